From an optimization exercise on the open Yosys and OpenROAD flow, aimed at small area, a short achievable clock period and few clock cycles; shortcuts taken in it are not production practice.
Function was checked by simulation only, so behaviour that the tests miss may differ from the original.
Order is by start time. A run may have started before the one above it ended, and the first run may already hold edits.
Some runs may be left out. An edit can pass the tests and still lose a function that they never use.
Power figures rest on the tool's default switching activity, not on a simulated workload.

$ cat flow/constraint.sdc
create_clock -name core_clock -period 10.0 [get_ports {clk}]
set_input_delay 2.0000 -clock core_clock [delete_from_list [all_inputs] [get_ports {clk}]]
set_output_delay 2.0000 -clock core_clock [all_outputs]
set_load 0.01 [all_outputs]
$ cat flow/run.sh
#!/bin/bash
# synth_recipe.tcl (not shown) runs the flow's synth.tcl, then flattens the netlist and writes it again
# the make line also repeats each setting of config.mk as NAME=value (left out here)
make -C /OpenROAD-flow-scripts/flow DESIGN_CONFIG=/design/flow/config.mk WORK_HOME=/design/flow/orfs CLKGATE_MAP_FILE= SYNTH_SCRIPT=/design/flow/synth_recipe.tcl finish
$ cat flow/design.v
module fpu(
  input logic [31:0] data_a,
  input logic [31:0] data_b,
  input logic [5:0] data_op, 
  output logic [31:0] result
  );
  localparam FPU_FUNCT_MOV  = 6'b000110;
  localparam FPU_FUNCT_NEG  = 6'b000111;
  localparam FPU_FUNCT_ABS  = 6'b000101;
  localparam FPU_FUNCT_C_EQ = 6'b110001;
  localparam FPU_FUNCT_C_LT = 6'b110010;
  localparam FPU_FUNCT_C_LE = 6'b110011;
  logic a_nan, b_nan, unordered, both_zero;
  assign a_nan = (data_a[30:23] == 8'hff) && (data_a[22:0] != 23'b0);
  assign b_nan = (data_b[30:23] == 8'hff) && (data_b[22:0] != 23'b0);
  assign unordered = a_nan || b_nan;
  assign both_zero = (data_a[30:0] == 31'b0) && (data_b[30:0] == 31'b0);
  logic mag_lt, mag_eq, lt, eq;
  assign mag_lt = data_a[30:0] < data_b[30:0];
  assign mag_eq = data_a[30:0] == data_b[30:0];
  assign eq = !unordered && (both_zero || (data_a == data_b));
  assign lt = !unordered && !both_zero &&
              ((data_a[31] && !data_b[31]) ||
               (!data_a[31] && !data_b[31] && mag_lt) ||
               (data_a[31] && data_b[31] && !mag_lt && !mag_eq));
  always_comb begin
    case(data_op)
      FPU_FUNCT_NEG: result = {~data_a[31],data_a[30:0]};
      FPU_FUNCT_MOV: result = data_a[31:0];
      FPU_FUNCT_ABS: result = {1'b0,data_a[30:0]};
      FPU_FUNCT_C_EQ: result = {31'b0,eq};
      FPU_FUNCT_C_LT: result = {31'b0,lt};
      FPU_FUNCT_C_LE: result = {31'b0,lt|eq};
      default result = 32'b0;
    endcase
  end
endmodule
`timescale 1 ns / 100 ps
module top_core #(
	parameter MEM_WIDTH = 16,
	parameter INST_WIDTH = 16
)(
		input logic clk,
		input logic rst,
	output logic [INST_WIDTH-1:0] imem_addr,
	input logic [31:0] imem_rdata,
	output logic [MEM_WIDTH-1:0] dmem_addr,
	output logic [31:0] dmem_wdata,
	output logic dmem_we,
	input logic [31:0] dmem_rdata,
	input logic in_valid,
	input logic [31:0] in_data,
	output logic in_ready,
	output logic out_valid,
	output logic [31:0] out_data,
	output logic out_byte
);
	localparam OP_SPECIAL = 6'b000000;
	localparam OP_FPU     = 6'b010001;
	localparam OP_ADDI    = 6'b001000;
	localparam OP_ANDI    = 6'b001100;
	localparam OP_ORI     = 6'b001101;
	localparam OP_IN      = 6'b011010;
	localparam OP_OUT     = 6'b011011;
	localparam OP_LUI    = 6'b001111;
	localparam OP_BEQ     = 6'b000100;
	localparam OP_BNE     = 6'b000101;
	localparam OP_BGEZ     = 6'b000001;
	localparam OP_BGTZ     = 6'b000111;
	localparam OP_BLEZ  = 6'b000110;
	localparam OP_J       = 6'b000010;
	localparam OP_JAL     = 6'b000011;
	localparam OP_LW      = 6'b100011;
	localparam OP_SW      = 6'b101011;
	localparam OP_FSW      = 6'b110001;
	localparam OP_FLW      = 6'b111001;
	localparam OP_MTFC	  = 6'b010011;
	localparam OP_FBCT     = 6'b010101;
	localparam FPU_FUNCT_FTOI = 6'b011000;
	localparam FUNCT_ADD  = 6'b100000;
	localparam FUNCT_SUB  = 6'b100010;
	localparam FUNCT_AND  = 6'b100100;
	localparam FUNCT_OR   = 6'b100101;
	localparam FUNCT_SLL  = 6'b000000;
	localparam FUNCT_SRL  = 6'b000010;
	localparam FUNCT_JR   = 6'b001000;
	localparam FUNCT_JALR = 6'b001001;
	localparam FPU_FUNCT_C_EQ = 6'b110001;
	localparam FPU_FUNCT_C_LT = 6'b110010;
	localparam FPU_FUNCT_C_LE = 6'b110011;
	localparam FETCH = 2'b00;
	localparam DECODE = 2'b01;
	localparam EXECUTE = 2'b10;
	localparam WRITE = 2'b11;
	logic [31:0] instr;
	logic [1:0] stage;
	logic [31:0] [31:0] gpr;
	logic [31:0] [31:0] fpr;
	logic [0:0] cond_reg;
	logic [31:0] reg_ew;
	logic [INST_WIDTH-1:0] reg_pc;
 logic [MEM_WIDTH-1:0] addra;
 logic [31:0] din;
 logic [31:0] dout;
 logic wea;
 assign dmem_addr = addra;
 assign dmem_wdata = din;
 assign dmem_we = wea;
 assign dout = dmem_rdata;
 logic [0:0] latency;
	logic [INST_WIDTH-1:0] pc;
	logic [INST_WIDTH-1:0] pc_add_1;
	assign pc_add_1 = pc +1;
   logic [31:0] doutb;
   assign imem_addr = pc;
   assign doutb = imem_rdata;
 logic [31:0] res_fp;
 fpu fpu(.data_a(fpr[instr[15:11]]),.data_b(fpr[instr[20:16]]),.data_op(instr[5:0]),.result(res_fp));
	logic valid_rec;
	logic ready_rec;
	assign ready_rec = (instr[31:26] == OP_IN && stage == EXECUTE) ? 1:0;
	assign in_ready = ready_rec;
	assign valid_rec = in_valid;
	logic [31:0] data_rec;
	assign data_rec = in_data;
	logic valid_send;
	logic [31:0] data_send;
	logic [0:0] id;
	assign out_valid = valid_send;
	assign out_data = data_send;
	assign out_byte = id;
	logic gpr_we, fpr_we;
	logic [4:0] gpr_waddr, fpr_waddr;
	logic [31:0] gpr_wdata, fpr_wdata;
	always_comb begin
		gpr_we = 1'b0;
		gpr_waddr = instr[20:16];
		gpr_wdata = reg_ew;
		fpr_we = 1'b0;
		fpr_waddr = instr[20:16];
		fpr_wdata = reg_ew;
		case(instr[31:26])
			OP_SPECIAL:
				case(instr[5:0])
					FUNCT_ADD,FUNCT_SUB,FUNCT_AND,FUNCT_OR,FUNCT_JALR,FUNCT_SLL,FUNCT_SRL:begin
						gpr_we = 1'b1;
						gpr_waddr = instr[15:11];
					end
				endcase
			OP_FPU:
				case(instr[5:0])
					FPU_FUNCT_C_EQ,FPU_FUNCT_C_LE,FPU_FUNCT_C_LT:;
					FPU_FUNCT_FTOI:begin
						gpr_we = 1'b1;
						gpr_waddr = instr[10:6];
					end
					default begin
						fpr_we = 1'b1;
						fpr_waddr = instr[10:6];
					end
				endcase
			OP_LUI,OP_ADDI,OP_ANDI,OP_ORI,OP_IN:gpr_we = 1'b1;
			OP_JAL:begin
				gpr_we = 1'b1;
				gpr_waddr = 5'd31;
				gpr_wdata = {16'b0,reg_pc};
			end
			OP_MTFC:begin
				if(instr[25:21]==5'b0) begin
					gpr_we = 1'b1;
				end else begin
					fpr_we = 1'b1;
					fpr_waddr = instr[15:11];
				end
			end
			OP_LW:begin
				gpr_we = !latency;
				gpr_wdata = dout;
			end
			OP_FLW:begin
				fpr_we = !latency;
				fpr_wdata = dout;
			end
			default:;
		endcase
		if (stage != WRITE) begin
			gpr_we = 1'b0;
			fpr_we = 1'b0;
		end
	end
	always@(posedge clk) begin
	if (rst) begin
		stage <= FETCH;
		pc <= 0;
		cond_reg <= 0;
		wea <= 1'b0;
		latency <= 1'b0;
		valid_send <= 1'b0;
		gpr[0] <= 32'b0;
		addra <= 0;
	end else begin
		if(stage == FETCH) begin
			stage <= stage +1;
		end else if (stage == DECODE) begin 
			instr <= doutb;
			stage <= stage +1;
		end else if (stage == EXECUTE) begin 
			case(instr[31:26])
				OP_SPECIAL:
					case(instr[5:0])
						FUNCT_ADD:reg_ew <= gpr[instr[25:21]] + gpr[instr[20:16]];
						FUNCT_SUB:reg_ew <= gpr[instr[25:21]] - gpr[instr[20:16]];
						FUNCT_AND:reg_ew <= gpr[instr[25:21]] & gpr[instr[20:16]];
						FUNCT_OR:reg_ew <= gpr[instr[25:21]] | gpr[instr[20:16]];
						FUNCT_SLL:reg_ew <= gpr[instr[20:16]] << instr[10:6];
						FUNCT_SRL:reg_ew <= gpr[instr[20:16]] >> instr[10:6];
						FUNCT_JALR:begin
							reg_pc<=gpr[instr[25:21]][INST_WIDTH-1:0];
							reg_ew <= {16'b0,pc_add_1};
						end
						FUNCT_JR:reg_pc <= gpr[instr[25:21]][INST_WIDTH-1:0];
					endcase
				OP_ADDI:reg_ew <= gpr[instr[25:21]] + $signed({{16{instr[15]}},instr[15:0]});
				OP_ANDI:reg_ew <= gpr[instr[25:21]] & {16'b0,instr[15:0]};
				OP_ORI:reg_ew<= gpr[instr[25:21]] | {16'b0,instr[15:0]};
				OP_LUI:reg_ew<= {instr[15:0],16'b0};
				OP_J:reg_pc <= instr[INST_WIDTH-1:0];
				OP_JAL:reg_pc <= pc_add_1;
				OP_MTFC:begin
					if(instr[25:21]==5'b0) begin
						reg_ew<=fpr[instr[15:11]];
					end else begin
						reg_ew<=gpr[instr[20:16]];
					end
				end
				OP_LW:begin
					addra [MEM_WIDTH-1:0] <= gpr[instr[25:21]][MEM_WIDTH-1:0]+$signed({instr[15],instr[MEM_WIDTH-2:0]});
					latency <= 1'b1;
				end
				OP_SW:begin
					addra [MEM_WIDTH-1:0] <= gpr[instr[25:21]][MEM_WIDTH-1:0]+$signed({instr[15],instr[MEM_WIDTH-2:0]});
					din <= gpr[instr[20:16]];
					wea <= 1'b1;
				end
				OP_FLW:begin
					addra [MEM_WIDTH-1:0] <= gpr[instr[25:21]][MEM_WIDTH-1:0]+$signed({instr[15],instr[MEM_WIDTH-2:0]});
					latency <= 1'b1;
				end
				OP_FSW:begin
					addra [MEM_WIDTH-1:0] <= gpr[instr[25:21]][MEM_WIDTH-1:0]+$signed({instr[15],instr[MEM_WIDTH-2:0]});
					din <= fpr[instr[20:16]];
					wea <= 1'b1;
				end
				OP_BEQ:reg_pc <= pc+$signed({instr[15],instr[MEM_WIDTH-2:0]});
				OP_BNE:reg_pc <= pc+$signed({instr[15],instr[MEM_WIDTH-2:0]});
				OP_BGEZ:reg_pc <= pc+$signed({instr[15],instr[MEM_WIDTH-2:0]});
				OP_BGTZ:reg_pc <= pc+$signed({instr[15],instr[MEM_WIDTH-2:0]});
				OP_BLEZ:reg_pc <= pc+$signed({instr[15],instr[MEM_WIDTH-2:0]});
				OP_FBCT:reg_pc <= pc+$signed({instr[15],instr[MEM_WIDTH-2:0]});
			OP_FPU:reg_ew <= res_fp;
			OP_IN:begin
				if (valid_rec) begin
								reg_ew <= data_rec;
							end
			end
			OP_OUT:	begin
									id <= instr[21];
									data_send <= gpr[instr[20:16]];
									valid_send <= 1'b1;
							end
					default reg_ew <= reg_ew;
			endcase
	case(instr[31:26])
		OP_IN:begin
			if (valid_rec) begin
				stage <= stage +1;
			end else begin
					stage <= stage;
			end
		end
		OP_OUT:begin
						if (valid_send) begin
							stage <= stage + 1;
							valid_send <= 1'b0;
						end else begin
							stage <= stage;
						end
					end
		default stage <= stage + 1;
	endcase
		end else if (stage == WRITE) begin
			if (gpr_we) gpr[gpr_waddr] <= gpr_wdata;
			if (fpr_we) fpr[fpr_waddr] <= fpr_wdata;
			case(instr[31:26])
				OP_FPU:
					case(instr[5:0])
						FPU_FUNCT_C_EQ,FPU_FUNCT_C_LE,FPU_FUNCT_C_LT:cond_reg <= reg_ew[0];
					endcase
				OP_LW,OP_FLW:begin
					if(latency) begin
						latency <= 1'b0;
					end
				end
				OP_SW,OP_FSW:wea <= 1'b0;
			endcase
			case(instr[31:26])
				OP_SPECIAL:
					case(instr[5:0])
						FUNCT_JALR:pc <= reg_pc;
						FUNCT_JR:pc <= reg_pc;
						default  pc <= pc_add_1;
					endcase
				OP_BEQ:begin
					if (gpr[instr[25:21]] == gpr[instr[20:16]])	begin
						pc <= reg_pc;
					end else begin
						pc <= pc_add_1;
					end
				end
				OP_BNE:begin
					if (gpr[instr[25:21]] != gpr[instr[20:16]])	begin
						pc <= reg_pc;
					end else begin
						pc <= pc_add_1;
					end
				end
				OP_BGEZ:begin
					if (gpr[instr[25:21]] >= gpr[0])	begin
						pc <= reg_pc;
					end else begin
						pc <= pc_add_1;
					end
				end
				OP_BGTZ:begin
					if (gpr[instr[25:21]] > gpr[0])	begin
						pc <= reg_pc;
					end else begin
						pc <= pc_add_1;
					end
				end
				OP_BLEZ:begin
					if (gpr[instr[25:21]] <= gpr[0])	begin
						pc <= reg_pc;
					end else begin
						pc <= pc_add_1;
					end
				end
				OP_FBCT:begin
					if (cond_reg)	begin
						pc <= reg_pc;
					end else begin
						pc <= pc_add_1;
					end
				end
				OP_J:pc <= reg_pc;
				OP_JAL:pc <= pc+$signed({instr[15],instr[INST_WIDTH-2:0]});
				OP_LW,OP_FLW:begin
					if(latency) begin
						pc <= pc;
					end else begin
						pc <= pc_add_1;
					end
				end
				default : pc <= pc_add_1;
			endcase
			if(latency)begin
				stage <= stage;
			end else begin
		 		stage <= stage+1;
			end
		end
	end
	end
endmodule
$ cat flow/config.mk
export PLATFORM = sky130hd
export DESIGN_NAME = top_core
export DESIGN_NICKNAME = top_core
export VERILOG_FILES = /design/flow/design.v
export SDC_FILE = /design/flow/constraint.sdc
export NUM_CORES = 4
export LEC_CHECK = 0
export CAP_MARGIN = 20
export CELL_PAD_IN_SITES_DETAIL_PLACEMENT = 1
export CELL_PAD_IN_SITES_GLOBAL_PLACEMENT = 2
export CORE_MARGIN = 2
export CORE_UTILIZATION = 30
export PLACE_DENSITY = 0.5
export SLEW_MARGIN = 20
==> notes.md, run 1 <==
Final Net Count=around 12k; largest family of logic cells by synthesized area=multiplexers; final worst slack=1.77 ns; status=finished clean; die height=roughly 690 um; xor/xnor cell area share of the yosys netlist=0.566%; Max Cap Viol=0; syn avg cell area=12.5 sq um; Lkg Pwr=0.0536 uW; CTS resizes=0; Post-Syn Nets=11.6k; Syn. warnings=2; Finished Cell Area=0.161 sq mm; row count=between 200 and 300; ys async rst share=0%; flip-flop and latch count after synthesis=2231; largest registers=fpr (1024), gpr (1024); CTS Buffer Depth=4; Final Non-Filler Cells=17.7k; final wirelength=730 mm; CP arrival=9.02 ns; first-pass GRT wire length=about 990 mm; die area=0.474 sq mm; prevailing post-synth register cell=edfxtp_1; fin crit period=just over 8 ns; register area share after synthesis=47.1%; Hold Path Class=register to register; slowest stage delay, CP=between 0.9 and 1 ns; Top cell by count, worst path=buf_4; CTS tree=yes; Layout Skew=about 0.075 ns; GRT Util Overall=a little under a third; Slowest-stage cell, CP=nor4_2; setup_tns=0 ns; dpl ws=approximately 2.1 ns; Worst Setup Start Kind=register; DP Wirelength=between 400 and 500 mm; placed inst area=0.151 sq mm; Placed Cells=~17k; Compound-Gate Fraction of Synth Area=10.7%; Post-CTS Setup Inserts=0; Data required, critical path=10.79 ns; PwrDens=180 mW/mm^2; Vias=108k; # DRC=0; PnR Total Power=28900 uW; number of enable flip-flop cells after synthesis=~2.2k; Mapped Area=0.141 sq mm; Placer Congestion=between 0.9 and 1; Mapped Cells=roughly 11k; Adder-Cell Fraction of Synth Area=~2.1%; worst slew pin tran=between 1 and 1.5 ns; routed vias/inst=6.11; initial antenna violation count=62; post-synth cell types=110; Core Area=0.467 sq mm; fin crit share=82.3%; clock-pin slew on the worst setup and hold paths=0.06 ns; DR WL/cell=41.4 um; Layout area overhead=14.4%; Peak VDD IR=0.123 mV; CP cell instances=buf_4, nand4b_1, buf_4, buf_4, o22ai_1, nor4_2, nand3_2, inv_1, ha_1, nor3_1, buf_4, nand3_1, nor4_2, xnor2_1, a221oi_1, o211a_1, nand2_1, a221oi_1, a221oi_1; share of cells above drive strength 1=between 20% and 30%; Root Driver=clkbuf_16; clk sinks=approximately 2.2k; DRT Pass-1 Iters=12; top-area cell type share of the netlist area=46.1%; Post-DRT Antenna Nets=0; number of global-route vias before repair=around 110k; H-tree depth=5; Iter 0 DRT Violations=12.1k; top post-synthesis cells by area=edfxtp_1 (46%), mux4_2 (14%), mux2_2 (7.2%); grt ovf=0; max-slew violations=0; area leader, netlist=edfxtp_1; Max FO, Critical Path=50; largest net degree at the start of global routing=170; slew margin rel.=16.2%; Fin. Hold Viols=0; post-synthesis mux area share=about 28%; IO buf count=198; # IOs=about 200; Crit Path Class=register to register; clock latency on the worst-skew pair=0.98 ns; Crit. End Element=register; f_max=0.122 GHz; final setup fails=0; Simple-Gate Fraction of Synth Area=7.89%; Fillers=49.0k; initial core utilization=between 30% and 40%; CTS buffer count=302; cts hold-fix bufs=0; die width=689 um; RSZ-0062 raised after global routing=false
-- per-layer routing --
metal | part of all wire [%] | global-route usage [%] | wire [um]
met1 | 45 | 43.6 | 332000
met2 | 44 | 45.4 | 319000
met3 | 6.7 | 4.47 | 48800
met4 | 4.1 | 10.5 | 29900
met5 | 0.0099 | 0 | 72
-- synth_stat cells (all sizes together) (32+ instances only) --
library cell	count
and3	69
clkbuf	589
ha	232
o211ai	46
nor2b	37
nand3	152
a211oi	63
inv	188
mux2	1110
nor4	80
nor2	1052
mux2i	625
a21oi	1069
nor3	118
buf	463
o221ai	44
or3	32
edfxtp	2161
o21ai	451
dfxtp	70
mux4	894
a221o	39
nand4	43
a22oi	179
nand2	624
or2	44
a31oi	46
xnor2	58
o22ai	150
a221oi	102
a21o	37
-- per-stage QoR --
stage	utilization (%)	hold WS, ns
after CTS	34.4	0.500
after global placement	32.3	0.476
after detailed placement	32.4	0.488
final	34.4	0.501
after floorplan	-	0.424
after global routing	34.4	0.538
-- cells in the final DEF (no fill, tap or decap), types with 149 or more instances in the layout --
cell             Yosys  final
mux2i_1            625    617
o21ai_0            435    434
buf_4               39    418
a22oi_1            179    179
clkbuf_16            0    311
nand2_1            624    623
mux2_2             900    900
mux2_1             210    210
o22ai_1            149    149
edfxtp_1          2161   2161
inv_1              186    183
a21oi_1           1066   1044
clkdlybuf4s50_1      0    197
mux4_2             894    894
ha_1               232    232
nor2_1            1051   1036
-- area by class of cell --
| type | instances | area, sq um | area share (%) |
|---|---|---|---|
| Timing Repair Buffer | 683 | 6390 | 3.97 |
| Sequential cell | 2231 | 66300 | 41.2 |
| Antenna cell | 21 | 52.6 | 0.0327 |
| Clock buffer | 381 | 8100 | 5.03 |
| Multi-Input combinational cell | 7785 | 70000 | 43.5 |
| Clock inverter | 160 | 1550 | 0.961 |
| Tap cell | 6198 | 7750 | 4.82 |
| Inverter | 197 | 744 | 0.463 |
-- power by group --
group | switching [uW] | leakage [uW] | internal [uW]
clock network | 4660 | 0.00472 | 6380
logic | 5220 | 0.0289 | 2260
registers | 65.6 | 0.0200 | 10300
total | 9950 | 0.0536 | 18900
-- path summary, 6_finish.rpt --
path / cells past startpoint / startpoint / to / slack (ns)
min reg2reg: 2 / gpr[14] / gpr[14] / 0.50
max reg2reg: 19 / instr[17] / pc[14] / 1.77
max: 19 / instr[17] / pc[14] / 1.77
min: 2 / gpr[14] / gpr[14] / 0.50
-- critical path: cells and delay by family (launching register included) --
| family | cells | cell delay [ns] |
|---|---|---|
| buf+inv | 5 | 2.12 |
| xor+xnor | 1 | 0.27 |
| flops | 1 | 0.35 |
| simple gates | 7 | 3.47 |
| fa+ha+maj | 1 | 0.36 |
| compound gates | 5 | 1.38 |
-- cells by family after synthesis --
group | Yosys count
muxes | 2629
AOI/OAI and AO/OA | 2459
and+or+nand+nor | 2374
DFF | 2231
buffers and inverters | 1249
adders and majority gates | 236
xor gates and xnor gates | 87
Testbench counts, summed over its fixed seeds: cycles 138,437.
==> run 2, diff against run 1 <==
==> flow/design.v (replaced) <==
module fpu(
  input logic [31:0] data_a,
  input logic [31:0] data_b,
  input logic mag_eq,    
  input logic mag_ge,    
  output logic eq,
  output logic lt
  );
  logic a_nan, b_nan, unordered, both_zero, mag_lt;
  assign a_nan = (data_a[30:23] == 8'hff) && (data_a[22:0] != 23'b0);
  assign b_nan = (data_b[30:23] == 8'hff) && (data_b[22:0] != 23'b0);
  assign unordered = a_nan || b_nan;
  assign both_zero = (data_a[30:0] == 31'b0) && (data_b[30:0] == 31'b0);
  assign mag_lt = !mag_ge;
  assign eq = !unordered && (both_zero || (mag_eq && data_a[31] == data_b[31]));
  assign lt = !unordered && !both_zero &&
              ((data_a[31] && !data_b[31]) ||
               (!data_a[31] && !data_b[31] && mag_lt) ||
               (data_a[31] && data_b[31] && !mag_lt && !mag_eq));
endmodule
`timescale 1 ns / 100 ps
module top_core #(
	parameter MEM_WIDTH = 16,
	parameter INST_WIDTH = 16
)(
		input logic clk,
		input logic rst,
	output logic [INST_WIDTH-1:0] imem_addr,
	input logic [31:0] imem_rdata,
	output logic [MEM_WIDTH-1:0] dmem_addr,
	output logic [31:0] dmem_wdata,
	output logic dmem_we,
	input logic [31:0] dmem_rdata,
	input logic in_valid,
	input logic [31:0] in_data,
	output logic in_ready,
	output logic out_valid,
	output logic [31:0] out_data,
	output logic out_byte
);
	localparam OP_SPECIAL = 6'b000000;
	localparam OP_FPU     = 6'b010001;
	localparam OP_ADDI    = 6'b001000;
	localparam OP_ANDI    = 6'b001100;
	localparam OP_ORI     = 6'b001101;
	localparam OP_IN      = 6'b011010;
	localparam OP_OUT     = 6'b011011;
	localparam OP_LUI     = 6'b001111;
	localparam OP_BEQ     = 6'b000100;
	localparam OP_BNE     = 6'b000101;
	localparam OP_BGEZ    = 6'b000001;
	localparam OP_BGTZ    = 6'b000111;
	localparam OP_BLEZ    = 6'b000110;
	localparam OP_J       = 6'b000010;
	localparam OP_JAL     = 6'b000011;
	localparam OP_LW      = 6'b100011;
	localparam OP_SW      = 6'b101011;
	localparam OP_FSW     = 6'b110001;
	localparam OP_FLW     = 6'b111001;
	localparam OP_MTFC    = 6'b010011;
	localparam OP_FBCT    = 6'b010101;
	localparam FUNCT_ADD  = 6'b100000;
	localparam FUNCT_SUB  = 6'b100010;
	localparam FUNCT_AND  = 6'b100100;
	localparam FUNCT_OR   = 6'b100101;
	localparam FUNCT_SLL  = 6'b000000;
	localparam FUNCT_SRL  = 6'b000010;
	localparam FUNCT_JR   = 6'b001000;
	localparam FUNCT_JALR = 6'b001001;
	localparam FPU_FUNCT_MOV  = 6'b000110;
	localparam FPU_FUNCT_NEG  = 6'b000111;
	localparam FPU_FUNCT_ABS  = 6'b000101;
	localparam FPU_FUNCT_C_EQ = 6'b110001;
	localparam FPU_FUNCT_C_LT = 6'b110010;
	localparam FPU_FUNCT_C_LE = 6'b110011;
	localparam FPU_FUNCT_FTOI = 6'b011000;
	logic [63:0][31:0] rf;
	logic flag;
	logic [15:0] pcF, pcF_prev;
	logic vfetch;
	assign imem_addr = pcF;
	logic vD2;
	logic [31:0] ir;
	logic [15:0] pcD2;
	logic [5:0] idA, idB;
	logic useA, useB;
	logic vE;
	logic [31:0] opA, opB;
	logic [15:0] immE, tgtE;
	logic [4:0] shE;
	logic cinE, selSumE, selAndE, selOrE, selBE, selAE, selShlE, selShrE, negE, absE;
	logic brEqE, brNeE, brGeE, brGtE, brLeE, brFcE, jrE, ldE, stE, inE, outE, outByteE;
	logic cmpEqE, cmpLtE, cmpLeE;
	logic wenE;
	logic [5:0] widE;
	logic vM, vW;
	logic [31:0] resM, resW;
	logic wenM, ldM, wenW, ldW;
	logic [5:0] widM, widW;
	logic [31:0] insD1;
	logic [15:0] pcD1;
	logic vD1;
	assign insD1 = imem_rdata;
	assign pcD1 = pcF_prev;
	assign vD1 = vfetch;
	logic [5:0] op1, fn1;
	logic fpA1, fpB1, zB1, useA1, useB1;
	logic [5:0] idA1, idB1;
	always_comb begin
		op1 = insD1[31:26];
		fn1 = insD1[5:0];
		fpA1 = (op1 == OP_FPU) || (op1 == OP_MTFC && insD1[25:21] == 5'd0);
		fpB1 = (op1 == OP_FPU) || (op1 == OP_FSW);
		zB1 = (op1 == OP_BGEZ) || (op1 == OP_BGTZ) || (op1 == OP_BLEZ);
		idA1 = fpA1 ? {1'b1, insD1[15:11]} : {1'b0, insD1[25:21]};
		idB1 = fpB1 ? {1'b1, insD1[20:16]} : (zB1 ? 6'd0 : {1'b0, insD1[20:16]});
		useA1 = 1'b0;
		useB1 = 1'b0;
		case (op1)
			OP_SPECIAL: begin
				useA1 = (fn1 == FUNCT_ADD) || (fn1 == FUNCT_SUB) || (fn1 == FUNCT_AND) ||
				        (fn1 == FUNCT_OR) || (fn1 == FUNCT_JR) || (fn1 == FUNCT_JALR);
				useB1 = (fn1 == FUNCT_ADD) || (fn1 == FUNCT_SUB) || (fn1 == FUNCT_AND) ||
				        (fn1 == FUNCT_OR) || (fn1 == FUNCT_SLL) || (fn1 == FUNCT_SRL);
			end
			OP_ADDI, OP_ANDI, OP_ORI, OP_LW, OP_FLW: useA1 = 1'b1;
			OP_BEQ, OP_BNE, OP_BGEZ, OP_BGTZ, OP_BLEZ, OP_SW, OP_FSW: begin
				useA1 = 1'b1;
				useB1 = 1'b1;
			end
			OP_MTFC: begin
				useA1 = (insD1[25:21] == 5'd0);
				useB1 = (insD1[25:21] != 5'd0);
			end
			OP_FPU: begin
				useA1 = 1'b1;
				useB1 = (fn1 == FPU_FUNCT_C_EQ) || (fn1 == FPU_FUNCT_C_LT) || (fn1 == FPU_FUNCT_C_LE);
			end
			OP_OUT: useB1 = 1'b1;
			default: ;
		endcase
	end
	logic [5:0] op2, fn2;
	logic [15:0] imm2;
	assign op2 = ir[31:26];
	assign fn2 = ir[5:0];
	assign imm2 = ir[15:0];
	logic wen2;
	logic [5:0] wid2;
	logic selSum2, selAnd2, selOr2, selB2, selA2, selShl2, selShr2, neg2, abs2;
	logic bImm2, invB2, rev2;
	logic [31:0] immVal2;
	logic brEq2, brNe2, brGe2, brGt2, brLe2, brFc2, jr2, ld2, st2, in2, out2, jmp2;
	logic cmpEq2, cmpLt2, cmpLe2;
	logic [15:0] pcInc2, pcOff2, tgtD2;
	assign pcInc2 = pcD2 + 16'd1;
	assign pcOff2 = pcD2 + imm2;
	assign tgtD2 = (op2 == OP_J) ? imm2 : pcOff2;
	always_comb begin
		wen2 = 1'b0;
		wid2 = {1'b0, ir[20:16]};
		selSum2 = 1'b0; selAnd2 = 1'b0; selOr2 = 1'b0; selB2 = 1'b0; selA2 = 1'b0;
		selShl2 = 1'b0; selShr2 = 1'b0; neg2 = 1'b0; abs2 = 1'b0;
		bImm2 = 1'b0; invB2 = 1'b0; rev2 = 1'b0; immVal2 = 32'd0;
		brEq2 = 1'b0; brNe2 = 1'b0; brGe2 = 1'b0; brGt2 = 1'b0; brLe2 = 1'b0; brFc2 = 1'b0;
		jr2 = 1'b0; ld2 = 1'b0; st2 = 1'b0; in2 = 1'b0; out2 = 1'b0; jmp2 = 1'b0;
		cmpEq2 = 1'b0; cmpLt2 = 1'b0; cmpLe2 = 1'b0;
		case (op2)
			OP_SPECIAL: begin
				case (fn2)
					FUNCT_ADD: begin wen2 = 1'b1; selSum2 = 1'b1; end
					FUNCT_SUB: begin wen2 = 1'b1; selSum2 = 1'b1; invB2 = 1'b1; end
					FUNCT_AND: begin wen2 = 1'b1; selAnd2 = 1'b1; end
					FUNCT_OR:  begin wen2 = 1'b1; selOr2 = 1'b1; end
					FUNCT_SLL: begin wen2 = 1'b1; selShl2 = 1'b1; end
					FUNCT_SRL: begin wen2 = 1'b1; selShr2 = 1'b1; rev2 = 1'b1; end
					FUNCT_JR:  jr2 = 1'b1;
					FUNCT_JALR: begin
						jr2 = 1'b1; wen2 = 1'b1; selB2 = 1'b1;
						bImm2 = 1'b1; immVal2 = {16'd0, pcInc2};
					end
					default: ;
				endcase
				wid2 = {1'b0, ir[15:11]};
			end
			OP_ADDI: begin wen2 = 1'b1; selSum2 = 1'b1; bImm2 = 1'b1; immVal2 = {{16{imm2[15]}}, imm2}; end
			OP_ANDI: begin wen2 = 1'b1; selAnd2 = 1'b1; bImm2 = 1'b1; immVal2 = {16'd0, imm2}; end
			OP_ORI:  begin wen2 = 1'b1; selOr2 = 1'b1; bImm2 = 1'b1; immVal2 = {16'd0, imm2}; end
			OP_LUI:  begin wen2 = 1'b1; selB2 = 1'b1; bImm2 = 1'b1; immVal2 = {imm2, 16'd0}; end
			OP_IN:   begin wen2 = 1'b1; in2 = 1'b1; end
			OP_OUT:  out2 = 1'b1;
			OP_LW:   begin wen2 = 1'b1; ld2 = 1'b1; end
			OP_FLW:  begin wen2 = 1'b1; ld2 = 1'b1; wid2 = {1'b1, ir[20:16]}; end
			OP_SW, OP_FSW: st2 = 1'b1;
			OP_BEQ:  brEq2 = 1'b1;
			OP_BNE:  brNe2 = 1'b1;
			OP_BGEZ: brGe2 = 1'b1;
			OP_BGTZ: brGt2 = 1'b1;
			OP_BLEZ: brLe2 = 1'b1;
			OP_FBCT: brFc2 = 1'b1;
			OP_J:    jmp2 = 1'b1;
			OP_JAL:  begin
				jmp2 = 1'b1; wen2 = 1'b1; wid2 = {1'b0, 5'd31};
				selB2 = 1'b1; bImm2 = 1'b1; immVal2 = {16'd0, pcInc2};
			end
			OP_MTFC: begin
				wen2 = 1'b1;
				if (ir[25:21] == 5'd0) begin
					selA2 = 1'b1;
				end else begin
					selB2 = 1'b1;
					wid2 = {1'b1, ir[15:11]};
				end
			end
			OP_FPU: begin
				case (fn2)
					FPU_FUNCT_C_EQ: cmpEq2 = 1'b1;
					FPU_FUNCT_C_LT: cmpLt2 = 1'b1;
					FPU_FUNCT_C_LE: cmpLe2 = 1'b1;
					FPU_FUNCT_FTOI: begin wen2 = 1'b1; wid2 = {1'b0, ir[10:6]}; end
					FPU_FUNCT_MOV: begin wen2 = 1'b1; wid2 = {1'b1, ir[10:6]}; selA2 = 1'b1; end
					FPU_FUNCT_NEG: begin wen2 = 1'b1; wid2 = {1'b1, ir[10:6]}; selA2 = 1'b1; neg2 = 1'b1; end
					FPU_FUNCT_ABS: begin wen2 = 1'b1; wid2 = {1'b1, ir[10:6]}; selA2 = 1'b1; abs2 = 1'b1; end
					default: begin wen2 = 1'b1; wid2 = {1'b1, ir[10:6]}; end
				endcase
			end
			default: ;
		endcase
	end
	logic [31:0] rfA, rfB;
	assign rfA = rf[idA];
	assign rfB = rf[idB];
	logic [31:0] resE;
	logic [31:0] wdW;
	assign wdW = ldW ? dmem_rdata : resW;
	logic hEA, hMA, hWA, hEB, hMB, hWB;
	assign hWA = vW & wenW & (widW == idA);
	assign hWB = vW & wenW & (widW == idB);
	assign hEA = vE & wenE & (widE == idA);
	assign hMA = vM & wenM & (widM == idA);
	assign hEB = vE & wenE & (widE == idB);
	assign hMB = vM & wenM & (widM == idB);
	logic [31:0] fwdA, fwdB;
	always_comb begin
		if (hEA) fwdA = resE;
		else if (hMA) fwdA = resM;
		else if (hWA) fwdA = resW;
		else fwdA = rfA;
		if (hEB) fwdB = resE;
		else if (hMB) fwdB = resM;
		else if (hWB) fwdB = resW;
		else fwdB = rfB;
	end
	logic stall;
	assign stall = vD2 & (((ldE | inE) & ((useA & hEA) | (useB & hEB))) |
	                      (ldM & ((useA & ~hEA & hMA) | (useB & ~hEB & hMB))) |
	                      (ldW & ((useA & ~hEA & ~hMA & hWA) | (useB & ~hEB & ~hMB & hWB))));
	logic [32:0] sumE;
	assign sumE = {1'b0, opA} + {1'b0, opB} + {32'd0, cinE};
	logic eq31, ge31, sgnEq, eqvE, geuE, takenE;
	assign eq31 = opA[30:0] == opB[30:0];
	assign ge31 = opA[30:0] >= opB[30:0];
	assign sgnEq = opA[31] == opB[31];
	assign eqvE = eq31 & sgnEq;
	assign geuE = (opA[31] & ~opB[31]) | (sgnEq & ge31);
	logic fcEq, fcLt;
	fpu fpu(.data_a(opA), .data_b(opB), .mag_eq(eq31), .mag_ge(ge31), .eq(fcEq), .lt(fcLt));
	assign takenE = (brEqE & eqvE) | (brNeE & ~eqvE) | (brGeE & geuE) | (brGtE & geuE & ~eqvE) |
	                (brLeE & (~geuE | eqvE)) | (brFcE & flag);
	logic [31:0] shlE, shrE;
	assign shlE = opB << shE;
	always_comb for (int i = 0; i < 32; i++) shrE[i] = shlE[31-i];
	assign resE = ({32{selSumE}} & sumE[31:0]) |
	              ({32{selAndE}} & (opA & opB)) |
	              ({32{selOrE}} & (opA | opB)) |
	              ({32{selBE}} & opB) |
	              ({32{selAE}} & {(opA[31] & ~absE) ^ negE, opA[30:0]}) |
	              ({32{selShlE}} & shlE) |
	              ({32{selShrE}} & shrE);
	logic inFail, jumpE, mD2, mD1, mF, eRedir, eKillD2, eKillD1;
	assign in_ready = vE & inE;
	assign inFail = vE & inE & ~in_valid;
	assign jumpE = vE & (jrE | ((brEqE | brNeE | brGeE | brGtE | brLeE | brFcE) & takenE));
	logic [15:0] tgtSelE;
	assign tgtSelE = jrE ? opA[15:0] : tgtE;
	assign mD2 = vD2 & (pcD2 == tgtSelE);
	assign mD1 = vD1 & (pcD1 == tgtSelE);
	assign mF = (pcF == tgtSelE);
	assign eRedir = inFail | (jumpE & ~mD2 & (stall | (~mD1 & ~mF)));
	assign eKillD2 = jumpE & ~mD2 & ~stall & (mD1 | mF);
	assign eKillD1 = jumpE & ~mD2 & ~stall & ~mD1 & mF;
	logic dJump, dmD1, dmF, dRedir, dKillD1;
	assign dJump = vD2 & jmp2 & ~eKillD2 & ~eRedir;
	assign dmD1 = vD1 & (pcD1 == tgtD2);
	assign dmF = (pcF == tgtD2);
	assign dRedir = dJump & ~dmD1 & ~dmF;
	assign dKillD1 = dJump & ~dmD1 & dmF;
	always_ff @(posedge clk) begin
		if (rst) pcF <= 16'd0;
		else if (eRedir) pcF <= tgtSelE;
		else if (dRedir) pcF <= tgtD2;
		else if (stall) pcF <= pcInc2;
		else pcF <= pcF + 16'd1;
		pcF_prev <= pcF;
		vfetch <= !rst && !eRedir && !dRedir && !stall;
		if (rst || eRedir || dRedir) vD2 <= 1'b0;
		else if (!stall) vD2 <= vD1 & ~eKillD1 & ~dKillD1;
		if (!stall) begin
			ir <= insD1;
			pcD2 <= pcD1;
			idA <= idA1;
			idB <= idB1;
			useA <= useA1;
			useB <= useB1;
		end
		vE <= !rst && !eRedir && !eKillD2 && vD2 && !stall;
		opA <= fwdA;
		if (bImm2) opB <= immVal2;
		else if (rev2) for (int i = 0; i < 32; i++) opB[i] <= fwdB[31-i];
		else opB <= fwdB ^ {32{invB2}};
		immE <= imm2;
		tgtE <= in2 ? pcD2 : pcOff2;
		shE <= ir[10:6];
		cinE <= invB2;
		selSumE <= selSum2; selAndE <= selAnd2; selOrE <= selOr2; selBE <= selB2; selAE <= selA2;
		selShlE <= selShl2; selShrE <= selShr2; negE <= neg2; absE <= abs2;
		brEqE <= brEq2; brNeE <= brNe2; brGeE <= brGe2; brGtE <= brGt2; brLeE <= brLe2; brFcE <= brFc2;
		jrE <= jr2; ldE <= ld2; stE <= st2; inE <= in2; outE <= out2; outByteE <= ir[21];
		cmpEqE <= cmpEq2; cmpLtE <= cmpLt2; cmpLeE <= cmpLe2;
		wenE <= wen2;
		widE <= wid2;
		if (rst) flag <= 1'b0;
		else if (vE & (cmpEqE | cmpLtE | cmpLeE))
			flag <= (cmpEqE & fcEq) | (cmpLtE & fcLt) | (cmpLeE & (fcLt | fcEq));
		dmem_we <= !rst && vE && stE;
		dmem_addr <= opA[15:0] + immE;
		dmem_wdata <= opB;
		out_valid <= !rst && vE && outE;
		out_data <= opB;
		out_byte <= outByteE;
		vM <= !rst && vE && !inFail;
		resM <= inE ? in_data : resE;
		wenM <= wenE; widM <= widE; ldM <= ldE;
		vW <= !rst && vM;
		resW <= resM;
		wenW <= wenM; widW <= widM; ldW <= ldM;
		for (int i = 0; i < 64; i++) begin
			if (rst && i == 0) rf[i] <= 32'd0;
			else if (vW && wenW && widW == 6'(i)) rf[i] <= wdW;
		end
	end
endmodule
--- a/flow/config.mk
+++ b/flow/config.mk
@@ -9,6 +9,9 @@
 export CELL_PAD_IN_SITES_DETAIL_PLACEMENT = 1
 export CELL_PAD_IN_SITES_GLOBAL_PLACEMENT = 2
 export CORE_MARGIN = 2
-export CORE_UTILIZATION = 30
-export PLACE_DENSITY = 0.5
+export CORE_UTILIZATION = 50
+export CTS_CLUSTER_DIAMETER = 50
+export CTS_CLUSTER_SIZE = 20
+export PLACE_DENSITY = 0.7
+export SETUP_SLACK_MARGIN = 5
 export SLEW_MARGIN = 20
==> run 2 against run 1 <==
Still clean. Non-clock buffer count fell by 231. Sequential cell count increased by 176. Count of clock-buffer cells in the layout fell by 57. Global-route usage grew 7.9 points. Sequential share of layout area increased by 10 points. First-iteration DRC count decreased by 8.3%. Wire length shrank 37%. Largest power group is now registers. Highest routed layer unchanged.
==> notes.md, run 2 <==
die width=490 um (-29%); CTS Buffer Depth=4 (unchanged); cts hold-fix bufs=0 (unchanged); Data required, critical path=10.80 ns (about the same); number of enable flip-flop cells after synthesis=2078 (-3.8%); routed vias/inst=7.29 (+19%); final core utilization=57.3% (+23 points); f_max=0.200 GHz (+65%); Layout area overhead=13.9%; Lkg Pwr=0.0439 uW (-18%); fin crit share=49.9% (-32 points); clock-pin slew on the worst setup and hold paths=0.07 ns (about the same); PnR Total Power=25600 uW (-12%); Layout Skew=0.0588 ns (-0.0165 ns); flip-flop and latch count after synthesis=2407 (+7.9%); setup_tns=0 ns (unchanged); initial antenna violation count=34 (-45%); DRT Pass-1 Iters=6 (-6); CTS tree=yes; ys async rst share=0% (unchanged); die height=490 um (-29%); largest net degree at the start of global routing=141 (-17%); CP arrival=5.79 ns (-3.23 ns); Placer Congestion=0.973 (+3.0%); first-pass GRT wire length=630 mm (-36%); final setup fails=0 (unchanged); Largest register FFs=2048; # DRC=0 (unchanged); PwrDens=190 mW/mm^2 (+5.7%); number of global-route vias before repair=75.6k (-30%); count leader, synth=edfxtp_1; commonest non-fill, non-tap cell in the layout=edfxtp_1; top post-synthesis cells by area=edfxtp_1 (53%), mux4_2 (26%), dfxtp_1 (5.6%); DR WL/cell=44.2 um (+6.9%); row count=178 (-29%); clk sinks=2407 (+7.9%); final wirelength=458 mm (-37%); CTS buffer count=285 (-5.6%); most frequent cells after synthesis=edfxtp_1 (2078), mux4_2 (1364), dfxtp_1 (329), clkbuf_1 (315), nand2_1 (310); IO buf count=198 (unchanged); max-slew violations=0 (unchanged); placed inst area=0.124 sq mm (-18%); prevailing post-synth register cell=edfxtp_1; register area share after synthesis=58.4% (+11 points); syn avg cell area=17.4 sq um (+39%); RSZ-0062 raised after global routing=true; Compound-Gate Fraction of Synth Area=4.46% (-6.3 points); Syn. warnings=1 (-1); Crit. End Element=register; Vias=75.6k (-30%); fin crit period=4.99 ns (-3.24 ns); share of cells above drive strength 1=31.7% (+5.7 points); Post-Syn Nets=7034 (-39%); xor/xnor cell area share of the yosys netlist=1.39% (+0.83 points); post-synthesis mux area share=27.7% (+0.036 points); Finished Cell Area=0.135 sq mm (-16%); Worst Setup Start Kind=register; WHS=0.336 ns (-0.165 ns); Mapped Area=0.118 sq mm (-16%); grt ovf=0 (unchanged); Max FO, Critical Path=14 (-72%); Root Driver=clkbuf_16; Simple-Gate Fraction of Synth Area=4.27% (-3.6 points); area leader, netlist=edfxtp_1; # IOs=199 (unchanged); Peak VDD IR=0.161 mV (+31%); GRT Util Overall=37.9% (+7.9 points); Adder-Cell Fraction of Synth Area=1.42% (-0.70 points); Core Area=0.235 sq mm (-50%); Hold Path Class=register to register; top-area cell type share of the netlist area=52.8% (+6.6 points); Post-DRT Antenna Nets=0 (unchanged); die area=0.240 sq mm (-49%); post-synth cell types=102 (-7.3%); Final Net Count=7232 (-37%); H-tree depth=5 (unchanged); largest family of logic cells by synthesized area=multiplexers; Crit Path Class=register to register; Fin. Hold Viols=0 (unchanged); Iter 0 DRT Violations=11.1k (-8.3%); most frequent cells in the layout=edfxtp_1 (2078), mux4_2 (1364), dfxtp_1 (318); worst slew pin tran=1.34 ns (+0.0815 ns); DP Wirelength=268 mm (-46%); slew margin rel.=9.96% (-6.3 points); Mapped Cells=6803 (-40%); clock latency on the worst-skew pair=0.98 ns (about the same); status=finished clean; initial core utilization=50.3% (+20 points); Max Cap Viol=0 (unchanged); largest register by flop count=rf
-- run 2: final timing paths --
path	start	end	slack [ns]	depth (start not counted)
worst min-delay path	outByteE	out_byte	0.34	0
worst max-delay path	opB[3]	pcF[15]	5.01	12
worst max register to register	opB[3]	pcF[15]	5.01	12
worst min register to register	outByteE	out_byte	0.34	0
-- run 2: critical path: stages, from the launching register on --
cell and delay [ns]:
dfxtp_1 0.57, inv_1 0.17, ha_1 0.41, nor4_4 0.48, nand3_1 0.19, or4_1 0.78, mux2_4 0.39, a211oi_2 0.22
nor3b_2 0.42, o211a_1 0.31, o21a_2 0.42, a211oi_1 0.16, a311o_1 0.29
-- run 2: layer usage --
layer	GRT usage, %	routed length (um)	up-vias
met3	9.07	51400	1053
met2	58.6	213000	5133
met1	51.2	168000	40600
li1	-	-	28800
met4	17.8	25700	20
met5	0	114	-
-- run 2: area by class of cell --
class / instances / area [sq um]
fill: 20600 / 100000
clock buffer: 324 / 7510
multi-input combinational: 3715 / 47100
clock inverter: 175 / 2170
timing repair buffer: 452 / 4410
inverter: 140 / 526
sequential: 2407 / 69000
tap: 3150 / 3940
antenna: 9 / 22.5
-- run 2: logic make-up after synthesis --
kind of cell	count (synthesis)
xor+xnor	185
fa+ha+maj	132
compound gates	778
flops	2407
mux	1557
simple gates	1063
buf+inv	681
-- run 2: where the power goes --
| part | leakage, uW | internal [uW] | switching (uW) |
|---|---|---|---|
| registers | 0.0220 | 11100 | 211 |
| logic | 0.0172 | 1410 | 2020 |
| clock network | 0.00471 | 6270 | 4570 |
| total | 0.0439 | 18800 | 6800 |
-- run 2: per-stage QoR --
step	worst slack (ns)	cells
finish	5.01	10400
global route	4.95	10400
CTS	4.94	10400
detailed placement	4.30	9847
global placement	4.28	9844
floorplan	5.98	6803
-- run 2: repair_timing --
action                                  CTS  global route
endpoints found under the setup margin  118            33
buffers inserted                          4             5
endpoints found under the hold margin     0             0
cloned                                    5             3
gates resized for setup                  35            31
pin swaps                                 1             1
Testbench counts for the RTL of run 2, summed over its fixed seeds: cycles 38,788.
==> run 3, diff against run 2 <==
--- a/flow/design.v
+++ b/flow/design.v
@@ -83,11 +83,14 @@
 	logic [31:0] ir;
 	logic [15:0] pcD2;
 	logic [5:0] idA, idB;
+	logic [7:0] loA, loB;    
+	logic [7:0] hiA, hiB;    
 	logic useA, useB;
 	logic vE;
 	logic [31:0] opA, opB;
 	logic [15:0] immE, tgtE;
 	logic [4:0] shE;
+	logic bImmE, immSxE, immHiE, revE;
 	logic cinE, selSumE, selAndE, selOrE, selBE, selAE, selShlE, selShrE, negE, absE;
 	logic brEqE, brNeE, brGeE, brGtE, brLeE, brFcE, jrE, ldE, stE, inE, outE, outByteE;
 	logic cmpEqE, cmpLtE, cmpLeE;
@@ -148,8 +151,7 @@
 	logic wen2;
 	logic [5:0] wid2;
 	logic selSum2, selAnd2, selOr2, selB2, selA2, selShl2, selShr2, neg2, abs2;
-	logic bImm2, invB2, rev2;
-	logic [31:0] immVal2;
+	logic bImm2, invB2, rev2, immSx2, immHi2, link2;
 	logic brEq2, brNe2, brGe2, brGt2, brLe2, brFc2, jr2, ld2, st2, in2, out2, jmp2;
 	logic cmpEq2, cmpLt2, cmpLe2;
 	logic [15:0] pcInc2, pcOff2, tgtD2;
@@ -161,7 +163,7 @@
 		wid2 = {1'b0, ir[20:16]};
 		selSum2 = 1'b0; selAnd2 = 1'b0; selOr2 = 1'b0; selB2 = 1'b0; selA2 = 1'b0;
 		selShl2 = 1'b0; selShr2 = 1'b0; neg2 = 1'b0; abs2 = 1'b0;
-		bImm2 = 1'b0; invB2 = 1'b0; rev2 = 1'b0; immVal2 = 32'd0;
+		bImm2 = 1'b0; invB2 = 1'b0; rev2 = 1'b0; immSx2 = 1'b0; immHi2 = 1'b0; link2 = 1'b0;
 		brEq2 = 1'b0; brNe2 = 1'b0; brGe2 = 1'b0; brGt2 = 1'b0; brLe2 = 1'b0; brFc2 = 1'b0;
 		jr2 = 1'b0; ld2 = 1'b0; st2 = 1'b0; in2 = 1'b0; out2 = 1'b0; jmp2 = 1'b0;
 		cmpEq2 = 1'b0; cmpLt2 = 1'b0; cmpLe2 = 1'b0;
@@ -177,16 +179,16 @@
 					FUNCT_JR:  jr2 = 1'b1;
 					FUNCT_JALR: begin
 						jr2 = 1'b1; wen2 = 1'b1; selB2 = 1'b1;
-						bImm2 = 1'b1; immVal2 = {16'd0, pcInc2};
+						bImm2 = 1'b1; link2 = 1'b1;
 					end
 					default: ;
 				endcase
 				wid2 = {1'b0, ir[15:11]};
 			end
-			OP_ADDI: begin wen2 = 1'b1; selSum2 = 1'b1; bImm2 = 1'b1; immVal2 = {{16{imm2[15]}}, imm2}; end
-			OP_ANDI: begin wen2 = 1'b1; selAnd2 = 1'b1; bImm2 = 1'b1; immVal2 = {16'd0, imm2}; end
-			OP_ORI:  begin wen2 = 1'b1; selOr2 = 1'b1; bImm2 = 1'b1; immVal2 = {16'd0, imm2}; end
-			OP_LUI:  begin wen2 = 1'b1; selB2 = 1'b1; bImm2 = 1'b1; immVal2 = {imm2, 16'd0}; end
+			OP_ADDI: begin wen2 = 1'b1; selSum2 = 1'b1; bImm2 = 1'b1; immSx2 = 1'b1; end
+			OP_ANDI: begin wen2 = 1'b1; selAnd2 = 1'b1; bImm2 = 1'b1; end
+			OP_ORI:  begin wen2 = 1'b1; selOr2 = 1'b1; bImm2 = 1'b1; end
+			OP_LUI:  begin wen2 = 1'b1; selB2 = 1'b1; bImm2 = 1'b1; immHi2 = 1'b1; end
 			OP_IN:   begin wen2 = 1'b1; in2 = 1'b1; end
 			OP_OUT:  out2 = 1'b1;
 			OP_LW:   begin wen2 = 1'b1; ld2 = 1'b1; end
@@ -201,7 +203,7 @@
 			OP_J:    jmp2 = 1'b1;
 			OP_JAL:  begin
 				jmp2 = 1'b1; wen2 = 1'b1; wid2 = {1'b0, 5'd31};
-				selB2 = 1'b1; bImm2 = 1'b1; immVal2 = {16'd0, pcInc2};
+				selB2 = 1'b1; bImm2 = 1'b1; link2 = 1'b1;
 			end
 			OP_MTFC: begin
 				wen2 = 1'b1;
@@ -228,8 +230,25 @@
 		endcase
 	end
 	logic [31:0] rfA, rfB;
-	assign rfA = rf[idA];
-	assign rfB = rf[idB];
+	logic [7:0][31:0] grpA, grpB;
+	always_comb begin
+		for (int k = 0; k < 8; k++) begin
+			grpA[k] = 32'd0;
+			grpB[k] = 32'd0;
+			for (int j = 0; j < 8; j++) begin
+				grpA[k] = grpA[k] | (rf[8*k+j] & {32{loA[j]}});
+				grpB[k] = grpB[k] | (rf[8*k+j] & {32{loB[j]}});
+			end
+		end
+	end
+	always_comb begin
+		rfA = 32'd0;
+		rfB = 32'd0;
+		for (int k = 0; k < 8; k++) begin
+			rfA = rfA | (grpA[k] & {32{hiA[k]}});
+			rfB = rfB | (grpB[k] & {32{hiB[k]}});
+		end
+	end
 	logic [31:0] resE;
 	logic [31:0] wdW;
 	assign wdW = ldW ? dmem_rdata : resW;
@@ -255,8 +274,11 @@
 	assign stall = vD2 & (((ldE | inE) & ((useA & hEA) | (useB & hEB))) |
 	                      (ldM & ((useA & ~hEA & hMA) | (useB & ~hEB & hMB))) |
 	                      (ldW & ((useA & ~hEA & ~hMA & hWA) | (useB & ~hEB & ~hMB & hWB))));
+	logic [31:0] bE, bAddE;
+	assign bE = bImmE ? (immHiE ? {immE, 16'd0} : {{16{immSxE & immE[15]}}, immE}) : opB;
+	assign bAddE = bE ^ {32{cinE}};
 	logic [32:0] sumE;
-	assign sumE = {1'b0, opA} + {1'b0, opB} + {32'd0, cinE};
+	assign sumE = {1'b0, opA} + {1'b0, bAddE} + {32'd0, cinE};
 	logic eq31, ge31, sgnEq, eqvE, geuE, takenE;
 	assign eq31 = opA[30:0] == opB[30:0];
 	assign ge31 = opA[30:0] >= opB[30:0];
@@ -267,13 +289,14 @@
 	fpu fpu(.data_a(opA), .data_b(opB), .mag_eq(eq31), .mag_ge(ge31), .eq(fcEq), .lt(fcLt));
 	assign takenE = (brEqE & eqvE) | (brNeE & ~eqvE) | (brGeE & geuE) | (brGtE & geuE & ~eqvE) |
 	                (brLeE & (~geuE | eqvE)) | (brFcE & flag);
-	logic [31:0] shlE, shrE;
-	assign shlE = opB << shE;
+	logic [31:0] shlE, shrE, shInE;
+	always_comb for (int i = 0; i < 32; i++) shInE[i] = revE ? opB[31-i] : opB[i];
+	assign shlE = shInE << shE;
 	always_comb for (int i = 0; i < 32; i++) shrE[i] = shlE[31-i];
 	assign resE = ({32{selSumE}} & sumE[31:0]) |
-	              ({32{selAndE}} & (opA & opB)) |
-	              ({32{selOrE}} & (opA | opB)) |
-	              ({32{selBE}} & opB) |
+	              ({32{selAndE}} & (opA & bE)) |
+	              ({32{selOrE}} & (opA | bE)) |
+	              ({32{selBE}} & bE) |
 	              ({32{selAE}} & {(opA[31] & ~absE) ^ negE, opA[30:0]}) |
 	              ({32{selShlE}} & shlE) |
 	              ({32{selShrE}} & shrE);
@@ -291,8 +314,13 @@
 	assign eKillD1 = jumpE & ~mD2 & ~stall & ~mD1 & mF;
 	logic dJump, dmD1, dmF, dRedir, dKillD1;
 	assign dJump = vD2 & jmp2 & ~eKillD2 & ~eRedir;
-	assign dmD1 = vD1 & (pcD1 == tgtD2);
-	assign dmF = (pcF == tgtD2);
+	logic [15:0] pcInc2b;
+	logic tgt1, tgt2;
+	assign pcInc2b = pcD2 + 16'd2;
+	assign tgt1 = (op2 == OP_J) ? (imm2 == pcInc2) : (imm2 == 16'd1);
+	assign tgt2 = (op2 == OP_J) ? (imm2 == pcInc2b) : (imm2 == 16'd2);
+	assign dmD1 = vD1 & (pcD1 == pcInc2) & tgt1;
+	assign dmF = (pcF == pcInc2b) & tgt2;
 	assign dRedir = dJump & ~dmD1 & ~dmF;
 	assign dKillD1 = dJump & ~dmD1 & dmF;
 	always_ff @(posedge clk) begin
@@ -310,15 +338,20 @@
 			pcD2 <= pcD1;
 			idA <= idA1;
 			idB <= idB1;
+			for (int j = 0; j < 8; j++) begin
+				loA[j] <= idA1[2:0] == 3'(j);
+				loB[j] <= idB1[2:0] == 3'(j);
+				hiA[j] <= idA1[5:3] == 3'(j);
+				hiB[j] <= idB1[5:3] == 3'(j);
+			end
 			useA <= useA1;
 			useB <= useB1;
 		end
 		vE <= !rst && !eRedir && !eKillD2 && vD2 && !stall;
 		opA <= fwdA;
-		if (bImm2) opB <= immVal2;
-		else if (rev2) for (int i = 0; i < 32; i++) opB[i] <= fwdB[31-i];
-		else opB <= fwdB ^ {32{invB2}};
-		immE <= imm2;
+		opB <= fwdB;
+		immE <= link2 ? pcInc2 : imm2;
+		bImmE <= bImm2; immSxE <= immSx2; immHiE <= immHi2; revE <= rev2;
 		tgtE <= in2 ? pcD2 : pcOff2;
 		shE <= ir[10:6];
 		cinE <= invB2;
==> flow/flow/run.sh (new file) <==
#!/bin/bash
export SETUP_SLACK_MARGIN=6.5
bash standard.sh > standard.log 2>&1
status=$?
exit $status
==> flow/standard.sh (new file) <==
#!/bin/bash
# synth_recipe.tcl (not shown) runs the flow's synth.tcl, then flattens the netlist and writes it again
# the make line also repeats each setting of config.mk as NAME=value (left out here)
make -C /OpenROAD-flow-scripts/flow DESIGN_CONFIG=/design/flow/config.mk WORK_HOME=/design/flow/orfs CLKGATE_MAP_FILE= SYNTH_SCRIPT=/design/flow/synth_recipe.tcl "${@:-finish}"
--- a/flow/config.mk
+++ b/flow/config.mk
@@ -10,8 +10,7 @@
 export CELL_PAD_IN_SITES_GLOBAL_PLACEMENT = 2
 export CORE_MARGIN = 2
 export CORE_UTILIZATION = 50
-export CTS_CLUSTER_DIAMETER = 50
-export CTS_CLUSTER_SIZE = 20
+export CTS_CLUSTER_DIAMETER = 80
+export CTS_CLUSTER_SIZE = 25
 export PLACE_DENSITY = 0.7
-export SETUP_SLACK_MARGIN = 5
 export SLEW_MARGIN = 20
removed: flow/run.sh
==> run 3 against run 2 <==
Still clean on timing, DRC and antenna. Combinational power is 11% lower. Power is 18% lower. Non-clock buffer count is 216 higher. Synthesized area is 6.8% lower. Sequential cell count is 40 higher. Clock power is 38% lower. Sequential power hardly changed. Global-route usage is 8.5 points higher. Critical endpoint is now opB[27]. Largest cell class unchanged. Largest power group unchanged.
==> notes.md, run 3 <==
status=finished clean; Peak VDD IR=0.182 mV (+13%); clock latency on the worst-skew pair=0.88 ns (-0.10 ns); most frequent cells in the layout=edfxtp_1 (2110), a22oi_1 (2065), nand4_1 (569); GRT Util Overall=46.4% (+8.5 points); register area share after synthesis=63.6% (+5.3 points); Mapped Cells=8535 (+25%); top post-synthesis cells by area=edfxtp_1 (57%), a22oi_1 (14%), dfxtp_1 (6.1%); grt ovf=0 (unchanged); slowest stage delay, CP=0.61 ns (-0.17 ns); Vias=93.0k (+23%); DP Wirelength=312 mm (+16%); H-tree depth=4 (-1); area leader, netlist=edfxtp_1; Post-Syn Nets=8734 (+24%); Iter 0 DRT Violations=17.3k (+56%); row count=172 (-3.4%); slew margin rel.=12.8% (+2.9 points); first-pass GRT wire length=727 mm (+15%); Layout Skew=0.0440 ns (-0.0148 ns); fin crit period=3.86 ns (-1.13 ns); routed vias/inst=8.00 (+9.8%); Root Driver=clkbuf_16; max-slew violations=0 (unchanged); number of global-route vias before repair=89.2k (+18%); f_max=0.259 GHz (+29%); post-synth cell types=80 (-22%); final wirelength=542 mm (+18%); number of enable flip-flop cells after synthesis=2110 (+1.5%); Layout area overhead=13.3%; Crit Path Class=register to register; largest net degree at the start of global routing=111 (-21%); top-area cell type share of the netlist area=57.5% (+4.7 points); ys async rst share=0% (unchanged); CTS Buffer Depth=3 (-1); Hold Path Class=register to register; initial core utilization=50.3% (about the same); Worst Setup Start Kind=register; Lkg Pwr=0.0398 uW (-9.3%); Post-DRT Antenna Nets=0 (unchanged); CP cell instances=buf_4, buf_12, buf_6, a22oi_1, nand4_1, a22o_1, a221oi_1, nand3_1, o21ai_0, o211ai_1, o21a_1; cts hold-fix bufs=0 (unchanged); DR WL/cell=46.7 um (+5.5%); Max FO, Critical Path=84 (+70); die height=473 um (-3.4%); Finished Cell Area=0.125 sq mm (-7.3%); Crit. End Element=register; Fin. Hold Viols=0 (unchanged); share of cells above drive strength 1=13.8% (-18 points); clock-pin slew on the worst setup and hold paths=0.10 ns (+0.03 ns); hold depth=0 (unchanged); clk sinks=2447 (+1.7%); syn avg cell area=12.9 sq um (-26%); final setup fails=0 (unchanged); Final Net Count=8815 (+22%); largest register by flop count=rf; CTS buffer count=138 (-52%); die width=473 um (-3.4%); # IOs=199 (unchanged); CP Depth=11 (-1); Mapped Area=0.110 sq mm (-6.8%); CP arrival=4.62 ns (-1.17 ns); count leader, synth=edfxtp_1; CTS tree=yes; fin crit share=38.6% (-11 points); Buffers & Inverters on Critical Path=3 (+2); initial antenna violation count=49 (+44%); prevailing post-synth register cell=edfxtp_1; DRT Pass-1 Iters=8 (+2); Core Area=0.219 sq mm (-6.8%); Syn. warnings=1 (unchanged); die area=0.224 sq mm (-6.7%); setup_tns=0 ns (unchanged); R2R cell count=11 (-1); placed inst area=0.116 sq mm (-6.8%); Slowest-stage cell, CP=nand3_1; Largest delay share family, worst path=compound AO/OA/AOI/OAI gates; RSZ-0062 raised after global routing=true; Max Cap Viol=0 (unchanged); PwrDens=169 mW/mm^2 (-11%); WHS=0.340 ns (+0.00347 ns); commonest non-fill, non-tap cell in the layout=edfxtp_1; Placer Congestion=0.989 (+1.7%); Data required, critical path=10.76 ns (-0.04 ns); IO buf count=198 (unchanged); Largest register FFs=2048 (unchanged); most frequent cells after synthesis=edfxtp_1 (2110), a22oi_1 (2079), nand4_1 (569), clkbuf_1 (566), nor2_1 (361); flip-flop and latch count after synthesis=2447 (+1.7%); # DRC=0 (unchanged); worst slew pin tran=1.30 ns (-0.0339 ns)
==> run 3: final timing paths <==
kind | endpoint | slack (ns) | startpoint
setup / recovery | opB[27] | 6.14 | loB[2]
hold / removal | out_byte | 0.34 | outByteE
setup reg to reg | opB[27] | 6.14 | loB[2]
hold reg to reg | out_byte | 0.34 | outByteE
==> run 3: stage by stage <==
stage | power [uW] | std cells | util [%] | worst slack, ns
final | 21100 | 11600 | 57.0 | 6.14
after floorplan | 13000 | 8535 | - | 6.22
after CTS | 20800 | 11500 | 56.2 | 6.23
after detailed placement | 14300 | 11100 | 52.9 | 4.53
after global routing | 21400 | 11600 | 56.9 | 6.01
after global placement | 14200 | 11100 | 52.8 | 4.48
==> run 3: cell type report <==
class / instances / area (sq um)
clock inverters: 57 / 726
repair inverters: 1 / 16.3
repair buffers: 668 / 6790
clock buffers: 193 / 3840
multi-input cells: 5231 / 39100
flip-flops and latches: 2447 / 70300
diodes: 29 / 72.6
well taps: 2871 / 3590
fillers: 20900 / 94400
inverters: 129 / 514
==> run 3: worst register-to-register path, cell delays in order (launching register included) <==
cell and delay, ns:
edfxtp_1 0.38, buf_4 0.28, buf_12 0.27, buf_6 0.64, a22oi_1 0.25, nand4_1 0.20
a22o_1 0.29, a221oi_1 0.34, nand3_1 0.61, o21ai_0 0.27, o211ai_1 0.11, o21a_1 0.13
==> run 3: power by group <==
part	switching, uW	internal (uW)
registers	204	11200
logic	2020	1030
clock network	3680	2960
==> run 3: repair_timing <==
| action | CTS | global route |
|---|---|---|
| setup buffers | 128 | 55 |
| pin swaps | 123 | 81 |
| gates resized for setup | 501 | 207 |
| gates cloned | 11 | 9 |
| endpoints found under the setup margin | 423 | 219 |
==> run 3: routing by layer <==
layer	GRT usage, %	share of wire [%]	vias to the layer above
met3	15.0	14	2229
met5	0.498	0.082	-
met4	31.4	8.2	44
met1	57.9	34	46700
li1	-	-	35200
met2	68.9	43	8836
==> run 3: logic make-up (layout without fill, tap and decap cells) <==
kind of cell	count (synthesis)	in the layout	share of synthesized area [%]
xor+xnor	224	224	1.82
flops	2447	2447	63.6
mux	201	201	2.27
other cells	0	29	0
buf+inv	858	1048	3.07
fa+ha+maj	100	100	1.16
compound gates	3081	3081	20.4
simple gates	1624	1625	7.68
Testbench counts for the RTL of run 3, summed over its fixed seeds: cycles 38,788.
==> run 4, diff against run 3 <==
==> flow/run.sh (new file) <==
#!/bin/bash
# synth_recipe.tcl (not shown) runs the flow's synth.tcl, then flattens the netlist and writes it again
# the make line also repeats each setting of config.mk as NAME=value (left out here)
make -C /OpenROAD-flow-scripts/flow DESIGN_CONFIG=/design/flow/config.mk WORK_HOME=/design/flow/orfs CLKGATE_MAP_FILE= SYNTH_SCRIPT=/design/flow/synth_recipe.tcl finish
--- a/flow/config.mk
+++ b/flow/config.mk
@@ -13,4 +13,5 @@
 export CTS_CLUSTER_DIAMETER = 80
 export CTS_CLUSTER_SIZE = 25
 export PLACE_DENSITY = 0.7
+export SETUP_SLACK_MARGIN = 5
 export SLEW_MARGIN = 20
removed: flow/flow/run.sh
removed: flow/standard.sh
==> run 4 against run 3 <==
Count of clock-buffer cells in the layout fell by 19. Cell count shrank 1.9%. Cell area down 3.5%. Still clean. Maximum frequency is 19% lower. Hold slack gained 0.018 ns. Sequential power hardly changed. Synthesized area unchanged. Register-to-register slack lost 0.91 ns. Critical endpoint is now pcF[15]. Highest routed layer unchanged. Power decreased by 2.2%.
==> notes.md, run 4 <==
dpl ws=4.26 ns (-0.271 ns); RSZ-0062 raised after global routing=false; Iter 0 DRT Violations=16.9k (-2.1%); Syn. warnings=1 (unchanged); initial antenna violation count=54 (+10%); hold depth=0 (unchanged); Placed Cells=11.1k (-0.090%); Final Net Count=8603 (-2.4%); Peak VDD IR=0.210 mV (+15%); clk sinks=2447 (unchanged); Core Area=0.219 sq mm (unchanged); top post-synthesis cells by area=edfxtp_1 (57%), a22oi_1 (14%), dfxtp_1 (6.1%); DP Wirelength=307 mm (-1.6%); worst reg2reg path endpoint=pcF[15]; DRT Pass-1 Iters=9 (+1); PwrDens=171 mW/mm^2 (+1.3%); Max FO, Critical Path=10 (-88%); share of cells above drive strength 1=7.96% (-5.9 points); die area=0.224 sq mm (unchanged); r2r setup slk=5.24 ns (-0.91 ns); CP arrival=5.45 ns (+0.83 ns); Clock power frac=31.7% (+0.2 points); Mapped Area=0.110 sq mm (unchanged); post-synth cell types=80 (unchanged); internal power=15000 uW (-1.4%); GRT Util Overall=45.2% (-1.3 points); Placer Congestion=0.988 (-0.14%); Hold Path Sink=out_byte; clock latency on the worst-skew pair=0.89 ns (about the same); Worst Setup Start Kind=register; Mapped Cells=8535 (unchanged); CTS buffer count=136 (-1.4%); Min-Delay Startpoint=outByteE; count leader, synth=edfxtp_1; routed vias/inst=7.98 (-0.32%); flip-flop and latch count after synthesis=2447 (unchanged); Post-Syn Nets=8734 (unchanged); Logic pwr share=12.9% (-1.6 points); Crit. End Element=register; row count=172 (unchanged); DR WL/cell=45.7 um (-2.0%); Post-CTS Setup Inserts=0 (-100%); Psw=5650 uW (-4.3%); prevailing post-synth register cell=edfxtp_1; largest net degree at the start of global routing=100 (-9.9%); top-area cell type share of the netlist area=57.5% (unchanged); setup_tns=0 ns (unchanged); final worst slack=5.24 ns (-0.907 ns); largest register by flop count=rf; worst slew pin tran=1.30 ns (-0.000623 ns); ys async rst share=0% (unchanged); final core utilization=55.0% (-2.0 points); CTS tree=yes; IO buf count=198 (unchanged); first-pass GRT wire length=709 mm (-2.5%); Max Cap Viol=0 (unchanged); fin crit share=47.6% (+9.1 points); met3 wire len=73.8 mm (-5.9%); register area share after synthesis=63.6% (unchanged); placed inst area=0.116 sq mm (-0.14%); final wirelength=521 mm (-3.9%); commonest non-fill, non-tap cell in the layout=edfxtp_1; Fin. Hold Viols=0 (unchanged); WL met1=186 mm (+1.1%); Layout Skew=0.0675 ns (+0.0236 ns); routed wire length on met2=224 mm (-4.7%); status=finished clean; max-slew violations=0 (unchanged); clock-pin slew on the worst setup and hold paths=0.10 ns (about the same); CTS Buffer Depth=3 (unchanged); fin crit period=4.76 ns (+0.907 ns); Net Sw Frac=27.4% (-0.61 points); initial core utilization=50.3% (unchanged); part of the power in registers=55.4% (+1.4 points); number of enable flip-flop cells after synthesis=2110 (unchanged); R2R cell count=13 (+2); most frequent cells in the layout=edfxtp_1 (2110), a22oi_1 (2079), nand4_1 (569); syn avg cell area=12.9 sq um (unchanged); Largest register FFs=2048 (unchanged); Vias=90.9k (-2.2%); Hold Path Class=register to register; # DRC=0 (unchanged); area leader, netlist=edfxtp_1; grt ovf=0 (unchanged); slew margin rel.=13.1% (+0.25 points); reg-to-reg startpoint=opB[27]; Final Non-Filler Cells=11.4k (-1.9%); Finished Cell Area=0.121 sq mm (-3.5%); die width=473 um (unchanged); # IOs=199 (unchanged); Crit Path Class=register to register; Root Driver=clkbuf_16; DR top layer=met5; most frequent cells after synthesis=edfxtp_1 (2110), a22oi_1 (2079), nand4_1 (569), clkbuf_1 (566), nor2_1 (361); die height=473 um (unchanged); f_max=0.210 GHz (-19%); Data required, critical path=10.68 ns (-0.08 ns); number of global-route vias before repair=88.9k (-0.31%); final setup fails=0 (unchanged); Post-DRT Antenna Nets=0 (unchanged); Layout area overhead=9.39%; H-tree depth=4 (unchanged); Lkg Pwr=0.0377 uW (-5.4%)
==> run 4: cell counts after synthesis <==
Identical to the previous run, type by type.
==> run 4: how the worst max path moves through the flow <==
stage,cells past startpoint,start,end
6_report,13,opB[27],pcF[15]
4_1_cts,15,bImmE,resM[30]
3_5_place_dp,15,bImmE,resM[30]
5_1_grt,13,opB[27],pcF[15]
3_3_place_gp,15,bImmE,resM[30]
2_1_floorplan,10,idA[1],vD2
==> run 4: stage by stage <==
| stage | total power, uW | hold slack [ns] |
|---|---|---|
| after floorplan | 13000 | 0.310 |
| after global placement | 14200 | 0.313 |
| after detailed placement | 14200 | 0.334 |
| after CTS | 20500 | 0.354 |
| after global routing | 21000 | 0.367 |
| final | 20600 | 0.358 |
==> run 4: cell type report <==
cell class / count / area, sq um
flip-flops and latches: 2447 / 70100
well taps: 2871 / 3590
clock inverters: 62 / 776
clock buffers: 174 / 3730
multi-input cells: 5230 / 37400
inverters: 129 / 487
diodes: 28 / 70.1
repair buffers: 460 / 4400
fillers: 21200 / 98800
==> run 4: per-layer routing <==
layer  up-vias  global-route usage (%)
met4        42                    27.3
met5         -                   0.108
li1      34800                       -
met1     46000                    57.9
met3      1963                    14.6
met2      8112                    66.8
==> run 4: power groups by stage <==
stage                     registers, uW  clock network [uW]  logic (uW)
after floorplan                   11500                   0        1450
after global placement            11700                   0        2510
after detailed placement          11700                   0        2530
after CTS                         11400                6510        2550
after global routing              11400                6830        2760
final                             11400                6530        2660
==> run 4: timing repair <==
item,in CTS,in global routing
setup endpoints to repair,44,24
hold buffers,0,0
gates resized for setup,4,5
==> run 4: cells by family after synthesis <==
| logic type | share of synthesized area [%] |
|---|---|
| mux | 2.27 |
| flops | 63.6 |
| compound gates | 20.4 |
| fa+ha+maj | 1.16 |
| buf+inv | 3.07 |
| simple gates | 7.68 |
| xor+xnor | 1.82 |
==> run 4: worst max-delay path, cell delays in order, from the launching register on <==
cell and delay (ns):
dfxtp_1 0.73, inv_1 0.13, ha_1 0.35, nand3_1 0.11, nor3_1 0.43, nand4_1 0.38
or2_2 0.43, mux2i_1 0.13, a311oi_1 0.27, a41oi_1 0.36, a211oi_4 0.69, buf_8 0.25
mux2i_1 0.22, o22ai_1 0.10
==> run 5, diff against run 4 <==
==> flow/flow/run.sh (new file) <==
#!/bin/bash
export SETUP_SLACK_MARGIN=6.5
bash standard.sh > standard.log 2>&1
status=$?
exit $status
==> flow/standard.sh (new file) <==
#!/bin/bash
# synth_recipe.tcl (not shown) runs the flow's synth.tcl, then flattens the netlist and writes it again
# the make line also repeats each setting of config.mk as NAME=value (left out here)
make -C /OpenROAD-flow-scripts/flow DESIGN_CONFIG=/design/flow/config.mk WORK_HOME=/design/flow/orfs CLKGATE_MAP_FILE= SYNTH_SCRIPT=/design/flow/synth_recipe.tcl "${@:-finish}"
--- a/flow/config.mk
+++ b/flow/config.mk
@@ -9,9 +9,8 @@
 export CELL_PAD_IN_SITES_DETAIL_PLACEMENT = 1
 export CELL_PAD_IN_SITES_GLOBAL_PLACEMENT = 2
 export CORE_MARGIN = 2
-export CORE_UTILIZATION = 50
+export CORE_UTILIZATION = 58
 export CTS_CLUSTER_DIAMETER = 80
 export CTS_CLUSTER_SIZE = 25
-export PLACE_DENSITY = 0.7
-export SETUP_SLACK_MARGIN = 5
+export PLACE_DENSITY = 0.78
 export SLEW_MARGIN = 20
removed: flow/run.sh
==> run 5 against run 4 <==
Clock skew is 0.0055 ns higher. Cell count is 1.8% lower. Worst setup slack improved by 0.79 ns. Critical endpoint is now opB[22]. Power grew 1.1%. Highest routed layer unchanged. Still clean on timing, DRC and antenna. Synthesized cell count did not move.
==> notes.md, run 5 <==
Logic pwr share=14.2% (+1.3 points); Syn. warnings=1 (unchanged); PnR Total Power=20800 uW (+1.1%); CTS Buffer Depth=3 (unchanged); first-pass GRT wire length=730 mm (+3.0%); Post-Syn Nets=8734 (unchanged); Layout area overhead=11.9%; row count=159 (-7.6%); post-synth cell types=80 (unchanged); Layout Skew=0.0730 ns (+0.00549 ns); Largest register FFs=2048 (unchanged); die area=0.193 sq mm (-14%); commonest non-fill, non-tap cell in the layout=edfxtp_1; most frequent cells after synthesis=edfxtp_1 (2110), a22oi_1 (2079), nand4_1 (569), clkbuf_1 (566), nor2_1 (361); GRT Util Overall=54.0% (+8.9 points); CTS buffer count=136 (unchanged); die height=440 um (-7.1%); Fin. Hold Viols=0 (unchanged); Net Sw Frac=27.6% (+0.15 points); clock latency on the worst-skew pair=0.89 ns (about the same); top-area cell type share of the netlist area=57.5% (unchanged); Worst Setup Start Kind=register; final worst slack=6.03 ns (+0.794 ns); # DRC=0 (unchanged); area leader, netlist=edfxtp_1; Psw=5740 uW (+1.6%); share of cells above drive strength 1=12.9% (+5.0 points); Data required, critical path=10.70 ns (+0.02 ns); DR top layer=met5; WL met1=162 mm (-13%); part of the power in registers=54.7% (-0.7 points); initial antenna violation count=44 (-19%); H-tree depth=4 (unchanged); die width=440 um (-7.1%); Iter 0 DRT Violations=22.1k (+31%); register area share after synthesis=63.6% (unchanged); Final Net Count=8762 (+1.8%); DP Wirelength=306 mm (-0.57%); Crit Path Class=register to register; Crit. End Element=register; Placed Cells=10.8k (-3.4%); Mapped Cells=8535 (unchanged); initial core utilization=58.6% (+8.3 points); Root Driver=clkbuf_16; Lkg Pwr=0.0393 uW (+4.3%); max-slew violations=0 (unchanged); DRT Pass-1 Iters=10 (+1); largest net degree at the start of global routing=114 (+14%); Post-DRT Antenna Nets=0 (unchanged); Slowest-stage cell, CP=buf_16; setup_tns=0 ns (unchanged); Final Non-Filler Cells=11.2k (-1.8%); IO buf count=198 (unchanged); ys async rst share=0% (unchanged); CP arrival=4.67 ns (-0.78 ns); clock-pin slew on the worst setup and hold paths=0.10 ns (about the same); final setup fails=0 (unchanged); routed wire length on met2=224 mm (about the same); internal power=15100 uW (+0.86%); most frequent cells in the layout=edfxtp_1 (2110), a22oi_1 (2064), nand4_1 (569); syn avg cell area=12.9 sq um (unchanged); WHS=0.316 ns (-0.0418 ns); CTS tree=yes; dpl ws=4.76 ns (+0.504 ns); RSZ-0062 raised after global routing=true; Fillers=17.4k (-18%); DR WL/cell=48.5 um (+6.0%); worst slew pin tran=1.40 ns (+0.0948 ns); fin crit share=39.7% (-7.9 points); Max Cap Viol=0 (unchanged); number of global-route vias before repair=94.6k (+6.4%); number of enable flip-flop cells after synthesis=2110 (unchanged); Peak VDD IR=0.213 mV (+1.0%); largest register by flop count=rf; Max FO, Critical Path=117 (+107); slew margin rel.=6.77% (-6.3 points); flip-flop and latch count after synthesis=2447 (unchanged); Vias=97.1k (+6.8%); Placer Congestion=1.01 (+2.6%); multi-input gate area in the final layout=0.0388 sq mm (+3.9%); f_max=0.252 GHz (+20%); Core Area=0.188 sq mm (-14%); Clock power frac=31.1% (-0.6 points); grt ovf=0 (unchanged); # IOs=199 (unchanged); CP cell instances=buf_12, buf_16, buf_4, a22oi_1, nand4_1, a22o_1, a221oi_1, nand3_4, o21ai_0, nor2_1, a211oi_2, a21oi_1; final wirelength=543 mm (+4.1%); Hold Path Class=register to register; PwrDens=169 mW/mm^2 (-1.2%); fin crit period=3.97 ns (-0.794 ns); clk sinks=2447 (unchanged); slowest stage delay, CP=0.47 ns (-0.26 ns); FF/Latch Area=0.0702 sq mm (+0.18%); Mapped Area=0.110 sq mm (unchanged); routed vias/inst=8.68 (+8.8%); met3 wire len=95.8 mm (+30%); top post-synthesis cells by area=edfxtp_1 (57%), a22oi_1 (14%), dfxtp_1 (6.1%); status=finished clean; count leader, synth=edfxtp_1; prevailing post-synth register cell=edfxtp_1
## run 5: cell counts after synthesis
Identical to the previous run, type by type.
## run 5: critical path: cells and delay by family, from the launching register on
| family | cells | cell delay [ns] |
|---|---|---|
| AO/OA/AOI/OAI | 6 | 1.42 |
| buffers and inverters | 3 | 0.85 |
| flip-flops | 1 | 0.43 |
| AND/OR/NAND/NOR | 3 | 0.58 |
## run 5: per-stage QoR
step	util, %	cell area (sq um)
6_report	65.5	123000
5_1_grt	65.5	123000
4_1_cts	64.7	122000
3_5_place_dp	61.2	115000
3_3_place_gp	61.1	115000
2_1_floorplan	-	110000
## run 5: cell families (layout without fill, tap and decap cells)
logic type	after synthesis	after routing	synth area share, %
adders and majority gates	100	100	1.16
muxes	201	201	2.27
buffers and inverters	858	986	3.07
DFF	2447	2447	63.6
xor gates and xnor gates	224	224	1.82
and+or+nand+nor	1624	1624	7.68
AOI/OAI and AO/OA	3081	3081	20.4
other	0	38	0
## run 5: power by group through the flow
stage / clock, uW / sequential, uW / combinational (uW)
CTS: 6370 / 11400 / 2680
floorplan: 0 / 11500 / 1450
global placement: 0 / 11600 / 2490
detailed placement: 0 / 11600 / 2540
global route: 6680 / 11400 / 3010
finish: 6490 / 11400 / 2960
## run 5: layout make-up
type,count,area share (%)
Sequential cell,2447,56.9
Multi-Input combinational cell,5230,31.5
Timing Repair Buffer,618,4.98
Clock buffer,193,3.10
Tap cell,2495,2.53
Clock inverter,45,0.459
Inverter,129,0.417
Antenna cell,38,0.0771
Timing Repair inverter,1,0.0132
## run 5: repair_timing
action	4_1_cts	5_1_grt
cloned	7	8
hold buffers	0	0
buffers inserted	116	32
pin swaps	72	59
resized for setup	486	195
endpoints found under the setup margin	321	224
## run 5: path summary, 6_finish.rpt
path | startpoint | endpoint | slack (ns) | cells past startpoint
max | loB[2] | opB[22] | 6.03 | 12
min | resM[27] | resW[27] | 0.32 | 0
max reg2reg | loB[2] | opB[22] | 6.03 | 12
min reg2reg | resM[27] | resW[27] | 0.32 | 0
## run 5: metal layers
layer,track usage [%],vias to the layer above
met3,24.7,3831
li1,-,35100
met1,61.9,46500
met5,0.298,-
met4,45.7,44
met2,76.8,11600
==> run 6, diff against run 5 <==
==> flow/flow/run.sh (replaced) <==
#!/bin/bash
export SETUP_SLACK_MARGIN=6.8
bash standard.sh > standard.log 2>&1
status=$?
exit $status
--- a/flow/config.mk
+++ b/flow/config.mk
@@ -9,8 +9,8 @@
 export CELL_PAD_IN_SITES_DETAIL_PLACEMENT = 1
 export CELL_PAD_IN_SITES_GLOBAL_PLACEMENT = 2
 export CORE_MARGIN = 2
-export CORE_UTILIZATION = 58
+export CORE_UTILIZATION = 50
 export CTS_CLUSTER_DIAMETER = 80
 export CTS_CLUSTER_SIZE = 25
-export PLACE_DENSITY = 0.78
+export PLACE_DENSITY = 0.7
 export SLEW_MARGIN = 20
==> run 6 against run 5 <==
Count of clock-buffer cells in the layout fell by 8. Power grew 1.8%. Worst setup slack better by 0.072 ns. Highest routed layer unchanged.
==> notes.md, run 6 <==
final wirelength=551 mm (+1.5%); CTS Buffer Depth=3 (unchanged); initial antenna violation count=43 (-2.3%); Psw=5890 uW (+2.5%); worst slew pin tran=1.30 ns (-0.101 ns); status=finished clean; number of global-route vias before repair=90.7k (-4.1%); Hold Path Class=register to register; Iter 0 DRT Violations=17.8k (-19%); top post-synthesis cells by area=edfxtp_1 (57%), a22oi_1 (14%), dfxtp_1 (6.1%); CP Depth=12 (unchanged); Net Sw Frac=27.8% (+0.20 points); dpl ws=4.98 ns (+0.216 ns); syn avg cell area=12.9 sq um (unchanged); DP Wirelength=312 mm (+2.0%); PnR Total Power=21200 uW (+1.8%); routed vias/inst=8.03 (-7.5%); Syn. warnings=1 (unchanged); DR WL/cell=47.3 um (-2.5%); Buffers & Inverters on Critical Path=3 (unchanged); most frequent cells in the layout=edfxtp_1 (2110), a22oi_1 (2064), nand4_1 (569); first-pass GRT wire length=733 mm (+0.40%); CP cell instances=buf_4, buf_4, buf_4, a22oi_1, nand4_1, a22o_1, a221oi_1, nand3_1, o21ai_0, nor2_1, a211oi_1, a21oi_2; prevailing post-synth register cell=edfxtp_1; max-slew violations=0 (unchanged); Peak VDD IR=0.224 mV (+5.5%); Logic pwr share=14.5% (+0.3 points); top-area cell type share of the netlist area=57.5% (unchanged); Slowest-stage cell, CP=nand3_1; r2r setup slk=6.10 ns (+0.07 ns); CTS tree=yes; # DRC=0 (unchanged); CP startpoint=loB[5]; Crit. End Element=register; final setup fails=0 (unchanged); row count=172 (+8.2%); Lkg Pwr=0.0403 uW (+2.8%); Top cell by count, worst path=buf_4; slowest stage delay, CP=0.61 ns (+0.14 ns); final worst slack=6.10 ns (+0.0723 ns); clk sinks=2447 (unchanged); Worst Setup Start Kind=register; flip-flop and latch count after synthesis=2447 (unchanged); largest net degree at the start of global routing=104 (-8.8%); placed inst area=0.116 sq mm (+0.68%); Final Net Count=8856 (+1.1%); internal power=15300 uW (+1.5%); commonest non-fill, non-tap cell in the layout=edfxtp_1; Mapped Area=0.110 sq mm (unchanged); die area=0.224 sq mm (+16%); register area share after synthesis=63.6% (unchanged); number of enable flip-flop cells after synthesis=2110 (unchanged); Largest delay share family, worst path=compound AO/OA/AOI/OAI gates; die height=473 um (+7.6%); count leader, synth=edfxtp_1; part of the power in registers=53.8% (-0.9 points); Crit Path Class=register to register; PwrDens=168 mW/mm^2 (-0.43%); final core utilization=57.5% (-8.0 points); most frequent cells after synthesis=edfxtp_1 (2110), a22oi_1 (2079), nand4_1 (569), clkbuf_1 (566), nor2_1 (361); Core Area=0.219 sq mm (+17%); Largest register FFs=2048 (unchanged); Mapped Cells=8535 (unchanged); end of the critical path=opB[29]; slew margin rel.=13.5% (+6.8 points); fin crit period=3.90 ns (-0.0723 ns); share of cells above drive strength 1=16.3% (+3.4 points); RSZ-0062 raised after global routing=true; Layout Skew=0.0893 ns (+0.0163 ns); Max Cap Viol=0 (unchanged); area leader, netlist=edfxtp_1; worst reg2reg path endpoint=opB[29]; Data required, critical path=10.72 ns (+0.02 ns); Vias=93.6k (-3.7%); setup_tns=0 ns (unchanged); clock-pin slew on the worst setup and hold paths=0.09 ns (about the same); clock latency on the worst-skew pair=0.90 ns (about the same); DRT Pass-1 Iters=6 (-4); H-tree depth=4 (unchanged); reg-to-reg startpoint=loB[5]; Post-DRT Antenna Nets=0 (unchanged); cts hold-fix bufs=0 (unchanged); GRT Util Overall=46.9% (-7.1 points); Root Driver=clkbuf_16; initial core utilization=50.3% (-8.3 points); CP arrival=4.61 ns (-0.06 ns); # IOs=199 (unchanged); ys async rst share=0% (unchanged); CTS buffer count=139 (+2.2%); Clock power frac=31.7% (+0.6 points); post-synth cell types=80 (unchanged); fin crit share=39.0% (-0.72 points); Fillers=20.9k (+20%); f_max=0.257 GHz (+1.9%); Layout area overhead=14.4%; R2R cell count=12 (unchanged); die width=473 um (+7.6%); grt ovf=0 (unchanged); Placer Congestion=0.985 (-2.8%); Post-Syn Nets=8734 (unchanged); Finished Cell Area=0.126 sq mm (+2.2%); Max FO, Critical Path=33 (-72%); IO buf count=198 (unchanged); largest register by flop count=rf; Fin. Hold Viols=0 (unchanged)
run 6: cell counts after synthesis:
No cell type changed its count.
run 6: routing by layer:
layer / share of wire (%) / track usage, % / up-vias
met5: 0.059 / 0.151 / -
met4: 8.3 / 31.9 / 48
met3: 15 / 15.9 / 2325
met2: 43 / 69.1 / 8792
met1: 34 / 58.4 / 47100
li1: - / - / 35300
run 6: area by class of cell:
| class | count | area, sq um | area share, % |
|---|---|---|---|
| multi-input combinational | 5233 | 39300 | 31.2 |
| clock buffer | 185 | 3880 | 3.08 |
| clock inverter | 64 | 807 | 0.640 |
| tap | 2871 | 3590 | 2.85 |
| timing repair inverter | 1 | 16.3 | 0.0129 |
| timing repair buffer | 706 | 7630 | 6.05 |
| sequential | 2447 | 70300 | 55.8 |
| antenna | 20 | 50.0 | 0.0397 |
| inverter | 129 | 500 | 0.397 |
run 6: worst min-delay path by stage:
stage | from | to | slack, ns | cells after the start
3_3_place_gp | outByteE | out_byte | 0.32 | 0
2_1_floorplan | outByteE | out_byte | 0.31 | 0
6_report | outByteE | out_byte | 0.34 | 0
3_5_place_dp | outByteE | out_byte | 0.33 | 0
5_1_grt | resM[23] | resW[23] | 0.35 | 0
4_1_cts | resM[23] | resW[23] | 0.34 | 0
run 6: what timing repair did:
action	CTS	global route
pin swaps	112	120
setup endpoints to repair	1151	592
buffers inserted	166	59
resized for setup	882	278
gates cloned	17	18
run 6: logic make-up after synthesis:
family	after synthesis	synth area share [%]
compound gates	3081	20.4
flops	2447	63.6
simple gates	1624	7.68
buf+inv	858	3.07
xor+xnor	224	1.82
mux	201	2.27
fa+ha+maj	100	1.16
run 6: per-stage QoR:
step,hold WS (ns),std cells
2_1_floorplan,0.310,8535
3_3_place_gp,0.315,11100
3_5_place_dp,0.326,11100
4_1_cts,0.339,11600
5_1_grt,0.345,11600
6_report,0.340,11700
run 6: power by group through the flow:
stage	logic [uW]	clock network, uW	registers (uW)
3_3_place_gp	2540	0	11600
3_5_place_dp	2560	0	11600
5_1_grt	3150	7010	11400
4_1_cts	2760	6690	11400
6_report	3080	6720	11400
2_1_floorplan	1470	0	11500
run 6: worst reg2reg max path, stage by stage (launching register included):
cell and delay [ns]:
edfxtp_1 0.38, buf_4 0.19, buf_4 0.32, buf_4 0.44
a22oi_1 0.29, nand4_1 0.20, a22o_1 0.31, a221oi_1 0.31
nand3_1 0.61, o21ai_0 0.28, nor2_1 0.06, a211oi_1 0.31
a21oi_2 0.04

## separate check: timing with driven ports
How much do the figures lean on ideal ports? The routed layouts below were timed once more, with nothing changed but the port constraints. Step 1 sets driving cells, clkbuf_16 on the clock port and buf_2 on the other inputs (assumed; they add their load-dependent delay and slew). Step 2, shift: input delay + t, output delay - t, t = (earliest + latest rising clock arrival at the registers) / 2. This alone moves slack from input paths to output paths. Slacks: ideal ports / drivers / drivers and shift; pairs: ideal ports / drivers.
| run | t, ns | setup slack, ns | slew at the worst register clock pin (ns) | pins driven straight from the clock port |
|---|---|---|---|---|
| run 1 | 1.056 | 1.771 / 1.771 / 1.771 | 0.07 / 0.07 | 1 |
| run 2 | 1.046 | 5.010 / 5.010 / 5.010 | 0.08 / 0.08 | 1 |
| run 3 | 0.970 | 6.144 / 6.144 / 5.768 | 0.11 / 0.11 | 1 |
| run 4 | 0.965 | 5.237 / 5.237 / 4.980 | 0.11 / 0.11 | 1 |
| run 5 | 0.958 | 6.031 / 6.031 / 5.655 | 0.12 / 0.12 | 1 |
| run 6 | 0.957 | 6.103 / 6.103 / 5.913 | 0.11 / 0.11 | 1 |
After both steps setup and hold are still met in every run listed.
